Background: an optimization exercise with open tools, aiming at small area and a short achievable clock period. Do not read the settings as production practice. RTL that was checked went through simulation tests only; none was proved equivalent to the original. Order is by start time. A run may have started before the one above it ended, and the first run may already hold edits. The series may have gaps, and a smaller design here may also do less where the tests do not look. For run 1, only the layout was checked, not whether the RTL still works. Power figures rest on the tool's default switching activity, not on a simulated workload.

<file path="config.mk">
export PLATFORM = sky130hd
export DESIGN_NAME = photon_tile
export DESIGN_NICKNAME = photon_tile
export VERILOG_FILES = /design/flow/design.v
export SDC_FILE = /design/flow/constraint.sdc
export NUM_CORES = 4
export LEC_CHECK = 0
export CAP_MARGIN = 20
export CORE_MARGIN = 2
export CORE_UTILIZATION = 40
export SLEW_MARGIN = 20
</file>
<file path="constraint.sdc">
create_clock -name core_clock -period 10.0 [get_ports {clk}]
set_input_delay 2.0000 -clock core_clock [delete_from_list [all_inputs] [get_ports {clk}]]
set_output_delay 2.0000 -clock core_clock [all_outputs]
set_load 0.01 [all_outputs]
</file>
<file path="design.v">
module photon_tile #(
    parameter TILE_ID = 0,
    parameter OPTICAL_LATENCY = 10  
)(
    input  wire                clk,
    input  wire                rst_n,
    input  wire [31:0]         q_amplitude,  
    input  wire [31:0]         k_phase,      
    input  wire                fire_pulse,   
    output reg  [31:0]         digital_score,
    output reg                 score_valid
);
    reg [31:0] flight_path [0:OPTICAL_LATENCY-1];
    reg        valid_path  [0:OPTICAL_LATENCY-1];
    integer i;
    wire [31:0] optical_interaction;
    assign optical_interaction = q_amplitude * k_phase;  
    always @(posedge clk or negedge rst_n) begin
        if (!rst_n) begin
            for (i=0; i<OPTICAL_LATENCY; i=i+1) begin
                flight_path[i] <= 0;
                valid_path[i]  <= 0;
            end
            digital_score <= 0;
            score_valid   <= 0;
        end else begin
            if (fire_pulse) begin
                flight_path[0] <= optical_interaction;
                valid_path[0]  <= 1;
            end else begin
                flight_path[0] <= 0;
                valid_path[0]  <= 0;
            end
            for (i=1; i<OPTICAL_LATENCY; i=i+1) begin
                flight_path[i] <= flight_path[i-1];
                valid_path[i]  <= valid_path[i-1];
            end
            digital_score <= flight_path[OPTICAL_LATENCY-1];
            score_valid   <= valid_path[OPTICAL_LATENCY-1];
        end
    end
endmodule
</file>
<file path="run.sh">
#!/bin/bash
# synth_recipe.tcl (not shown) runs the flow's synth.tcl, then flattens the netlist and writes it again
# the make line also repeats each setting of config.mk as NAME=value (left out here)
make -C /OpenROAD-flow-scripts/flow DESIGN_CONFIG=/design/flow/config.mk WORK_HOME=/design/flow/orfs CLKGATE_MAP_FILE= SYNTH_SCRIPT=/design/flow/synth_recipe.tcl finish
</file>
==> results_dict.tcl, run 1 <==
set metrics [dict create \
    use_met3 0.0184 \
    antennaDiodeCount 0 \
    io_pins 100 \
    rsz0062_at_grt "false" \
    cts_hold_buffers 0 \
    required_ps 10470 \
    ant_nets 0 \
    nets 2808 \
    holdPathStages 0 \
    drv_slew 0 \
    post_cts_resized 0 \
    cp-end-kind "flip-flop" \
    antenna_found_initial 1 \
    synth_top_family_by_area "adder cells" \
    avgSynthCellArea_um2 11.8 \
    finalHoldViolCount 0 \
    overflow 0 \
    fillers 5766 \
    ys.flop_type "dfrtp_1" \
    avgRoutedWirePerCell_um 16.7 \
    hp-start "flight_path[1][20]" \
    gp_congestion 0.901 \
    synthAdderAreaFrac 0.388 \
    dieHeight_um 254 \
    coreArea_um2 61700 \
    r2r_end "flight_path[8][0]" \
    yosys.area_share.xor_xnor 0.0276 \
    fin_tns_setup_ps 0 \
    ctsRootBufferMaster "clkbuf_16" \
    clock_sinks 363 \
    insertion_delay_ps 560 \
    grt.met2_usage 0.291 \
    yosysTopAreaCell "dfrtp_1" \
    syn_to_final_growth_pct 12.2 \
    crit_fanout 13 \
    setup_viol 0 \
    via_count 14400 \
    place.port_buffers 99 \
    synth_most_common_cell "fa_1" \
    place_worst_setup_slack_ps 610 \
    worst_slew_pin_slew_ps 1160 \
    cts_tree "built" \
    slew_headroom 0.222 \
    cts_setup_buffers 0 \
    dp_hpwl_mm 40.4 \
    syn_area_um2 25000 \
    r2r_cells 0 \
    hold_end "flight_path[2][20]" \
    rows 91 \
    grt_use_met1 0.232 \
    grt-busiest-layer "met2" \
    layout-drive-gt1-share 0.0506 \
    final_area_um2 28000 \
    period_minus_slack_ps 8910 \
    ys_ff_latch 363 \
    synthSimpleGateAreaFrac 0.130 \
    h-tree-depth 1 \
    track_usage 0.171 \
    clockBufferDepth 3 \
    die_area_um2 64500 \
    yosysSeqAreaShare 0.363 \
    place_area_um2 27000 \
    synth_top_area_frac 0.363 \
    r2r_slack_ps 9510 \
    max_cap_violations 0 \
    yosysWarnings 3 \
    synth-compound-area-share 0.0188 \
    r2r_start "flight_path[7][0]" \
    outcome "finished clean" \
    clk_pin_slew_ps 70 \
    fmax_ghz 0.112 \
    hold_path_class "reg2reg" \
    critPathKind "in2reg" \
    start_util 0.405 \
    dr.pass1.iters 5 \
    first_global_vias 16200 \
    synth_commonest_cells "408 x fa_1, 379 x inv_1, 363 x dfrtp_1" \
    fin_skew_ps 20.7 \
    syn_nets 2722 \
    period_share 0.891 \
    routed_via_density 4.69 \
    cp.arrival_ps 9380 \
    grt_max_degree 192 \
    drtIter0Drc 703 \
    netlist_top_cells_area "dfrtp_1 36%, fa_1 33%, and2_1 7.9%" \
    worst_slack_ps 1090 \
    synth.distinct_cells 50 \
    numCtsBuffers 30 \
    routed_wirelength_mm 51.3 \
    post-route-drc-count 0 \
    synthMuxAreaShare 0.000801 \
    die_x_um 254 \
    ys_async_sr_fraction 1.00 \
    netlist_instances 2124 \
    grt_pass1_wl_mm 86.5 \
    crit_path_start_kind "input pin" \
    synth_edf_count 0 \
]
through the flow:
stage,hold slack (ps),std cells,utilization
final,325,3071,0.454
after global routing,341,3071,0.454
after CTS,324,3071,0.454
after detailed placement,335,3015,0.438
after global placement,331,3015,0.438
after floorplan,331,2124,-
worst max-delay path, stage by stage:
cell and delay, ps:
clkdlybuf4s50_1 830, buf_4 380, and2_1 180, fa_1 510, inv_1 50, fa_1 490, fa_1 560, inv_1 60
fa_1 400, fa_1 480, fa_1 590, fa_1 440, fa_1 450, ha_1 360, and3_1 230, nand2_1 90
nor3b_1 250, o21ai_0 210, a21oi_4 230, o211ai_1 130, a211o_1 320, a21oi_2 120
cells by family after synthesis:
logic type                 count (synthesis)
AOI/OAI and AO/OA                         62
xor gates and xnor gates                  78
adders and majority gates                531
buffers and inverters                    468
DFF                                      363
muxes                                      2
and+or+nand+nor                          620
worst max path at each step:
stage,slack [ps],to,cells past startpoint,from
final,1090,flight_path[0][31],22,q_amplitude[10]
after CTS,1180,flight_path[0][31],22,q_amplitude[10]
after global placement,730,flight_path[0][31],23,k_phase[4]
after floorplan,1680,flight_path[0][31],24,q_amplitude[12]
after detailed placement,610,flight_path[0][31],22,q_amplitude[10]
after global routing,820,flight_path[0][31],22,q_amplitude[9]
layout make-up:
class,instances,area (um2),share of cell area
clock buffers,42,866,0.0309
clock inverters,14,128,0.00455
inverters,380,1430,0.0509
multi-input cells,1293,14100,0.505
flip-flops and latches,363,9080,0.324
well taps,837,1050,0.0373
repair buffers,142,1340,0.0479
registers in the layout (all words and copies together) (netlist names):
register,flops
flight_path,320
digital_score,32
valid_path,10
score_valid,1
per-layer routing:
metal | up-vias | share of wire
li1 | 6379 | -
met1 | 7570 | 0.44
met2 | 373 | 0.49
met3 | 86 | 0.046
met4 | 0 | 0.029
met5 | - | 0
layout by cell type, fill, tap and decap left out, types with 30 or more instances in the layout:
cell,n
xnor2_1,56
clkbuf_16,30
ha_1,123
fa_1,408
inv_1,379
and2_1,315
nand2_1,227
clkdlybuf4s50_1,97
buf_4,40
dfrtp_1,363
Power of run 1 is not shown: default switching activity piles up to over one toggle a cycle in this logic, so the estimate is an artifact.
==> inputs of run 2 (changes only) <==
==> design.v (replaced) <==
module photon_tile #(
    parameter TILE_ID = 0,
    parameter OPTICAL_LATENCY = 10
)(
    input  wire                clk,
    input  wire                rst_n,
    input  wire [31:0]         q_amplitude,
    input  wire [31:0]         k_phase,
    input  wire                fire_pulse,
    output reg  [31:0]         digital_score,
    output reg                 score_valid
);
  reg [9:0] vld;
  always @(posedge clk or negedge rst_n) begin
    if (!rst_n) begin
      vld <= 10'd0;
      score_valid <= 1'b0;
      digital_score <= 32'd0;
    end else begin
      vld <= {vld[8:0], fire_pulse};
      score_valid <= vld[9];
      digital_score <= vld[9] ? prod9 : 32'd0;
    end
  end
  reg [31:0] a0, b0;
  always @(posedge clk) begin
    a0 <= q_amplitude;
    b0 <= k_phase;
  end
  reg [85:0] r1;
  reg [52:0] r2;
  reg [46:0] r3;
  reg [40:0] r4;
  reg [34:0] r5;
  wire pp1 = a0[0] & b0[0];
  wire pp2 = a0[1] & b0[0];
  wire pp3 = a0[2] & b0[0];
  wire pp4 = a0[3] & b0[0];
  wire pp5 = a0[4] & b0[0];
  wire pp6 = a0[5] & b0[0];
  wire pp7 = a0[6] & b0[0];
  wire pp8 = a0[7] & b0[0];
  wire pp9 = a0[8] & b0[0];
  wire pp10 = a0[9] & b0[0];
  wire pp11 = a0[10] & b0[0];
  wire pp12 = a0[11] & b0[0];
  wire pp13 = a0[12] & b0[0];
  wire pp14 = a0[13] & b0[0];
  wire pp15 = a0[14] & b0[0];
  wire pp16 = a0[15] & b0[0];
  wire pp17 = a0[16] & b0[0];
  wire pp18 = a0[17] & b0[0];
  wire pp19 = a0[18] & b0[0];
  wire pp20 = a0[19] & b0[0];
  wire pp21 = a0[20] & b0[0];
  wire pp22 = a0[21] & b0[0];
  wire pp23 = a0[22] & b0[0];
  wire pp24 = a0[23] & b0[0];
  wire pp25 = a0[24] & b0[0];
  wire pp26 = a0[25] & b0[0];
  wire pp27 = a0[26] & b0[0];
  wire pp28 = a0[27] & b0[0];
  wire pp29 = a0[28] & b0[0];
  wire pp30 = a0[29] & b0[0];
  wire pp31 = a0[30] & b0[0];
  wire pp32 = a0[31] & b0[0];
  wire pp33 = a0[0] & b0[1];
  wire pp34 = a0[1] & b0[1];
  wire pp35 = a0[2] & b0[1];
  wire pp36 = a0[3] & b0[1];
  wire pp37 = a0[4] & b0[1];
  wire pp38 = a0[5] & b0[1];
  wire pp39 = a0[6] & b0[1];
  wire pp40 = a0[7] & b0[1];
  wire pp41 = a0[8] & b0[1];
  wire pp42 = a0[9] & b0[1];
  wire pp43 = a0[10] & b0[1];
  wire pp44 = a0[11] & b0[1];
  wire pp45 = a0[12] & b0[1];
  wire pp46 = a0[13] & b0[1];
  wire pp47 = a0[14] & b0[1];
  wire pp48 = a0[15] & b0[1];
  wire pp49 = a0[16] & b0[1];
  wire pp50 = a0[17] & b0[1];
  wire pp51 = a0[18] & b0[1];
  wire pp52 = a0[19] & b0[1];
  wire pp53 = a0[20] & b0[1];
  wire pp54 = a0[21] & b0[1];
  wire pp55 = a0[22] & b0[1];
  wire pp56 = a0[23] & b0[1];
  wire pp57 = a0[24] & b0[1];
  wire pp58 = a0[25] & b0[1];
  wire pp59 = a0[26] & b0[1];
  wire pp60 = a0[27] & b0[1];
  wire pp61 = a0[28] & b0[1];
  wire pp62 = a0[29] & b0[1];
  wire pp63 = a0[30] & b0[1];
  wire pp64 = a0[0] & b0[2];
  wire pp65 = a0[1] & b0[2];
  wire pp66 = a0[2] & b0[2];
  wire pp67 = a0[3] & b0[2];
  wire pp68 = a0[4] & b0[2];
  wire pp69 = a0[5] & b0[2];
  wire pp70 = a0[6] & b0[2];
  wire pp71 = a0[7] & b0[2];
  wire pp72 = a0[8] & b0[2];
  wire pp73 = a0[9] & b0[2];
  wire pp74 = a0[10] & b0[2];
  wire pp75 = a0[11] & b0[2];
  wire pp76 = a0[12] & b0[2];
  wire pp77 = a0[13] & b0[2];
  wire pp78 = a0[14] & b0[2];
  wire pp79 = a0[15] & b0[2];
  wire pp80 = a0[16] & b0[2];
  wire pp81 = a0[17] & b0[2];
  wire pp82 = a0[18] & b0[2];
  wire pp83 = a0[19] & b0[2];
  wire pp84 = a0[20] & b0[2];
  wire pp85 = a0[21] & b0[2];
  wire pp86 = a0[22] & b0[2];
  wire pp87 = a0[23] & b0[2];
  wire pp88 = a0[24] & b0[2];
  wire pp89 = a0[25] & b0[2];
  wire pp90 = a0[26] & b0[2];
  wire pp91 = a0[27] & b0[2];
  wire pp92 = a0[28] & b0[2];
  wire pp93 = a0[29] & b0[2];
  wire pp94 = a0[0] & b0[3];
  wire pp95 = a0[1] & b0[3];
  wire pp96 = a0[2] & b0[3];
  wire pp97 = a0[3] & b0[3];
  wire pp98 = a0[4] & b0[3];
  wire pp99 = a0[5] & b0[3];
  wire pp100 = a0[6] & b0[3];
  wire pp101 = a0[7] & b0[3];
  wire pp102 = a0[8] & b0[3];
  wire pp103 = a0[9] & b0[3];
  wire pp104 = a0[10] & b0[3];
  wire pp105 = a0[11] & b0[3];
  wire pp106 = a0[12] & b0[3];
  wire pp107 = a0[13] & b0[3];
  wire pp108 = a0[14] & b0[3];
  wire pp109 = a0[15] & b0[3];
  wire pp110 = a0[16] & b0[3];
  wire pp111 = a0[17] & b0[3];
  wire pp112 = a0[18] & b0[3];
  wire pp113 = a0[19] & b0[3];
  wire pp114 = a0[20] & b0[3];
  wire pp115 = a0[21] & b0[3];
  wire pp116 = a0[22] & b0[3];
  wire pp117 = a0[23] & b0[3];
  wire pp118 = a0[24] & b0[3];
  wire pp119 = a0[25] & b0[3];
  wire pp120 = a0[26] & b0[3];
  wire pp121 = a0[27] & b0[3];
  wire pp122 = a0[28] & b0[3];
  wire pp123 = a0[0] & b0[4];
  wire pp124 = a0[1] & b0[4];
  wire pp125 = a0[2] & b0[4];
  wire pp126 = a0[3] & b0[4];
  wire pp127 = a0[4] & b0[4];
  wire pp128 = a0[5] & b0[4];
  wire pp129 = a0[6] & b0[4];
  wire pp130 = a0[7] & b0[4];
  wire pp131 = a0[8] & b0[4];
  wire pp132 = a0[9] & b0[4];
  wire pp133 = a0[10] & b0[4];
  wire pp134 = a0[11] & b0[4];
  wire pp135 = a0[12] & b0[4];
  wire pp136 = a0[13] & b0[4];
  wire pp137 = a0[14] & b0[4];
  wire pp138 = a0[15] & b0[4];
  wire pp139 = a0[16] & b0[4];
  wire pp140 = a0[17] & b0[4];
  wire pp141 = a0[18] & b0[4];
  wire pp142 = a0[19] & b0[4];
  wire pp143 = a0[20] & b0[4];
  wire pp144 = a0[21] & b0[4];
  wire pp145 = a0[22] & b0[4];
  wire pp146 = a0[23] & b0[4];
  wire pp147 = a0[24] & b0[4];
  wire pp148 = a0[25] & b0[4];
  wire pp149 = a0[26] & b0[4];
  wire pp150 = a0[27] & b0[4];
  wire pp151 = a0[0] & b0[5];
  wire pp152 = a0[1] & b0[5];
  wire pp153 = a0[2] & b0[5];
  wire pp154 = a0[3] & b0[5];
  wire pp155 = a0[4] & b0[5];
  wire pp156 = a0[5] & b0[5];
  wire pp157 = a0[6] & b0[5];
  wire pp158 = a0[7] & b0[5];
  wire pp159 = a0[8] & b0[5];
  wire pp160 = a0[9] & b0[5];
  wire pp161 = a0[10] & b0[5];
  wire pp162 = a0[11] & b0[5];
  wire pp163 = a0[12] & b0[5];
  wire pp164 = a0[13] & b0[5];
  wire pp165 = a0[14] & b0[5];
  wire pp166 = a0[15] & b0[5];
  wire pp167 = a0[16] & b0[5];
  wire pp168 = a0[17] & b0[5];
  wire pp169 = a0[18] & b0[5];
  wire pp170 = a0[19] & b0[5];
  wire pp171 = a0[20] & b0[5];
  wire pp172 = a0[21] & b0[5];
  wire pp173 = a0[22] & b0[5];
  wire pp174 = a0[23] & b0[5];
  wire pp175 = a0[24] & b0[5];
  wire pp176 = a0[25] & b0[5];
  wire pp177 = a0[26] & b0[5];
  wire pp178 = a0[0] & b0[6];
  wire pp179 = a0[1] & b0[6];
  wire pp180 = a0[2] & b0[6];
  wire pp181 = a0[3] & b0[6];
  wire pp182 = a0[4] & b0[6];
  wire pp183 = a0[5] & b0[6];
  wire pp184 = a0[6] & b0[6];
  wire pp185 = a0[7] & b0[6];
  wire pp186 = a0[8] & b0[6];
  wire pp187 = a0[9] & b0[6];
  wire pp188 = a0[10] & b0[6];
  wire pp189 = a0[11] & b0[6];
  wire pp190 = a0[12] & b0[6];
  wire pp191 = a0[13] & b0[6];
  wire pp192 = a0[14] & b0[6];
  wire pp193 = a0[15] & b0[6];
  wire pp194 = a0[16] & b0[6];
  wire pp195 = a0[17] & b0[6];
  wire pp196 = a0[18] & b0[6];
  wire pp197 = a0[19] & b0[6];
  wire pp198 = a0[20] & b0[6];
  wire pp199 = a0[21] & b0[6];
  wire pp200 = a0[22] & b0[6];
  wire pp201 = a0[23] & b0[6];
  wire pp202 = a0[24] & b0[6];
  wire pp203 = a0[25] & b0[6];
  wire pp204 = a0[0] & b0[7];
  wire pp205 = a0[1] & b0[7];
  wire pp206 = a0[2] & b0[7];
  wire pp207 = a0[3] & b0[7];
  wire pp208 = a0[4] & b0[7];
  wire pp209 = a0[5] & b0[7];
  wire pp210 = a0[6] & b0[7];
  wire pp211 = a0[7] & b0[7];
  wire pp212 = a0[8] & b0[7];
  wire pp213 = a0[9] & b0[7];
  wire pp214 = a0[10] & b0[7];
  wire pp215 = a0[11] & b0[7];
  wire pp216 = a0[12] & b0[7];
  wire pp217 = a0[13] & b0[7];
  wire pp218 = a0[14] & b0[7];
  wire pp219 = a0[15] & b0[7];
  wire pp220 = a0[16] & b0[7];
  wire pp221 = a0[17] & b0[7];
  wire pp222 = a0[18] & b0[7];
  wire pp223 = a0[19] & b0[7];
  wire pp224 = a0[20] & b0[7];
  wire pp225 = a0[21] & b0[7];
  wire pp226 = a0[22] & b0[7];
  wire pp227 = a0[23] & b0[7];
  wire pp228 = a0[24] & b0[7];
  wire pp229 = a0[0] & b0[8];
  wire pp230 = a0[1] & b0[8];
  wire pp231 = a0[2] & b0[8];
  wire pp232 = a0[3] & b0[8];
  wire pp233 = a0[4] & b0[8];
  wire pp234 = a0[5] & b0[8];
  wire pp235 = a0[6] & b0[8];
  wire pp236 = a0[7] & b0[8];
  wire pp237 = a0[8] & b0[8];
  wire pp238 = a0[9] & b0[8];
  wire pp239 = a0[10] & b0[8];
  wire pp240 = a0[11] & b0[8];
  wire pp241 = a0[12] & b0[8];
  wire pp242 = a0[13] & b0[8];
  wire pp243 = a0[14] & b0[8];
  wire pp244 = a0[15] & b0[8];
  wire pp245 = a0[16] & b0[8];
  wire pp246 = a0[17] & b0[8];
  wire pp247 = a0[18] & b0[8];
  wire pp248 = a0[19] & b0[8];
  wire pp249 = a0[20] & b0[8];
  wire pp250 = a0[21] & b0[8];
  wire pp251 = a0[22] & b0[8];
  wire pp252 = a0[23] & b0[8];
  wire pp253 = a0[0] & b0[9];
  wire pp254 = a0[1] & b0[9];
  wire pp255 = a0[2] & b0[9];
  wire pp256 = a0[3] & b0[9];
  wire pp257 = a0[4] & b0[9];
  wire pp258 = a0[5] & b0[9];
  wire pp259 = a0[6] & b0[9];
  wire pp260 = a0[7] & b0[9];
  wire pp261 = a0[8] & b0[9];
  wire pp262 = a0[9] & b0[9];
  wire pp263 = a0[10] & b0[9];
  wire pp264 = a0[11] & b0[9];
  wire pp265 = a0[12] & b0[9];
  wire pp266 = a0[13] & b0[9];
  wire pp267 = a0[14] & b0[9];
  wire pp268 = a0[15] & b0[9];
  wire pp269 = a0[16] & b0[9];
  wire pp270 = a0[17] & b0[9];
  wire pp271 = a0[18] & b0[9];
  wire pp272 = a0[19] & b0[9];
  wire pp273 = a0[20] & b0[9];
  wire pp274 = a0[21] & b0[9];
  wire pp275 = a0[22] & b0[9];
  wire pp276 = a0[0] & b0[10];
  wire pp277 = a0[1] & b0[10];
  wire pp278 = a0[2] & b0[10];
  wire pp279 = a0[3] & b0[10];
  wire pp280 = a0[4] & b0[10];
  wire pp281 = a0[5] & b0[10];
  wire pp282 = a0[6] & b0[10];
  wire pp283 = a0[7] & b0[10];
  wire pp284 = a0[8] & b0[10];
  wire pp285 = a0[9] & b0[10];
  wire pp286 = a0[10] & b0[10];
  wire pp287 = a0[11] & b0[10];
  wire pp288 = a0[12] & b0[10];
  wire pp289 = a0[13] & b0[10];
  wire pp290 = a0[14] & b0[10];
  wire pp291 = a0[15] & b0[10];
  wire pp292 = a0[16] & b0[10];
  wire pp293 = a0[17] & b0[10];
  wire pp294 = a0[18] & b0[10];
  wire pp295 = a0[19] & b0[10];
  wire pp296 = a0[20] & b0[10];
  wire pp297 = a0[21] & b0[10];
  wire pp298 = a0[0] & b0[11];
  wire pp299 = a0[1] & b0[11];
  wire pp300 = a0[2] & b0[11];
  wire pp301 = a0[3] & b0[11];
  wire pp302 = a0[4] & b0[11];
  wire pp303 = a0[5] & b0[11];
  wire pp304 = a0[6] & b0[11];
  wire pp305 = a0[7] & b0[11];
  wire pp306 = a0[8] & b0[11];
  wire pp307 = a0[9] & b0[11];
  wire pp308 = a0[10] & b0[11];
  wire pp309 = a0[11] & b0[11];
  wire pp310 = a0[12] & b0[11];
  wire pp311 = a0[13] & b0[11];
  wire pp312 = a0[14] & b0[11];
  wire pp313 = a0[15] & b0[11];
  wire pp314 = a0[16] & b0[11];
  wire pp315 = a0[17] & b0[11];
  wire pp316 = a0[18] & b0[11];
  wire pp317 = a0[19] & b0[11];
  wire pp318 = a0[20] & b0[11];
  wire pp319 = a0[0] & b0[12];
  wire pp320 = a0[1] & b0[12];
  wire pp321 = a0[2] & b0[12];
  wire pp322 = a0[3] & b0[12];
  wire pp323 = a0[4] & b0[12];
  wire pp324 = a0[5] & b0[12];
  wire pp325 = a0[6] & b0[12];
  wire pp326 = a0[7] & b0[12];
  wire pp327 = a0[8] & b0[12];
  wire pp328 = a0[9] & b0[12];
  wire pp329 = a0[10] & b0[12];
  wire pp330 = a0[11] & b0[12];
  wire pp331 = a0[12] & b0[12];
  wire pp332 = a0[13] & b0[12];
  wire pp333 = a0[14] & b0[12];
  wire pp334 = a0[15] & b0[12];
  wire pp335 = a0[16] & b0[12];
  wire pp336 = a0[17] & b0[12];
  wire pp337 = a0[18] & b0[12];
  wire pp338 = a0[19] & b0[12];
  wire pp339 = a0[0] & b0[13];
  wire pp340 = a0[1] & b0[13];
  wire pp341 = a0[2] & b0[13];
  wire pp342 = a0[3] & b0[13];
  wire pp343 = a0[4] & b0[13];
  wire pp344 = a0[5] & b0[13];
  wire pp345 = a0[6] & b0[13];
  wire pp346 = a0[7] & b0[13];
  wire pp347 = a0[8] & b0[13];
  wire pp348 = a0[9] & b0[13];
  wire pp349 = a0[10] & b0[13];
  wire pp350 = a0[11] & b0[13];
  wire pp351 = a0[12] & b0[13];
  wire pp352 = a0[13] & b0[13];
  wire pp353 = a0[14] & b0[13];
  wire pp354 = a0[15] & b0[13];
  wire pp355 = a0[16] & b0[13];
  wire pp356 = a0[17] & b0[13];
  wire pp357 = a0[18] & b0[13];
  wire pp358 = a0[0] & b0[14];
  wire pp359 = a0[1] & b0[14];
  wire pp360 = a0[2] & b0[14];
  wire pp361 = a0[3] & b0[14];
  wire pp362 = a0[4] & b0[14];
  wire pp363 = a0[5] & b0[14];
  wire pp364 = a0[6] & b0[14];
  wire pp365 = a0[7] & b0[14];
  wire pp366 = a0[8] & b0[14];
  wire pp367 = a0[9] & b0[14];
  wire pp368 = a0[10] & b0[14];
  wire pp369 = a0[11] & b0[14];
  wire pp370 = a0[12] & b0[14];
  wire pp371 = a0[13] & b0[14];
  wire pp372 = a0[14] & b0[14];
  wire pp373 = a0[15] & b0[14];
  wire pp374 = a0[16] & b0[14];
  wire pp375 = a0[17] & b0[14];
  wire pp376 = a0[0] & b0[15];
  wire pp377 = a0[1] & b0[15];
  wire pp378 = a0[2] & b0[15];
  wire pp379 = a0[3] & b0[15];
  wire pp380 = a0[4] & b0[15];
  wire pp381 = a0[5] & b0[15];
  wire pp382 = a0[6] & b0[15];
  wire pp383 = a0[7] & b0[15];
  wire pp384 = a0[8] & b0[15];
  wire pp385 = a0[9] & b0[15];
  wire pp386 = a0[10] & b0[15];
  wire pp387 = a0[11] & b0[15];
  wire pp388 = a0[12] & b0[15];
  wire pp389 = a0[13] & b0[15];
  wire pp390 = a0[14] & b0[15];
  wire pp391 = a0[15] & b0[15];
  wire pp392 = a0[16] & b0[15];
  wire pp393 = a0[0] & b0[16];
  wire pp394 = a0[1] & b0[16];
  wire pp395 = a0[2] & b0[16];
  wire pp396 = a0[3] & b0[16];
  wire pp397 = a0[4] & b0[16];
  wire pp398 = a0[5] & b0[16];
  wire pp399 = a0[6] & b0[16];
  wire pp400 = a0[7] & b0[16];
  wire pp401 = a0[8] & b0[16];
  wire pp402 = a0[9] & b0[16];
  wire pp403 = a0[10] & b0[16];
  wire pp404 = a0[11] & b0[16];
  wire pp405 = a0[12] & b0[16];
  wire pp406 = a0[13] & b0[16];
  wire pp407 = a0[14] & b0[16];
  wire pp408 = a0[15] & b0[16];
  wire pp409 = a0[0] & b0[17];
  wire pp410 = a0[1] & b0[17];
  wire pp411 = a0[2] & b0[17];
  wire pp412 = a0[3] & b0[17];
  wire pp413 = a0[4] & b0[17];
  wire pp414 = a0[5] & b0[17];
  wire pp415 = a0[6] & b0[17];
  wire pp416 = a0[7] & b0[17];
  wire pp417 = a0[8] & b0[17];
  wire pp418 = a0[9] & b0[17];
  wire pp419 = a0[10] & b0[17];
  wire pp420 = a0[11] & b0[17];
  wire pp421 = a0[12] & b0[17];
  wire pp422 = a0[13] & b0[17];
  wire pp423 = a0[14] & b0[17];
  wire pp424 = a0[0] & b0[18];
  wire pp425 = a0[1] & b0[18];
  wire pp426 = a0[2] & b0[18];
  wire pp427 = a0[3] & b0[18];
  wire pp428 = a0[4] & b0[18];
  wire pp429 = a0[5] & b0[18];
  wire pp430 = a0[6] & b0[18];
  wire pp431 = a0[7] & b0[18];
  wire pp432 = a0[8] & b0[18];
  wire pp433 = a0[9] & b0[18];
  wire pp434 = a0[10] & b0[18];
  wire pp435 = a0[11] & b0[18];
  wire pp436 = a0[12] & b0[18];
  wire pp437 = a0[13] & b0[18];
  wire pp438 = a0[0] & b0[19];
  wire pp439 = a0[1] & b0[19];
  wire pp440 = a0[2] & b0[19];
  wire pp441 = a0[3] & b0[19];
  wire pp442 = a0[4] & b0[19];
  wire pp443 = a0[5] & b0[19];
  wire pp444 = a0[6] & b0[19];
  wire pp445 = a0[7] & b0[19];
  wire pp446 = a0[8] & b0[19];
  wire pp447 = a0[9] & b0[19];
  wire pp448 = a0[10] & b0[19];
  wire pp449 = a0[11] & b0[19];
  wire pp450 = a0[12] & b0[19];
  wire pp451 = a0[0] & b0[20];
  wire pp452 = a0[1] & b0[20];
  wire pp453 = a0[2] & b0[20];
  wire pp454 = a0[3] & b0[20];
  wire pp455 = a0[4] & b0[20];
  wire pp456 = a0[5] & b0[20];
  wire pp457 = a0[6] & b0[20];
  wire pp458 = a0[7] & b0[20];
  wire pp459 = a0[8] & b0[20];
  wire pp460 = a0[9] & b0[20];
  wire pp461 = a0[10] & b0[20];
  wire pp462 = a0[11] & b0[20];
  wire pp463 = a0[0] & b0[21];
  wire pp464 = a0[1] & b0[21];
  wire pp465 = a0[2] & b0[21];
  wire pp466 = a0[3] & b0[21];
  wire pp467 = a0[4] & b0[21];
  wire pp468 = a0[5] & b0[21];
  wire pp469 = a0[6] & b0[21];
  wire pp470 = a0[7] & b0[21];
  wire pp471 = a0[8] & b0[21];
  wire pp472 = a0[9] & b0[21];
  wire pp473 = a0[10] & b0[21];
  wire pp474 = a0[0] & b0[22];
  wire pp475 = a0[1] & b0[22];
  wire pp476 = a0[2] & b0[22];
  wire pp477 = a0[3] & b0[22];
  wire pp478 = a0[4] & b0[22];
  wire pp479 = a0[5] & b0[22];
  wire pp480 = a0[6] & b0[22];
  wire pp481 = a0[7] & b0[22];
  wire pp482 = a0[8] & b0[22];
  wire pp483 = a0[9] & b0[22];
  wire pp484 = a0[0] & b0[23];
  wire pp485 = a0[1] & b0[23];
  wire pp486 = a0[2] & b0[23];
  wire pp487 = a0[3] & b0[23];
  wire pp488 = a0[4] & b0[23];
  wire pp489 = a0[5] & b0[23];
  wire pp490 = a0[6] & b0[23];
  wire pp491 = a0[7] & b0[23];
  wire pp492 = a0[8] & b0[23];
  wire pp493 = a0[0] & b0[24];
  wire pp494 = a0[1] & b0[24];
  wire pp495 = a0[2] & b0[24];
  wire pp496 = a0[3] & b0[24];
  wire pp497 = a0[4] & b0[24];
  wire pp498 = a0[5] & b0[24];
  wire pp499 = a0[6] & b0[24];
  wire pp500 = a0[7] & b0[24];
  wire pp501 = a0[0] & b0[25];
  wire pp502 = a0[1] & b0[25];
  wire pp503 = a0[2] & b0[25];
  wire pp504 = a0[3] & b0[25];
  wire pp505 = a0[4] & b0[25];
  wire pp506 = a0[5] & b0[25];
  wire pp507 = a0[6] & b0[25];
  wire pp508 = a0[0] & b0[26];
  wire pp509 = a0[1] & b0[26];
  wire pp510 = a0[2] & b0[26];
  wire pp511 = a0[3] & b0[26];
  wire pp512 = a0[4] & b0[26];
  wire pp513 = a0[5] & b0[26];
  wire pp514 = a0[0] & b0[27];
  wire pp515 = a0[1] & b0[27];
  wire pp516 = a0[2] & b0[27];
  wire pp517 = a0[3] & b0[27];
  wire pp518 = a0[4] & b0[27];
  wire pp519 = a0[0] & b0[28];
  wire pp520 = a0[1] & b0[28];
  wire pp521 = a0[2] & b0[28];
  wire pp522 = a0[3] & b0[28];
  wire pp523 = a0[0] & b0[29];
  wire pp524 = a0[1] & b0[29];
  wire pp525 = a0[2] & b0[29];
  wire pp526 = a0[0] & b0[30];
  wire pp527 = a0[1] & b0[30];
  wire pp528 = a0[0] & b0[31];
  wire c530, s529;
  assign {c530, s529} = pp3 + pp34 + pp64;
  wire c532, s531;
  assign {c532, s531} = pp35 + pp4 + pp65;
  wire c534, s533;
  assign {c534, s533} = pp94 + c530 + s531;
  wire c536, s535;
  assign {c536, s535} = pp123 + pp36 + pp5;
  wire c538, s537;
  assign {c538, s537} = pp66 + pp95 + c532;
  wire c540, s539;
  assign {c540, s539} = s535 + c534 + s537;
  wire c542, s541;
  assign {c542, s541} = pp124 + pp151 + pp37;
  wire c544, s543;
  assign {c544, s543} = pp6 + pp67 + pp96;
  wire c546, s545;
  assign {c546, s545} = c536 + s541 + s543;
  wire c548, s547;
  assign {c548, s547} = c538 + s545 + c540;
  wire c550, s549;
  assign {c550, s549} = pp125 + pp152 + pp178;
  wire c552, s551;
  assign {c552, s551} = pp38 + pp68 + pp7;
  wire c554, s553;
  assign {c554, s553} = pp97 + c542 + c544;
  wire c556, s555;
  assign {c556, s555} = s549 + s551 + c546;
  wire c558, s557;
  assign {c558, s557} = s553 + s555 + c548;
  wire c560, s559;
  assign {c560, s559} = pp126 + pp153 + pp179;
  wire c562, s561;
  assign {c562, s561} = pp204 + pp39 + pp69;
  wire c564, s563;
  assign {c564, s563} = pp8 + pp98 + c550;
  wire c566, s565;
  assign {c566, s565} = c552 + s559 + s561;
  wire c568, s567;
  assign {c568, s567} = c554 + s563 + s565;
  wire c570, s569;
  assign {c570, s569} = pp127 + pp154 + pp180;
  wire c572, s571;
  assign {c572, s571} = pp205 + pp229 + pp40;
  wire c574, s573;
  assign {c574, s573} = pp70 + pp9 + pp99;
  wire c576, s575;
  assign {c576, s575} = c560 + c562 + s569;
  wire c578, s577;
  assign {c578, s577} = s571 + s573 + c564;
  wire c580, s579;
  assign {c580, s579} = c566 + s575 + s577;
  wire c582, s581;
  assign {c582, s581} = pp10 + pp100 + pp128;
  wire c584, s583;
  assign {c584, s583} = pp155 + pp181 + pp206;
  wire c586, s585;
  assign {c586, s585} = pp230 + pp253 + pp41;
  wire c588, s587;
  assign {c588, s587} = pp71 + c570 + c572;
  wire c590, s589;
  assign {c590, s589} = c574 + s581 + s583;
  wire c592, s591;
  assign {c592, s591} = s585 + c576 + s587;
  wire c594, s593;
  assign {c594, s593} = s589 + c578 + s591;
  wire c596, s595;
  assign {c596, s595} = pp101 + pp11 + pp129;
  wire c598, s597;
  assign {c598, s597} = pp156 + pp182 + pp207;
  wire c600, s599;
  assign {c600, s599} = pp231 + pp254 + pp276;
  wire c602, s601;
  assign {c602, s601} = pp42 + pp72 + c582;
  wire c604, s603;
  assign {c604, s603} = c584 + c586 + s595;
  wire c606, s605;
  assign {c606, s605} = s597 + s599 + c588;
  wire c608, s607;
  assign {c608, s607} = c590 + s601 + s603;
  wire c610, s609;
  assign {c610, s609} = c592 + s605 + s607;
  wire c612, s611;
  assign {c612, s611} = pp102 + pp12 + pp130;
  wire c614, s613;
  assign {c614, s613} = pp157 + pp183 + pp208;
  wire c616, s615;
  assign {c616, s615} = pp232 + pp255 + pp277;
  wire c618, s617;
  assign {c618, s617} = pp298 + pp43 + pp73;
  wire c620, s619;
  assign {c620, s619} = c596 + c598 + c600;
  wire c622, s621;
  assign {c622, s621} = s611 + s613 + s615;
  wire c624, s623;
  assign {c624, s623} = s617 + c602 + c604;
  wire c626, s625;
  assign {c626, s625} = s619 + s621 + c606;
  wire c628, s627;
  assign {c628, s627} = c608 + s623 + s625;
  wire c630, s629;
  assign {c630, s629} = pp103 + pp13 + pp131;
  wire c632, s631;
  assign {c632, s631} = pp158 + pp184 + pp209;
  wire c634, s633;
  assign {c634, s633} = pp233 + pp256 + pp278;
  wire c636, s635;
  assign {c636, s635} = pp299 + pp319 + pp44;
  wire c638, s637;
  assign {c638, s637} = pp74 + c612 + c614;
  wire c640, s639;
  assign {c640, s639} = c616 + c618 + s629;
  wire c642, s641;
  assign {c642, s641} = s631 + s633 + s635;
  wire c644, s643;
  assign {c644, s643} = c620 + c622 + s637;
  wire c646, s645;
  assign {c646, s645} = s639 + s641 + c624;
  wire c648, s647;
  assign {c648, s647} = s643 + c626 + s645;
  wire c650, s649;
  assign {c650, s649} = pp104 + pp132 + pp14;
  wire c652, s651;
  assign {c652, s651} = pp159 + pp185 + pp210;
  wire c654, s653;
  assign {c654, s653} = pp234 + pp257 + pp279;
  wire c656, s655;
  assign {c656, s655} = pp300 + pp320 + pp339;
  wire c658, s657;
  assign {c658, s657} = pp45 + pp75 + c630;
  wire c660, s659;
  assign {c660, s659} = c632 + c634 + c636;
  wire c662, s661;
  assign {c662, s661} = s649 + s651 + s653;
  wire c664, s663;
  assign {c664, s663} = s655 + c638 + c640;
  wire c666, s665;
  assign {c666, s665} = c642 + s657 + s659;
  wire c668, s667;
  assign {c668, s667} = s661 + c644 + s663;
  wire c670, s669;
  assign {c670, s669} = s665 + c646 + s667;
  wire c672, s671;
  assign {c672, s671} = pp105 + pp133 + pp15;
  wire c674, s673;
  assign {c674, s673} = pp160 + pp186 + pp211;
  wire c676, s675;
  assign {c676, s675} = pp235 + pp258 + pp280;
  wire c678, s677;
  assign {c678, s677} = pp301 + pp321 + pp340;
  wire c680, s679;
  assign {c680, s679} = pp358 + pp46 + pp76;
  wire c682, s681;
  assign {c682, s681} = c650 + c652 + c654;
  wire c684, s683;
  assign {c684, s683} = c656 + s671 + s673;
  wire c686, s685;
  assign {c686, s685} = s675 + s677 + s679;
  wire c688, s687;
  assign {c688, s687} = c658 + c660 + c662;
  wire c690, s689;
  assign {c690, s689} = s681 + s683 + s685;
  wire c692, s691;
  assign {c692, s691} = c664 + c666 + s687;
  wire c694, s693;
  assign {c694, s693} = s689 + c668 + s691;
  wire c696, s695;
  assign {c696, s695} = pp106 + pp134 + pp16;
  wire c698, s697;
  assign {c698, s697} = pp161 + pp187 + pp212;
  wire c700, s699;
  assign {c700, s699} = pp236 + pp259 + pp281;
  wire c702, s701;
  assign {c702, s701} = pp302 + pp322 + pp341;
  wire c704, s703;
  assign {c704, s703} = pp359 + pp376 + pp47;
  wire c706, s705;
  assign {c706, s705} = pp77 + c672 + c674;
  wire c708, s707;
  assign {c708, s707} = c676 + c678 + c680;
  wire c710, s709;
  assign {c710, s709} = s695 + s697 + s699;
  wire c712, s711;
  assign {c712, s711} = s701 + s703 + c682;
  wire c714, s713;
  assign {c714, s713} = c684 + c686 + s705;
  wire c716, s715;
  assign {c716, s715} = s707 + s709 + c688;
  wire c718, s717;
  assign {c718, s717} = s711 + c690 + s713;
  wire c720, s719;
  assign {c720, s719} = c692 + s715 + s717;
  wire c722, s721;
  assign {c722, s721} = pp107 + pp135 + pp162;
  wire c724, s723;
  assign {c724, s723} = pp17 + pp188 + pp213;
  wire c726, s725;
  assign {c726, s725} = pp237 + pp260 + pp282;
  wire c728, s727;
  assign {c728, s727} = pp303 + pp323 + pp342;
  wire c730, s729;
  assign {c730, s729} = pp360 + pp377 + pp393;
  wire c732, s731;
  assign {c732, s731} = pp48 + pp78 + c696;
  wire c734, s733;
  assign {c734, s733} = c698 + c700 + c702;
  wire c736, s735;
  assign {c736, s735} = c704 + s721 + s723;
  wire c738, s737;
  assign {c738, s737} = s725 + s727 + s729;
  wire c740, s739;
  assign {c740, s739} = c706 + c708 + c710;
  wire c742, s741;
  assign {c742, s741} = s731 + s733 + s735;
  wire c744, s743;
  assign {c744, s743} = s737 + c712 + c714;
  wire c746, s745;
  assign {c746, s745} = s739 + s741 + c716;
  wire c748, s747;
  assign {c748, s747} = pp108 + pp136 + pp163;
  wire c750, s749;
  assign {c750, s749} = pp18 + pp189 + pp214;
  wire c752, s751;
  assign {c752, s751} = pp238 + pp261 + pp283;
  wire c754, s753;
  assign {c754, s753} = pp304 + pp324 + pp343;
  wire c756, s755;
  assign {c756, s755} = pp361 + pp378 + pp394;
  wire c758, s757;
  assign {c758, s757} = pp409 + pp49 + pp79;
  wire c760, s759;
  assign {c760, s759} = c722 + c724 + c726;
  wire c762, s761;
  assign {c762, s761} = c728 + c730 + s747;
  wire c764, s763;
  assign {c764, s763} = s749 + s751 + s753;
  wire c766, s765;
  assign {c766, s765} = s755 + s757 + c732;
  wire c768, s767;
  assign {c768, s767} = c734 + c736 + c738;
  wire c770, s769;
  assign {c770, s769} = s759 + s761 + s763;
  wire c772, s771;
  assign {c772, s771} = c740 + s765 + c742;
  wire c774, s773;
  assign {c774, s773} = s767 + s769 + c744;
  wire c776, s775;
  assign {c776, s775} = pp109 + pp137 + pp164;
  wire c778, s777;
  assign {c778, s777} = pp19 + pp190 + pp215;
  wire c780, s779;
  assign {c780, s779} = pp239 + pp262 + pp284;
  wire c782, s781;
  assign {c782, s781} = pp305 + pp325 + pp344;
  wire c784, s783;
  assign {c784, s783} = pp362 + pp379 + pp395;
  wire c786, s785;
  assign {c786, s785} = pp410 + pp424 + pp50;
  wire c788, s787;
  assign {c788, s787} = pp80 + c748 + c750;
  wire c790, s789;
  assign {c790, s789} = c752 + c754 + c756;
  wire c792, s791;
  assign {c792, s791} = c758 + s775 + s777;
  wire c794, s793;
  assign {c794, s793} = s779 + s781 + s783;
  wire c796, s795;
  assign {c796, s795} = s785 + c760 + c762;
  wire c798, s797;
  assign {c798, s797} = c764 + s787 + s789;
  wire c800, s799;
  assign {c800, s799} = s791 + s793 + c766;
  wire c802, s801;
  assign {c802, s801} = c768 + c770 + s795;
  wire c804, s803;
  assign {c804, s803} = s797 + s799 + c772;
  wire c806, s805;
  assign {c806, s805} = pp110 + pp138 + pp165;
  wire c808, s807;
  assign {c808, s807} = pp191 + pp20 + pp216;
  wire c810, s809;
  assign {c810, s809} = pp240 + pp263 + pp285;
  wire c812, s811;
  assign {c812, s811} = pp306 + pp326 + pp345;
  wire c814, s813;
  assign {c814, s813} = pp363 + pp380 + pp396;
  wire c816, s815;
  assign {c816, s815} = pp411 + pp425 + pp438;
  wire c818, s817;
  assign {c818, s817} = pp51 + pp81 + c776;
  wire c820, s819;
  assign {c820, s819} = c778 + c780 + c782;
  wire c822, s821;
  assign {c822, s821} = c784 + c786 + s805;
  wire c824, s823;
  assign {c824, s823} = s807 + s809 + s811;
  wire c826, s825;
  assign {c826, s825} = s813 + s815 + c788;
  wire c828, s827;
  assign {c828, s827} = c790 + c792 + c794;
  wire c830, s829;
  assign {c830, s829} = s817 + s819 + s821;
  wire c832, s831;
  assign {c832, s831} = s823 + c796 + c798;
  wire c834, s833;
  assign {c834, s833} = s825 + s827 + s829;
  wire c836, s835;
  assign {c836, s835} = c800 + c802 + s831;
  wire c838, s837;
  assign {c838, s837} = pp111 + pp139 + pp166;
  wire c840, s839;
  assign {c840, s839} = pp192 + pp21 + pp217;
  wire c842, s841;
  assign {c842, s841} = pp241 + pp264 + pp286;
  wire c844, s843;
  assign {c844, s843} = pp307 + pp327 + pp346;
  wire c846, s845;
  assign {c846, s845} = pp364 + pp381 + pp397;
  wire c848, s847;
  assign {c848, s847} = pp412 + pp426 + pp439;
  wire c850, s849;
  assign {c850, s849} = pp451 + pp52 + pp82;
  wire c852, s851;
  assign {c852, s851} = c806 + c808 + c810;
  wire c854, s853;
  assign {c854, s853} = c812 + c814 + c816;
  wire c856, s855;
  assign {c856, s855} = s837 + s839 + s841;
  wire c858, s857;
  assign {c858, s857} = s843 + s845 + s847;
  wire c860, s859;
  assign {c860, s859} = s849 + c818 + c820;
  wire c862, s861;
  assign {c862, s861} = c822 + c824 + s851;
  wire c864, s863;
  assign {c864, s863} = s853 + s855 + s857;
  wire c866, s865;
  assign {c866, s865} = c826 + c828 + s859;
  wire c868, s867;
  assign {c868, s867} = c830 + s861 + s863;
  wire c870, s869;
  assign {c870, s869} = c832 + s865 + c834;
  wire c872, s871;
  assign {c872, s871} = pp112 + pp140 + pp167;
  wire c874, s873;
  assign {c874, s873} = pp193 + pp218 + pp22;
  wire c876, s875;
  assign {c876, s875} = pp242 + pp265 + pp287;
  wire c878, s877;
  assign {c878, s877} = pp308 + pp328 + pp347;
  wire c880, s879;
  assign {c880, s879} = pp365 + pp382 + pp398;
  wire c882, s881;
  assign {c882, s881} = pp413 + pp427 + pp440;
  wire c884, s883;
  assign {c884, s883} = pp452 + pp463 + pp53;
  wire c886, s885;
  assign {c886, s885} = pp83 + c838 + c840;
  wire c888, s887;
  assign {c888, s887} = c842 + c844 + c846;
  wire c890, s889;
  assign {c890, s889} = c848 + c850 + s871;
  wire c892, s891;
  assign {c892, s891} = s873 + s875 + s877;
  wire c894, s893;
  assign {c894, s893} = s879 + s881 + s883;
  wire c896, s895;
  assign {c896, s895} = c852 + c854 + c856;
  wire c898, s897;
  assign {c898, s897} = c858 + s885 + s887;
  wire c900, s899;
  assign {c900, s899} = s889 + s891 + s893;
  wire c902, s901;
  assign {c902, s901} = c860 + c862 + c864;
  wire c904, s903;
  assign {c904, s903} = s895 + s897 + s899;
  wire c906, s905;
  assign {c906, s905} = c866 + c868 + s901;
  wire c908, s907;
  assign {c908, s907} = pp113 + pp141 + pp168;
  wire c910, s909;
  assign {c910, s909} = pp194 + pp219 + pp23;
  wire c912, s911;
  assign {c912, s911} = pp243 + pp266 + pp288;
  wire c914, s913;
  assign {c914, s913} = pp309 + pp329 + pp348;
  wire c916, s915;
  assign {c916, s915} = pp366 + pp383 + pp399;
  wire c918, s917;
  assign {c918, s917} = pp414 + pp428 + pp441;
  wire c920, s919;
  assign {c920, s919} = pp453 + pp464 + pp474;
  wire c922, s921;
  assign {c922, s921} = pp54 + pp84 + c872;
  wire c924, s923;
  assign {c924, s923} = c874 + c876 + c878;
  wire c926, s925;
  assign {c926, s925} = c880 + c882 + c884;
  wire c928, s927;
  assign {c928, s927} = s907 + s909 + s911;
  wire c930, s929;
  assign {c930, s929} = s913 + s915 + s917;
  wire c932, s931;
  assign {c932, s931} = s919 + c886 + c888;
  wire c934, s933;
  assign {c934, s933} = c890 + c892 + c894;
  wire c936, s935;
  assign {c936, s935} = s921 + s923 + s925;
  wire c938, s937;
  assign {c938, s937} = s927 + s929 + c896;
  wire c940, s939;
  assign {c940, s939} = c898 + s931 + c900;
  wire c942, s941;
  assign {c942, s941} = s933 + s935 + c902;
  wire c944, s943;
  assign {c944, s943} = s937 + c904 + s939;
  wire c946, s945;
  assign {c946, s945} = pp114 + pp142 + pp169;
  wire c948, s947;
  assign {c948, s947} = pp195 + pp220 + pp24;
  wire c950, s949;
  assign {c950, s949} = pp244 + pp267 + pp289;
  wire c952, s951;
  assign {c952, s951} = pp310 + pp330 + pp349;
  wire c954, s953;
  assign {c954, s953} = pp367 + pp384 + pp400;
  wire c956, s955;
  assign {c956, s955} = pp415 + pp429 + pp442;
  wire c958, s957;
  assign {c958, s957} = pp454 + pp465 + pp475;
  wire c960, s959;
  assign {c960, s959} = pp484 + pp55 + pp85;
  wire c962, s961;
  assign {c962, s961} = c908 + c910 + c912;
  wire c964, s963;
  assign {c964, s963} = c914 + c916 + c918;
  wire c966, s965;
  assign {c966, s965} = c920 + s945 + s947;
  wire c968, s967;
  assign {c968, s967} = s949 + s951 + s953;
  wire c970, s969;
  assign {c970, s969} = s955 + s957 + s959;
  wire c972, s971;
  assign {c972, s971} = c922 + c924 + c926;
  wire c974, s973;
  assign {c974, s973} = c928 + c930 + s961;
  wire c976, s975;
  assign {c976, s975} = s963 + s965 + s967;
  wire c978, s977;
  assign {c978, s977} = s969 + c932 + c934;
  wire c980, s979;
  assign {c980, s979} = c936 + s971 + s973;
  wire c982, s981;
  assign {c982, s981} = s975 + c938 + c940;
  wire c984, s983;
  assign {c984, s983} = pp115 + pp143 + pp170;
  wire c986, s985;
  assign {c986, s985} = pp196 + pp221 + pp245;
  wire c988, s987;
  assign {c988, s987} = pp25 + pp268 + pp290;
  wire c990, s989;
  assign {c990, s989} = pp311 + pp331 + pp350;
  wire c992, s991;
  assign {c992, s991} = pp368 + pp385 + pp401;
  wire c994, s993;
  assign {c994, s993} = pp416 + pp430 + pp443;
  wire c996, s995;
  assign {c996, s995} = pp455 + pp466 + pp476;
  wire c998, s997;
  assign {c998, s997} = pp485 + pp493 + pp56;
  wire c1000, s999;
  assign {c1000, s999} = pp86 + c946 + c948;
  wire c1002, s1001;
  assign {c1002, s1001} = c950 + c952 + c954;
  wire c1004, s1003;
  assign {c1004, s1003} = c956 + c958 + c960;
  wire c1006, s1005;
  assign {c1006, s1005} = s983 + s985 + s987;
  wire c1008, s1007;
  assign {c1008, s1007} = s989 + s991 + s993;
  wire c1010, s1009;
  assign {c1010, s1009} = s995 + s997 + c962;
  wire c1012, s1011;
  assign {c1012, s1011} = c964 + c966 + c968;
  wire c1014, s1013;
  assign {c1014, s1013} = c970 + s1001 + s1003;
  wire c1016, s1015;
  assign {c1016, s1015} = s999 + s1005 + s1007;
  wire c1018, s1017;
  assign {c1018, s1017} = c972 + c974 + s1009;
  wire c1020, s1019;
  assign {c1020, s1019} = c976 + s1011 + s1013;
  wire c1022, s1021;
  assign {c1022, s1021} = s1015 + c978 + c980;
  wire c1024, s1023;
  assign {c1024, s1023} = pp116 + pp144 + pp171;
  wire c1026, s1025;
  assign {c1026, s1025} = pp197 + pp222 + pp246;
  wire c1028, s1027;
  assign {c1028, s1027} = pp26 + pp269 + pp291;
  wire c1030, s1029;
  assign {c1030, s1029} = pp312 + pp332 + pp351;
  wire c1032, s1031;
  assign {c1032, s1031} = pp369 + pp386 + pp402;
  wire c1034, s1033;
  assign {c1034, s1033} = pp417 + pp431 + pp444;
  wire c1036, s1035;
  assign {c1036, s1035} = pp456 + pp467 + pp477;
  wire c1038, s1037;
  assign {c1038, s1037} = pp486 + pp494 + pp501;
  wire c1040, s1039;
  assign {c1040, s1039} = pp57 + pp87 + c984;
  wire c1042, s1041;
  assign {c1042, s1041} = c986 + c988 + c990;
  wire c1044, s1043;
  assign {c1044, s1043} = c992 + c994 + c996;
  wire c1046, s1045;
  assign {c1046, s1045} = c998 + s1023 + s1025;
  wire c1048, s1047;
  assign {c1048, s1047} = s1027 + s1029 + s1031;
  wire c1050, s1049;
  assign {c1050, s1049} = s1033 + s1035 + s1037;
  wire c1052, s1051;
  assign {c1052, s1051} = c1000 + c1002 + c1004;
  wire c1054, s1053;
  assign {c1054, s1053} = c1006 + c1008 + s1039;
  wire c1056, s1055;
  assign {c1056, s1055} = s1041 + s1043 + s1045;
  wire c1058, s1057;
  assign {c1058, s1057} = s1047 + s1049 + c1010;
  wire c1060, s1059;
  assign {c1060, s1059} = c1012 + c1014 + s1051;
  wire c1062, s1061;
  assign {c1062, s1061} = c1016 + s1053 + s1055;
  wire c1064, s1063;
  assign {c1064, s1063} = s1057 + c1018 + c1020;
  wire c1066, s1065;
  assign {c1066, s1065} = pp117 + pp145 + pp172;
  wire c1068, s1067;
  assign {c1068, s1067} = pp198 + pp223 + pp247;
  wire c1070, s1069;
  assign {c1070, s1069} = pp27 + pp270 + pp292;
  wire c1072, s1071;
  assign {c1072, s1071} = pp313 + pp333 + pp352;
  wire c1074, s1073;
  assign {c1074, s1073} = pp370 + pp387 + pp403;
  wire c1076, s1075;
  assign {c1076, s1075} = pp418 + pp432 + pp445;
  wire c1078, s1077;
  assign {c1078, s1077} = pp457 + pp468 + pp478;
  wire c1080, s1079;
  assign {c1080, s1079} = pp487 + pp495 + pp502;
  wire c1082, s1081;
  assign {c1082, s1081} = pp508 + pp58 + pp88;
  wire c1084, s1083;
  assign {c1084, s1083} = c1024 + c1026 + c1028;
  wire c1086, s1085;
  assign {c1086, s1085} = c1030 + c1032 + c1034;
  wire c1088, s1087;
  assign {c1088, s1087} = c1036 + c1038 + s1065;
  wire c1090, s1089;
  assign {c1090, s1089} = s1067 + s1069 + s1071;
  wire c1092, s1091;
  assign {c1092, s1091} = s1073 + s1075 + s1077;
  wire c1094, s1093;
  assign {c1094, s1093} = s1079 + s1081 + c1040;
  wire c1096, s1095;
  assign {c1096, s1095} = c1042 + c1044 + c1046;
  wire c1098, s1097;
  assign {c1098, s1097} = c1048 + c1050 + s1083;
  wire c1100, s1099;
  assign {c1100, s1099} = s1085 + s1087 + s1089;
  wire c1102, s1101;
  assign {c1102, s1101} = s1091 + c1052 + c1054;
  wire c1104, s1103;
  assign {c1104, s1103} = s1093 + c1056 + s1095;
  wire c1106, s1105;
  assign {c1106, s1105} = s1097 + s1099 + c1058;
  wire c1108, s1107;
  assign {c1108, s1107} = c1060 + s1101 + c1062;
  wire c1110, s1109;
  assign {c1110, s1109} = pp118 + pp146 + pp173;
  wire c1112, s1111;
  assign {c1112, s1111} = pp199 + pp224 + pp248;
  wire c1114, s1113;
  assign {c1114, s1113} = pp271 + pp28 + pp293;
  wire c1116, s1115;
  assign {c1116, s1115} = pp314 + pp334 + pp353;
  wire c1118, s1117;
  assign {c1118, s1117} = pp371 + pp388 + pp404;
  wire c1120, s1119;
  assign {c1120, s1119} = pp419 + pp433 + pp446;
  wire c1122, s1121;
  assign {c1122, s1121} = pp458 + pp469 + pp479;
  wire c1124, s1123;
  assign {c1124, s1123} = pp488 + pp496 + pp503;
  wire c1126, s1125;
  assign {c1126, s1125} = pp509 + pp514 + pp59;
  wire c1128, s1127;
  assign {c1128, s1127} = pp89 + c1066 + c1068;
  wire c1130, s1129;
  assign {c1130, s1129} = c1070 + c1072 + c1074;
  wire c1132, s1131;
  assign {c1132, s1131} = c1076 + c1078 + c1080;
  wire c1134, s1133;
  assign {c1134, s1133} = c1082 + s1109 + s1111;
  wire c1136, s1135;
  assign {c1136, s1135} = s1113 + s1115 + s1117;
  wire c1138, s1137;
  assign {c1138, s1137} = s1119 + s1121 + s1123;
  wire c1140, s1139;
  assign {c1140, s1139} = s1125 + c1084 + c1086;
  wire c1142, s1141;
  assign {c1142, s1141} = c1088 + c1090 + c1092;
  wire c1144, s1143;
  assign {c1144, s1143} = s1127 + s1129 + s1131;
  wire c1146, s1145;
  assign {c1146, s1145} = s1133 + s1135 + s1137;
  wire c1148, s1147;
  assign {c1148, s1147} = c1094 + c1096 + c1098;
  wire c1150, s1149;
  assign {c1150, s1149} = s1139 + c1100 + s1141;
  wire c1152, s1151;
  assign {c1152, s1151} = s1143 + s1145 + c1102;
  wire c1154, s1153;
  assign {c1154, s1153} = c1104 + s1147 + s1149;
  wire c1156, s1155;
  assign {c1156, s1155} = pp119 + pp147 + pp174;
  wire c1158, s1157;
  assign {c1158, s1157} = pp200 + pp225 + pp249;
  wire c1160, s1159;
  assign {c1160, s1159} = pp272 + pp29 + pp294;
  wire c1162, s1161;
  assign {c1162, s1161} = pp315 + pp335 + pp354;
  wire c1164, s1163;
  assign {c1164, s1163} = pp372 + pp389 + pp405;
  wire c1166, s1165;
  assign {c1166, s1165} = pp420 + pp434 + pp447;
  wire c1168, s1167;
  assign {c1168, s1167} = pp459 + pp470 + pp480;
  wire c1170, s1169;
  assign {c1170, s1169} = pp489 + pp497 + pp504;
  wire c1172, s1171;
  assign {c1172, s1171} = pp510 + pp515 + pp519;
  wire c1174, s1173;
  assign {c1174, s1173} = pp60 + pp90 + c1110;
  wire c1176, s1175;
  assign {c1176, s1175} = c1112 + c1114 + c1116;
  wire c1178, s1177;
  assign {c1178, s1177} = c1118 + c1120 + c1122;
  wire c1180, s1179;
  assign {c1180, s1179} = c1124 + c1126 + s1155;
  wire c1182, s1181;
  assign {c1182, s1181} = s1157 + s1159 + s1161;
  wire c1184, s1183;
  assign {c1184, s1183} = s1163 + s1165 + s1167;
  wire c1186, s1185;
  assign {c1186, s1185} = s1169 + s1171 + c1128;
  wire c1188, s1187;
  assign {c1188, s1187} = c1130 + c1132 + c1134;
  wire c1190, s1189;
  assign {c1190, s1189} = c1136 + c1138 + s1173;
  wire c1192, s1191;
  assign {c1192, s1191} = s1175 + s1177 + s1179;
  wire c1194, s1193;
  assign {c1194, s1193} = s1181 + s1183 + c1140;
  wire c1196, s1195;
  assign {c1196, s1195} = c1142 + c1144 + s1185;
  wire c1198, s1197;
  assign {c1198, s1197} = c1146 + s1187 + s1189;
  wire c1200, s1199;
  assign {c1200, s1199} = s1191 + s1193 + c1148;
  wire c1202, s1201;
  assign {c1202, s1201} = c1150 + s1195 + s1197;
  wire c1204, s1203;
  assign {c1204, s1203} = pp120 + pp148 + pp175;
  wire c1206, s1205;
  assign {c1206, s1205} = pp201 + pp226 + pp250;
  wire c1208, s1207;
  assign {c1208, s1207} = pp273 + pp295 + pp30;
  wire c1210, s1209;
  assign {c1210, s1209} = pp316 + pp336 + pp355;
  wire c1212, s1211;
  assign {c1212, s1211} = pp373 + pp390 + pp406;
  wire c1214, s1213;
  assign {c1214, s1213} = pp421 + pp435 + pp448;
  wire c1216, s1215;
  assign {c1216, s1215} = pp460 + pp471 + pp481;
  wire c1218, s1217;
  assign {c1218, s1217} = pp490 + pp498 + pp505;
  wire c1220, s1219;
  assign {c1220, s1219} = pp511 + pp516 + pp520;
  wire c1222, s1221;
  assign {c1222, s1221} = pp523 + pp61 + pp91;
  wire c1224, s1223;
  assign {c1224, s1223} = c1156 + c1158 + c1160;
  wire c1226, s1225;
  assign {c1226, s1225} = c1162 + c1164 + c1166;
  wire c1228, s1227;
  assign {c1228, s1227} = c1168 + c1170 + c1172;
  wire c1230, s1229;
  assign {c1230, s1229} = s1203 + s1205 + s1207;
  wire c1232, s1231;
  assign {c1232, s1231} = s1209 + s1211 + s1213;
  wire c1234, s1233;
  assign {c1234, s1233} = s1215 + s1217 + s1219;
  wire c1236, s1235;
  assign {c1236, s1235} = s1221 + c1174 + c1176;
  wire c1238, s1237;
  assign {c1238, s1237} = c1178 + c1180 + c1182;
  wire c1240, s1239;
  assign {c1240, s1239} = c1184 + s1223 + s1225;
  wire c1242, s1241;
  assign {c1242, s1241} = s1227 + s1229 + s1231;
  wire c1244, s1243;
  assign {c1244, s1243} = s1233 + c1186 + c1188;
  wire c1246, s1245;
  assign {c1246, s1245} = c1190 + s1235 + c1192;
  wire c1248, s1247;
  assign {c1248, s1247} = s1237 + s1239 + s1241;
  wire c1250, s1249;
  assign {c1250, s1249} = c1194 + c1196 + c1198;
  wire c1252, s1251;
  assign {c1252, s1251} = s1243 + s1245 + s1247;
  wire c1254, s1253;
  assign {c1254, s1253} = pp121 + pp149 + pp176;
  wire c1256, s1255;
  assign {c1256, s1255} = pp202 + pp227 + pp251;
  wire c1258, s1257;
  assign {c1258, s1257} = pp274 + pp296 + pp31;
  wire c1260, s1259;
  assign {c1260, s1259} = pp317 + pp337 + pp356;
  wire c1262, s1261;
  assign {c1262, s1261} = pp374 + pp391 + pp407;
  wire c1264, s1263;
  assign {c1264, s1263} = pp422 + pp436 + pp449;
  wire c1266, s1265;
  assign {c1266, s1265} = pp461 + pp472 + pp482;
  wire c1268, s1267;
  assign {c1268, s1267} = pp491 + pp499 + pp506;
  wire c1270, s1269;
  assign {c1270, s1269} = pp512 + pp517 + pp521;
  wire c1272, s1271;
  assign {c1272, s1271} = pp524 + pp526 + pp62;
  wire c1274, s1273;
  assign {c1274, s1273} = pp92 + c1204 + c1206;
  wire c1276, s1275;
  assign {c1276, s1275} = c1208 + c1210 + c1212;
  wire c1278, s1277;
  assign {c1278, s1277} = c1214 + c1216 + c1218;
  wire c1280, s1279;
  assign {c1280, s1279} = c1220 + c1222 + s1253;
  wire c1282, s1281;
  assign {c1282, s1281} = s1255 + s1257 + s1259;
  wire c1284, s1283;
  assign {c1284, s1283} = s1261 + s1263 + s1265;
  wire c1286, s1285;
  assign {c1286, s1285} = s1267 + s1269 + s1271;
  wire c1288, s1287;
  assign {c1288, s1287} = c1224 + c1226 + c1228;
  wire c1290, s1289;
  assign {c1290, s1289} = c1230 + c1232 + c1234;
  wire c1292, s1291;
  assign {c1292, s1291} = s1273 + s1275 + s1277;
  wire c1294, s1293;
  assign {c1294, s1293} = s1279 + s1281 + s1283;
  wire c1296, s1295;
  assign {c1296, s1295} = s1285 + c1236 + c1238;
  wire c1298, s1297;
  assign {c1298, s1297} = c1240 + s1287 + c1242;
  wire c1300, s1299;
  assign {c1300, s1299} = s1289 + s1291 + s1293;
  wire c1302, s1301;
  assign {c1302, s1301} = c1244 + c1246 + s1295;
  wire c1304, s1303;
  assign {c1304, s1303} = c1248 + s1297 + s1299;
  wire s1305 = pp122 ^ pp150 ^ pp177;
  wire s1306 = pp203 ^ pp228 ^ pp252;
  wire s1307 = pp275 ^ pp297 ^ pp318;
  wire s1308 = pp32 ^ pp338 ^ pp357;
  wire s1309 = pp375 ^ pp392 ^ pp408;
  wire s1310 = pp423 ^ pp437 ^ pp450;
  wire s1311 = pp462 ^ pp473 ^ pp483;
  wire s1312 = pp492 ^ pp500 ^ pp507;
  wire s1313 = pp513 ^ pp518 ^ pp522;
  wire s1314 = pp525 ^ pp527 ^ pp528;
  wire s1315 = pp63 ^ pp93 ^ c1254;
  wire s1316 = c1256 ^ c1258 ^ c1260;
  wire s1317 = c1262 ^ c1264 ^ c1266;
  wire s1318 = c1268 ^ c1270 ^ c1272;
  wire s1319 = s1305 ^ s1306 ^ s1307;
  wire s1320 = s1308 ^ s1309 ^ s1310;
  wire s1321 = s1311 ^ s1312 ^ s1313;
  wire s1322 = s1314 ^ c1274 ^ c1276;
  wire s1323 = c1278 ^ c1280 ^ c1282;
  wire s1324 = c1284 ^ c1286 ^ s1315;
  wire s1325 = s1316 ^ s1317 ^ s1318;
  wire s1326 = s1319 ^ s1320 ^ s1321;
  wire s1327 = c1288 ^ c1290 ^ c1292;
  wire s1328 = s1322 ^ c1294 ^ s1323;
  wire s1329 = s1324 ^ s1325 ^ s1326;
  wire s1330 = c1296 ^ c1298 ^ s1327;
  wire s1331 = c1300 ^ s1328 ^ s1329;
  wire s1332 = pp2 ^ pp33;
  wire c1333 = pp2 & pp33;
  wire s1334 = c1333 ^ s529;
  wire c1335 = c1333 & s529;
  wire s1336 = c1335 ^ s533;
  wire c1337 = c1335 & s533;
  wire s1338 = c1337 ^ s539;
  wire c1339 = c1337 & s539;
  wire s1340 = c1339 ^ s547;
  wire c1341 = c1339 & s547;
  wire c1343, s1342;
  assign {c1343, s1342} = r1[10] + r1[8] + r1[9];
  wire c1345, s1344;
  assign {c1345, s1344} = r1[11] + r1[12] + c1343;
  wire c1347, s1346;
  assign {c1347, s1346} = r1[13] + r1[14] + c1345;
  wire c1349, s1348;
  assign {c1349, s1348} = r1[15] + r1[16] + c1347;
  wire c1351, s1350;
  assign {c1351, s1350} = r1[17] + r1[18] + c1349;
  wire c1353, s1352;
  assign {c1353, s1352} = r1[19] + r1[20] + c1351;
  wire c1355, s1354;
  assign {c1355, s1354} = r1[27] + r1[28] + r1[29];
  wire c1357, s1356;
  assign {c1357, s1356} = r1[31] + r1[32] + r1[33];
  wire c1359, s1358;
  assign {c1359, s1358} = r1[34] + r1[35] + r1[36];
  wire c1361, s1360;
  assign {c1361, s1360} = r1[37] + r1[38] + r1[39];
  wire c1363, s1362;
  assign {c1363, s1362} = r1[40] + r1[41] + r1[42];
  wire c1365, s1364;
  assign {c1365, s1364} = r1[43] + r1[44] + r1[45];
  wire c1367, s1366;
  assign {c1367, s1366} = r1[46] + r1[47] + r1[48];
  wire c1369, s1368;
  assign {c1369, s1368} = r1[49] + r1[50] + r1[51];
  wire c1371, s1370;
  assign {c1371, s1370} = r1[52] + r1[53] + c1367;
  wire c1373, s1372;
  assign {c1373, s1372} = r1[54] + r1[55] + r1[56];
  wire c1375, s1374;
  assign {c1375, s1374} = r1[57] + c1369 + s1372;
  wire c1377, s1376;
  assign {c1377, s1376} = r1[58] + r1[59] + r1[60];
  wire c1379, s1378;
  assign {c1379, s1378} = r1[61] + c1373 + s1376;
  wire c1381, s1380;
  assign {c1381, s1380} = r1[62] + r1[63] + r1[64];
  wire c1383, s1382;
  assign {c1383, s1382} = r1[65] + c1377 + s1380;
  wire c1385, s1384;
  assign {c1385, s1384} = r1[66] + r1[67] + r1[68];
  wire c1387, s1386;
  assign {c1387, s1386} = r1[69] + c1381 + s1384;
  wire c1389, s1388;
  assign {c1389, s1388} = r1[70] + r1[71] + r1[72];
  wire c1391, s1390;
  assign {c1391, s1390} = r1[73] + c1385 + s1388;
  wire c1393, s1392;
  assign {c1393, s1392} = r1[74] + r1[75] + r1[76];
  wire c1395, s1394;
  assign {c1395, s1394} = r1[77] + c1389 + s1392;
  wire c1397, s1396;
  assign {c1397, s1396} = r1[78] + r1[79] + r1[80];
  wire c1399, s1398;
  assign {c1399, s1398} = r1[81] + c1393 + s1396;
  wire s1400 = r1[82] ^ r1[83] ^ r1[84];
  wire s1401 = r1[85] ^ c1397 ^ s1400;
  wire s1402 = r1[6] ^ r1[7];
  wire c1403 = r1[6] & r1[7];
  wire s1404 = c1403 ^ s1342;
  wire c1405 = c1403 & s1342;
  wire s1406 = c1405 ^ s1344;
  wire c1407 = c1405 & s1344;
  wire s1408 = c1407 ^ s1346;
  wire c1409 = c1407 & s1346;
  wire s1410 = c1409 ^ s1348;
  wire c1411 = c1409 & s1348;
  wire s1412 = c1411 ^ s1350;
  wire c1413 = c1411 & s1350;
  wire c1415, s1414;
  assign {c1415, s1414} = r2[14] + r2[15] + r2[16];
  wire c1417, s1416;
  assign {c1417, s1416} = r2[17] + r2[18] + c1415;
  wire c1419, s1418;
  assign {c1419, s1418} = r2[19] + r2[20] + c1417;
  wire c1421, s1420;
  assign {c1421, s1420} = r2[21] + r2[22] + c1419;
  wire c1423, s1422;
  assign {c1423, s1422} = r2[23] + r2[24] + c1421;
  wire c1425, s1424;
  assign {c1425, s1424} = r2[25] + r2[26] + c1423;
  wire s1426 = r2[12] ^ r2[13];
  wire c1427 = r2[12] & r2[13];
  wire s1428 = c1427 ^ s1414;
  wire c1429 = c1427 & s1414;
  wire s1430 = c1429 ^ s1416;
  wire c1431 = c1429 & s1416;
  wire s1432 = c1431 ^ s1418;
  wire c1433 = c1431 & s1418;
  wire s1434 = c1433 ^ s1420;
  wire c1435 = c1433 & s1420;
  wire s1436 = c1435 ^ s1422;
  wire c1437 = c1435 & s1422;
  wire c1439, s1438;
  assign {c1439, s1438} = r3[20] + r3[21] + r3[22];
  wire c1441, s1440;
  assign {c1441, s1440} = r3[23] + r3[24] + c1439;
  wire c1443, s1442;
  assign {c1443, s1442} = r3[25] + r3[26] + c1441;
  wire c1445, s1444;
  assign {c1445, s1444} = r3[27] + r3[28] + c1443;
  wire c1447, s1446;
  assign {c1447, s1446} = r3[29] + r3[30] + c1445;
  wire c1449, s1448;
  assign {c1449, s1448} = r3[31] + r3[32] + c1447;
  wire s1450 = r3[18] ^ r3[19];
  wire c1451 = r3[18] & r3[19];
  wire s1452 = c1451 ^ s1438;
  wire c1453 = c1451 & s1438;
  wire s1454 = c1453 ^ s1440;
  wire c1455 = c1453 & s1440;
  wire s1456 = c1455 ^ s1442;
  wire c1457 = c1455 & s1442;
  wire s1458 = c1457 ^ s1444;
  wire c1459 = c1457 & s1444;
  wire s1460 = c1459 ^ s1446;
  wire c1461 = c1459 & s1446;
  wire c1463, s1462;
  assign {c1463, s1462} = r4[26] + r4[27] + r4[28];
  wire c1465, s1464;
  assign {c1465, s1464} = r4[29] + r4[30] + c1463;
  wire c1467, s1466;
  assign {c1467, s1466} = r4[31] + r4[32] + c1465;
  wire c1469, s1468;
  assign {c1469, s1468} = r4[33] + r4[34] + c1467;
  wire c1471, s1470;
  assign {c1471, s1470} = r4[35] + r4[36] + c1469;
  wire c1473, s1472;
  assign {c1473, s1472} = r4[37] + r4[38] + c1471;
  wire s1474 = r4[24] ^ r4[25];
  wire c1475 = r4[24] & r4[25];
  wire s1476 = c1475 ^ s1462;
  wire c1477 = c1475 & s1462;
  wire s1478 = c1477 ^ s1464;
  wire c1479 = c1477 & s1464;
  wire s1480 = c1479 ^ s1466;
  wire c1481 = c1479 & s1466;
  wire s1482 = c1481 ^ s1468;
  wire c1483 = c1481 & s1468;
  wire s1484 = c1483 ^ s1470;
  wire c1485 = c1483 & s1470;
  wire s1486 = r5[32] ^ r5[33] ^ r5[34];
  wire s1487 = r5[30] ^ r5[31];
  wire c1488 = r5[30] & r5[31];
  wire s1489 = c1488 ^ s1486;
  always @(posedge clk) begin
    r1[0] <= pp1;
    r1[1] <= s1332;
    r1[2] <= s1334;
    r1[3] <= s1336;
    r1[4] <= s1338;
    r1[5] <= s1340;
    r1[6] <= s557;
    r1[7] <= c1341;
    r1[8] <= c556;
    r1[9] <= s567;
    r1[10] <= c558;
    r1[11] <= c568;
    r1[12] <= s579;
    r1[13] <= c580;
    r1[14] <= s593;
    r1[15] <= c594;
    r1[16] <= s609;
    r1[17] <= c610;
    r1[18] <= s627;
    r1[19] <= c628;
    r1[20] <= s647;
    r1[21] <= c648;
    r1[22] <= s669;
    r1[23] <= c670;
    r1[24] <= s693;
    r1[25] <= c694;
    r1[26] <= s719;
    r1[27] <= c718;
    r1[28] <= s743;
    r1[29] <= s745;
    r1[30] <= c720;
    r1[31] <= s771;
    r1[32] <= c746;
    r1[33] <= s773;
    r1[34] <= s801;
    r1[35] <= c774;
    r1[36] <= s803;
    r1[37] <= s833;
    r1[38] <= c804;
    r1[39] <= s835;
    r1[40] <= s867;
    r1[41] <= c836;
    r1[42] <= s869;
    r1[43] <= s903;
    r1[44] <= c870;
    r1[45] <= s905;
    r1[46] <= s941;
    r1[47] <= c906;
    r1[48] <= s943;
    r1[49] <= s977;
    r1[50] <= s979;
    r1[51] <= c942;
    r1[52] <= s981;
    r1[53] <= c944;
    r1[54] <= s1017;
    r1[55] <= s1019;
    r1[56] <= c982;
    r1[57] <= s1021;
    r1[58] <= s1059;
    r1[59] <= s1061;
    r1[60] <= c1022;
    r1[61] <= s1063;
    r1[62] <= s1103;
    r1[63] <= s1105;
    r1[64] <= c1064;
    r1[65] <= s1107;
    r1[66] <= c1106;
    r1[67] <= s1151;
    r1[68] <= c1108;
    r1[69] <= s1153;
    r1[70] <= c1152;
    r1[71] <= s1199;
    r1[72] <= c1154;
    r1[73] <= s1201;
    r1[74] <= c1200;
    r1[75] <= s1249;
    r1[76] <= c1202;
    r1[77] <= s1251;
    r1[78] <= c1250;
    r1[79] <= s1301;
    r1[80] <= c1252;
    r1[81] <= s1303;
    r1[82] <= c1302;
    r1[83] <= s1330;
    r1[84] <= c1304;
    r1[85] <= s1331;
    r2[0] <= r1[0];
    r2[1] <= r1[1];
    r2[2] <= r1[2];
    r2[3] <= r1[3];
    r2[4] <= r1[4];
    r2[5] <= r1[5];
    r2[6] <= s1402;
    r2[7] <= s1404;
    r2[8] <= s1406;
    r2[9] <= s1408;
    r2[10] <= s1410;
    r2[11] <= s1412;
    r2[12] <= s1352;
    r2[13] <= c1413;
    r2[14] <= r1[21];
    r2[15] <= r1[22];
    r2[16] <= c1353;
    r2[17] <= r1[23];
    r2[18] <= r1[24];
    r2[19] <= r1[25];
    r2[20] <= r1[26];
    r2[21] <= r1[30];
    r2[22] <= s1354;
    r2[23] <= c1355;
    r2[24] <= s1356;
    r2[25] <= c1357;
    r2[26] <= s1358;
    r2[27] <= c1359;
    r2[28] <= s1360;
    r2[29] <= c1361;
    r2[30] <= s1362;
    r2[31] <= c1363;
    r2[32] <= s1364;
    r2[33] <= c1365;
    r2[34] <= s1366;
    r2[35] <= s1368;
    r2[36] <= s1370;
    r2[37] <= c1371;
    r2[38] <= s1374;
    r2[39] <= c1375;
    r2[40] <= s1378;
    r2[41] <= c1379;
    r2[42] <= s1382;
    r2[43] <= c1383;
    r2[44] <= s1386;
    r2[45] <= c1387;
    r2[46] <= s1390;
    r2[47] <= c1391;
    r2[48] <= s1394;
    r2[49] <= c1395;
    r2[50] <= s1398;
    r2[51] <= c1399;
    r2[52] <= s1401;
    r3[0] <= r2[0];
    r3[1] <= r2[1];
    r3[2] <= r2[2];
    r3[3] <= r2[3];
    r3[4] <= r2[4];
    r3[5] <= r2[5];
    r3[6] <= r2[6];
    r3[7] <= r2[7];
    r3[8] <= r2[8];
    r3[9] <= r2[9];
    r3[10] <= r2[10];
    r3[11] <= r2[11];
    r3[12] <= s1426;
    r3[13] <= s1428;
    r3[14] <= s1430;
    r3[15] <= s1432;
    r3[16] <= s1434;
    r3[17] <= s1436;
    r3[18] <= s1424;
    r3[19] <= c1437;
    r3[20] <= r2[27];
    r3[21] <= r2[28];
    r3[22] <= c1425;
    r3[23] <= r2[29];
    r3[24] <= r2[30];
    r3[25] <= r2[31];
    r3[26] <= r2[32];
    r3[27] <= r2[33];
    r3[28] <= r2[34];
    r3[29] <= r2[35];
    r3[30] <= r2[36];
    r3[31] <= r2[37];
    r3[32] <= r2[38];
    r3[33] <= r2[39];
    r3[34] <= r2[40];
    r3[35] <= r2[41];
    r3[36] <= r2[42];
    r3[37] <= r2[43];
    r3[38] <= r2[44];
    r3[39] <= r2[45];
    r3[40] <= r2[46];
    r3[41] <= r2[47];
    r3[42] <= r2[48];
    r3[43] <= r2[49];
    r3[44] <= r2[50];
    r3[45] <= r2[51];
    r3[46] <= r2[52];
    r4[0] <= r3[0];
    r4[1] <= r3[1];
    r4[2] <= r3[2];
    r4[3] <= r3[3];
    r4[4] <= r3[4];
    r4[5] <= r3[5];
    r4[6] <= r3[6];
    r4[7] <= r3[7];
    r4[8] <= r3[8];
    r4[9] <= r3[9];
    r4[10] <= r3[10];
    r4[11] <= r3[11];
    r4[12] <= r3[12];
    r4[13] <= r3[13];
    r4[14] <= r3[14];
    r4[15] <= r3[15];
    r4[16] <= r3[16];
    r4[17] <= r3[17];
    r4[18] <= s1450;
    r4[19] <= s1452;
    r4[20] <= s1454;
    r4[21] <= s1456;
    r4[22] <= s1458;
    r4[23] <= s1460;
    r4[24] <= s1448;
    r4[25] <= c1461;
    r4[26] <= r3[33];
    r4[27] <= r3[34];
    r4[28] <= c1449;
    r4[29] <= r3[35];
    r4[30] <= r3[36];
    r4[31] <= r3[37];
    r4[32] <= r3[38];
    r4[33] <= r3[39];
    r4[34] <= r3[40];
    r4[35] <= r3[41];
    r4[36] <= r3[42];
    r4[37] <= r3[43];
    r4[38] <= r3[44];
    r4[39] <= r3[45];
    r4[40] <= r3[46];
    r5[0] <= r4[0];
    r5[1] <= r4[1];
    r5[2] <= r4[2];
    r5[3] <= r4[3];
    r5[4] <= r4[4];
    r5[5] <= r4[5];
    r5[6] <= r4[6];
    r5[7] <= r4[7];
    r5[8] <= r4[8];
    r5[9] <= r4[9];
    r5[10] <= r4[10];
    r5[11] <= r4[11];
    r5[12] <= r4[12];
    r5[13] <= r4[13];
    r5[14] <= r4[14];
    r5[15] <= r4[15];
    r5[16] <= r4[16];
    r5[17] <= r4[17];
    r5[18] <= r4[18];
    r5[19] <= r4[19];
    r5[20] <= r4[20];
    r5[21] <= r4[21];
    r5[22] <= r4[22];
    r5[23] <= r4[23];
    r5[24] <= s1474;
    r5[25] <= s1476;
    r5[26] <= s1478;
    r5[27] <= s1480;
    r5[28] <= s1482;
    r5[29] <= s1484;
    r5[30] <= s1472;
    r5[31] <= c1485;
    r5[32] <= r4[39];
    r5[33] <= r4[40];
    r5[34] <= c1473;
  end
  wire [31:0] prod_c = {s1489, s1487, r5[29], r5[28], r5[27], r5[26], r5[25], r5[24], r5[23], r5[22], r5[21], r5[20], r5[19], r5[18], r5[17], r5[16], r5[15], r5[14], r5[13], r5[12], r5[11], r5[10], r5[9], r5[8], r5[7], r5[6], r5[5], r5[4], r5[3], r5[2], r5[1], r5[0]};
  reg [31:0] prod6;
  reg [31:0] prod7;
  reg [31:0] prod8;
  reg [31:0] prod9;
  always @(posedge clk) begin
    prod6 <= prod_c;
    prod7 <= prod6;
    prod8 <= prod7;
    prod9 <= prod8;
  end
endmodule
==> flow/run.sh (new file) <==
#!/bin/bash
set -euo pipefail
MARGIN=$(cat flow/margin.txt)
bash standard.sh SETUP_SLACK_MARGIN=$MARGIN finish > standard_flow.log 2>&1
==> flow/margin.txt (new file) <==
6.8
==> standard.sh (new file) <==
#!/bin/bash
# synth_recipe.tcl (not shown) runs the flow's synth.tcl, then flattens the netlist and writes it again
# the make line also repeats each setting of config.mk as NAME=value (left out here)
make -C /OpenROAD-flow-scripts/flow DESIGN_CONFIG=/design/flow/config.mk WORK_HOME=/design/flow/orfs CLKGATE_MAP_FILE= SYNTH_SCRIPT=/design/flow/synth_recipe.tcl "${@:-finish}"
--- a/config.mk
+++ b/config.mk
@@ -9,3 +9,4 @@
 export CORE_MARGIN = 2
 export CORE_UTILIZATION = 40
+export CTS_BUF_LIST = sky130_fd_sc_hd__clkbuf_4 sky130_fd_sc_hd__clkbuf_8
 export SLEW_MARGIN = 20
removed: run.sh
==> run 2 against run 1 <==
- die area shrank 2.8%
- sequential share of layout area increased by 1.8 points
- setup slack better by 5400 ps
- first-iteration DRC count rose by 37%
- synthesized cell count fell by 3.7%
- routed wire length rose by 21%
- register-to-register slack got worse by 3100 ps
- utilization grew 4.8 points
- worst hold slack got worse by 29 ps
- non-clock buffer count increased by 112
- final area rose by 7.9%
- critical path type is now reg2reg
- critical endpoint is now r1[85]
==> results_dict.tcl, run 2 <==
set metrics [dict create \
    crit_fanout 3 \
    critPathKind "reg2reg" \
    place_worst_setup_slack_ps 5860 \
    ys_ff_latch 497 \
    cp.arrival_ps 4100 \
    dpl.cell_count 2854 \
    largest_reg_flops 86 \
    synth_top_family_by_area "adder cells" \
    ant_nets 0 \
    worst_slack_ps 6450 \
    syn_nets 2577 \
    cts_hold_buffers 0 \
    rsz0062_at_grt "true" \
    cts_tree "built" \
    dp_hpwl_mm 38.1 \
    coreArea_um2 60200 \
    avgSynthCellArea_um2 11.9 \
    io_pins 100 \
    leakagePower_nw 13.4 \
    synth_most_common_cell "dfxtp_1" \
    reg.largest.list "r1 x86, r2 x53, r3 x47" \
    ys_async_sr_fraction 0.0865 \
    netlist_instances 2045 \
    final_cell_mix "401 x dfxtp_1, 328 x inv_1, 288 x nand2_1, 278 x fa_1, 228 x and2_1" \
    h-tree-depth 3 \
    grt_max_degree 44 \
    place.port_buffers 99 \
    multi_input_area_um2 12900 \
    max_cap_violations 0 \
    top_register "r1" \
    ys.flop_type "dfxtp_1" \
    synth_edf_count 0 \
    via_count 14600 \
    power_density_nw_per_um2 244 \
    netlist_top_cells_area "dfxtp_1 37%, fa_1 36%, and2_1 6.8%" \
    layout-drive-gt1-share 0.270 \
    finalNonFillerCells 3140 \
    clock_sinks 497 \
    crit_chain "buf_12 -> and2_1 -> fa_1 -> inv_1 -> fa_1 -> fa_1 -> inv_2 -> fa_2 -> xor2_1 -> xnor2_1 -> xnor2_1 -> xnor2_1 -> xnor3_1" \
    fmax_ghz 0.282 \
    path_delay_family "adder cells" \
    synth_commonest_cells "454 x dfxtp_1, 435 x fa_1, 376 x inv_1" \
    avgRoutedWirePerCell_um 19.8 \
    synth_top_area_frac 0.374 \
    die_x_um 250 \
    drv_slew 0 \
    hold_path_class "reg2reg" \
    die_area_um2 62700 \
    synth-compound-area-share 0 \
    syn_area_um2 24300 \
    yosysSeqAreaShare 0.418 \
    insertion_delay_ps 680 \
    fin_tns_setup_ps 0 \
    path_buf_inv 3 \
    final_area_um2 30300 \
    yosysTopAreaCell "dfxtp_1" \
    dieHeight_um 250 \
    clk_pin_slew_ps 70 \
    synth.distinct_cells 14 \
    required_ps 10560 \
    period_minus_slack_ps 3550 \
    fillers 5245 \
    cpPeakStageDelay_ps 520 \
    yosysWarnings 1 \
    routed_wirelength_mm 62.2 \
    worst_slew_pin_slew_ps 863 \
    drtIter0Drc 966 \
    nets 2825 \
    routed_via_density 4.64 \
    synthAdderAreaFrac 0.374 \
    gp_congestion 0.894 \
    slew_headroom 0.425 \
    first_global_vias 16200 \
    yosys.area_share.xor_xnor 0.0222 \
    layout.cells.most_common "dfxtp_1" \
    post-route-drc-count 0 \
    start_util 0.403 \
    overflow 0 \
    ir_worst_vdd_mv 0.145 \
    cp-end-kind "flip-flop" \
    clockBufferDepth 3 \
    place_area_um2 26100 \
    crit_path_start_kind "flip-flop" \
    rows 90 \
    dr.pass1.iters 5 \
    period_share 0.355 \
    antenna_found_initial 2 \
    finalHoldViolCount 0 \
    power.total_w 0.00739 \
    outcome "finished clean" \
    fin_skew_ps 46.1 \
    synthSimpleGateAreaFrac 0.114 \
    numCtsBuffers 79 \
    layout.area.seq_um2 10300 \
    setup_viol 0 \
    synthMuxAreaShare 0 \
    slowest_stage "fa_1" \
    track_usage 0.207 \
    grt_pass1_wl_mm 95.2 \
    syn_to_final_growth_pct 24.6 \
    ctsRootBufferMaster "clkbuf_8" \
]
## run 2: final timing paths
| kind | startpoint | end | slack, ps | depth (start not counted) |
|---|---|---|---|---|
| worst max register to register | b0[7] | r1[85] | 6450 | 13 |
| max in group asynchronous | rst_n | digital_score[22] | 8270 | 1 |
| worst min-delay path | prod7[31] | prod8[31] | 300 | 0 |
| min in group asynchronous | rst_n | digital_score[8] | 1320 | 1 |
| worst min register to register | prod7[31] | prod8[31] | 300 | 0 |
| worst max-delay path | b0[7] | r1[85] | 6450 | 13 |
## run 2: metrics by stage
stage | hold WS [ps] | util
2_1_floorplan | 310 | -
3_3_place_gp | 310 | 0.433
3_5_place_dp | 312 | 0.433
4_1_cts | 289 | 0.496
5_1_grt | 302 | 0.502
6_report | 296 | 0.502
## run 2: worst register-to-register path: stages, from the launching register on
cell     delay [ps]
dfxtp_4         350
buf_12          130
and2_1          150
fa_1            500
inv_1            60
fa_1            510
fa_1            520
inv_2            40
fa_2            330
xor2_1          150
xnor2_1         160
xnor2_1         170
xnor2_1         150
xnor3_1         220
## run 2: cell type report
cell class / count / share of cell area
sequential: 497 / 0.342
timing repair buffer: 254 / 0.0910
clock buffer: 122 / 0.0499
antenna: 3 / 0.000248
clock inverter: 21 / 0.0114
multi-input combinational: 1085 / 0.427
tap: 782 / 0.0323
inverter: 376 / 0.0466
## run 2: logic make-up after synthesis
| family | after synthesis |
|---|---|
| XOR/XNOR | 60 |
| adder cells (fa/ha/maj) | 465 |
| buffers and inverters | 463 |
| flip-flops | 497 |
| AND/OR/NAND/NOR | 560 |
## run 2: per-layer routing
| metal | share of wire | wire length [um] | GRT usage |
|---|---|---|---|
| met2 | 0.46 | 28900 | 0.333 |
| met3 | 0.083 | 5180 | 0.0524 |
| met4 | 0.051 | 3170 | 0.103 |
| met1 | 0.40 | 24900 | 0.260 |
| met5 | 0 | 0 | 0 |
## run 2: repair_timing
item | 4_1_cts | 5_1_grt
pin swaps | 117 | 91
setup endpoints to repair | 109 | 77
gates resized for setup | 474 | 90
setup buffers | 109 | 17
cloned | 12 | 2
## run 2: power by group
part	switching (W)	leakage [nW]	internal, W
Clock	0.000799	0.975	0.00116
Sequential	0.000238	4.38	0.00285
Combinational	0.00124	8.02	0.00110
Total	0.00228	13.4	0.00511
==> inputs of run 3 (changes only) <==
==> run.sh (new file) <==
#!/bin/bash
# synth_recipe.tcl (not shown) runs the flow's synth.tcl, then flattens the netlist and writes it again
# the make line also repeats each setting of config.mk as NAME=value (left out here)
make -C /OpenROAD-flow-scripts/flow DESIGN_CONFIG=/design/flow/config.mk WORK_HOME=/design/flow/orfs CLKGATE_MAP_FILE= SYNTH_SCRIPT=/design/flow/synth_recipe.tcl finish
--- a/config.mk
+++ b/config.mk
@@ -9,4 +9,3 @@
 export CORE_MARGIN = 2
 export CORE_UTILIZATION = 40
-export CTS_BUF_LIST = sky130_fd_sc_hd__clkbuf_4 sky130_fd_sc_hd__clkbuf_8
 export SLEW_MARGIN = 20
removed: flow/run.sh
removed: flow/margin.txt
removed: standard.sh
==> run 3 against run 2 <==
- still clean
- worst hold slack better by 9.1 ps
- sequential share of layout area up 2.3 points
- critical path depth fell by 1
- first-iteration DRC count is 27% lower
- global-route usage is 2.5 points lower
- clock power barely moved
- flip-flop and latch count is the same
- setup slack worse by 720 ps
- synthesized area unchanged
- via count shrank 8.6%
- die area did not move
- count of clock-buffer cells in the layout shrank 51
- largest cell class unchanged
==> results_dict.tcl, run 3 <==
set metrics [dict create \
    outcome "finished clean" \
    r2r_end "r1[85]" \
    place.port_buffers 99 \
    rsz0062_at_grt "false" \
    fillers 5474 \
    first_global_vias 15100 \
    power_density_nw_per_um2 257 \
    fin_skew_ps 52.6 \
    clk_pin_slew_ps 60 \
    dp_hpwl_mm 38.9 \
    critPathKind "reg2reg" \
    drv_slew 0 \
    via_count 13300 \
    cp.arrival_ps 4770 \
    multi_input_area_um2 12400 \
    ys.flop_type "dfxtp_1" \
    synth.distinct_cells 14 \
    gp_congestion 0.888 \
    synth_most_common_cell "dfxtp_1" \
    overflow 0 \
    io_pins 100 \
    nets 2659 \
    layout.area.seq_um2 10200 \
    ir_worst_vdd_mv 0.142 \
    place_worst_setup_slack_ps 5740 \
    routed_wirelength_mm 53.5 \
    crit_chain "and2_1 -> fa_1 -> inv_1 -> fa_1 -> fa_1 -> inv_1 -> fa_1 -> xor2_1 -> xnor2_1 -> xnor2_1 -> xnor2_1 -> xnor3_1" \
    yosysTopAreaCell "dfxtp_1" \
    largest_reg_flops 86 \
    final_util 0.462 \
    antenna_found_initial 1 \
    h-tree-depth 2 \
    syn_area_um2 24300 \
    crit_fanout 28 \
    hold_path_class "reg2reg" \
    synth_top_area_frac 0.374 \
    clock_sinks 497 \
    top_register "r1" \
    layout.cells.most_common "dfxtp_1" \
    period_minus_slack_ps 4270 \
    crit_path_start_kind "flip-flop" \
    finalHoldViolCount 0 \
    reg.largest.list "r1 x86, r2 x53, r3 x47" \
    netlist_top_cells_area "dfxtp_1 37%, fa_1 36%, and2_1 6.8%" \
    r2r_start "b0[4]" \
    slew_headroom 0.250 \
    max_cap_violations 0 \
    start_util 0.403 \
    clockBufferDepth 3 \
    syn_to_final_growth_pct 14.6 \
    drtIter0Drc 706 \
    endpoint "r1[85]" \
    rows 90 \
    dieHeight_um 250 \
    worst_slack_ps 5730 \
    r2r_slack_ps 5730 \
    worst_slew_pin_slew_ps 1120 \
    setup.worst_path.start "b0[4]" \
    ctsRootBufferMaster "clkbuf_16" \
    cts_hold_buffers 0 \
    coreArea_um2 60200 \
    yosysSeqAreaShare 0.418 \
    yosysWarnings 1 \
    setup_viol 0 \
    crit_cells 12 \
    avgSynthCellArea_um2 11.9 \
    antennaDiodeCount 0 \
    die_x_um 250 \
    insertion_delay_ps 620 \
    leakagePower_nw 12.3 \
    numCtsBuffers 51 \
    final_area_um2 27900 \
    ys_ff_latch 497 \
    avgRoutedWirePerCell_um 18.1 \
    cts_tree "built" \
    routed_via_density 4.51 \
    required_ps 10500 \
    path_delay_family "adder cells" \
    grt_max_degree 44 \
    synth_commonest_cells "454 x dfxtp_1, 435 x fa_1, 376 x inv_1" \
    netlist_instances 2045 \
    final_cell_mix "454 x dfxtp_1, 435 x fa_1, 376 x inv_1, 296 x nand2_1, 264 x and2_1" \
    period_share 0.427 \
    track_usage 0.182 \
    r2r_cells 12 \
    path_buf_inv 2 \
    post-route-drc-count 0 \
    post_cts_resized 0 \
    ant_nets 0 \
    layout-drive-gt1-share 0.0475 \
    cpPeakStageDelay_ps 1030 \
    place_area_um2 26100 \
    fin_tns_setup_ps 0 \
    ys_async_sr_fraction 0.0865 \
    die_area_um2 62700 \
    slowest_stage "dfxtp_1" \
    grt_pass1_wl_mm 86.1 \
    cts_setup_buffers 0 \
    dr.pass1.iters 5 \
    syn_nets 2577 \
    critPathMostFrequentCell "fa_1" \
    synth_edf_count 0 \
    fmax_ghz 0.234 \
    cp-end-kind "flip-flop" \
]
## run 3: cell counts after synthesis
Identical to the previous run, type by type.
## run 3: kinds of logic after synthesis
family	synth area share
and+or+nand+nor	0.114
DFF	0.418
adders and majority gates	0.374
buffers and inverters	0.0720
xor gates and xnor gates	0.0222
## run 3: routing by layer
layer,up-vias,GRT usage,part of all wire
met2,452,0.307,0.49
met4,0,0.0669,0.036
met1,6796,0.235,0.42
met5,-,0,0
li1,5941,-,-
met3,111,0.0304,0.062
## run 3: worst min path at each step
stage,startpoint,to,slack [ps],cells after the start
final,r3[35],r4[29],310,0
after global routing,prod6[29],prod7[29],300,0
after global placement,prod7[14],prod8[14],310,0
after detailed placement,r5[11],prod6[11],310,0
after floorplan,r5[0],prod6[0],310,0
after CTS,r3[35],r4[29],290,0
## run 3: layout make-up
class,instances,area share
clock buffers,71,0.0530
clock inverters,25,0.0115
inverters,376,0.0507
multi-input cells,1085,0.445
flip-flops and latches,497,0.365
well taps,782,0.0351
repair buffers,116,0.0401
## run 3: stage by stage
step | hold slack, ps | std cells | total power, W
finish | 305 | 2952 | 0.00716
global route | 304 | 2952 | 0.00781
CTS | 294 | 2952 | 0.00734
detailed placement | 312 | 2856 | 0.00533
global placement | 310 | 2856 | 0.00525
floorplan | 310 | 2045 | 0.00459
## run 3: power by group
| group | switching, W | total [W] | leakage (nW) | internal [W] |
|---|---|---|---|---|
| Clock | 0.000800 | 0.00196 | 0.870 | 0.00116 |
| Combinational | 0.00111 | 0.00209 | 7.06 | 0.000973 |
| Sequential | 0.000260 | 0.00312 | 4.37 | 0.00286 |

[what the ideal ports hide]
The flow's constraints put no driver on any port. The routed layouts listed below were extracted and timed again, unchanged, in two steps.
Step 1, drivers: a clkbuf_16 drives clk and a buf_2 each remaining input, both assumed.
Step 2 also shifts input and output timing later by t, the mid clock arrival at the registers, as if the neighbouring blocks saw the same clock.
Three values: ideal ports, drivers, drivers and shift; two values: the first two.
| run | t (ns) | setup slack, ns | worst hold slack (ns) |
|---|---|---|---|
| run 1 | 0.583 | 1.094 / 1.031 / 0.448 | 0.325 / 0.325 / 0.325 |
| run 2 | 0.710 | 6.452 / 6.452 / 6.452 | 0.296 / 0.296 / 0.296 |
| run 3 | 0.651 | 5.728 / 5.728 / 5.728 | 0.305 / 0.305 / 0.305 |
After both steps setup and hold are still met in every run listed. For run 1, which loses most, drivers alone change the setup slack by -0.063 ns; drivers and shift together by -0.646 ns.
